Source: an optimization exercise on an open RTL-to-GDS flow (aim: a short achievable clock period and few clock cycles). Production flows keep margins and buffers that such runs may drop. RTL that was checked went through simulation tests only; none was proved equivalent to the original. Runs are listed by start time; runs that overlapped did not see each other's results, and the first one shown may already differ from the original design. The series may have gaps, and a smaller design here may also do less where the tests do not look. No functional check of the RTL was part of run 2. No activity file was given, so power comes from the tool's default toggle rates.

<file path="flow/run.sh">
#!/bin/bash
# synth_recipe.tcl (not shown) runs the flow's synth.tcl, then flattens the netlist and writes it again
# the make line also repeats each setting of config.mk as NAME=value (left out here)
make -C /OpenROAD-flow-scripts/flow DESIGN_CONFIG=/design/flow/config.mk WORK_HOME=/design/flow/orfs CLKGATE_MAP_FILE= SYNTH_SCRIPT=/design/flow/synth_recipe.tcl finish
</file>
<file path="flow/config.mk">
export PLATFORM = sky130hd
export DESIGN_NAME = PipelineCPU
export DESIGN_NICKNAME = PipelineCPU
export VERILOG_FILES = /design/flow/design.v
export SDC_FILE = /design/flow/constraint.sdc
export NUM_CORES = 4
export LEC_CHECK = 0
export CAP_MARGIN = 20
export CORE_MARGIN = 2
export CORE_UTILIZATION = 45
export SLEW_MARGIN = 20
</file>
<file path="flow/constraint.sdc">
create_clock -name core_clock -period 6.5 [get_ports {clk}]
set_input_delay 1.3000 -clock core_clock [delete_from_list [all_inputs] [get_ports {clk}]]
set_output_delay 1.3000 -clock core_clock [all_outputs]
set_load 0.01 [all_outputs]
</file>
<file path="flow/design.v">
module Adder(
 	input [31:0] data1, 
 	input [31:0] data2, 
 	output [31:0] data_o 
);
assign data_o=data1+data2; 
endmodule
module MUX32b(
 	input [31:0] data1, 
 	input [31:0] data2, 
 	input select, 
 	output [31:0] data_o 
 );
assign	data_o=(select)? data1:data2; 
endmodule
module MUX5b(
 	input [4:0] data1, 
 	input [4:0] data2, 
 	input select, 
 	output [4:0] data_o 
);
assign data_o=(select)?data1:data2; 
endmodule
module MUX9b(
 	input [8:0] data1, 
 	input [8:0] data2, 
 	input select, 
 	output [8:0] data_o 
);
assign data_o=(select)?data1:data2; 
endmodule
module MUX32b_3to1(
 	input [31:0] data1, 
 	input [31:0] data2, 
	input [31:0] data3, 
 	input [1:0]select, 
 	output [31:0] data_o 
 );
assign	data_o=(select==2'd0)? data1:(select==2'd1)? data2:data3; 
endmodule
module SE(
 	input [15:0] data_i, 
 	output [31:0] data_o 
);
assign	data_o={16'd0,data_i};
endmodule
module PC(
	input [31:0] Next_Instruction, 
	input PCWrite, 
	input rst, 
 	input clk, 
 	output reg [31:0] Instruction_Address 
);
always@(posedge clk)begin
	if(rst) Instruction_Address<=32'd0;
	else if(PCWrite) Instruction_Address<=Next_Instruction; 
end
endmodule
module IF_ID(
 	input [31:0] Instruction_in, 
 	input clk, 
	input rst, 
	input IF_ID_Write, 
 	output reg [31:0] Instruction_out 
);
always@(posedge clk)begin 
	if(rst) Instruction_out<=32'd0;
	else if(IF_ID_Write) Instruction_out<=Instruction_in;
end
endmodule
module Hazard_detection(
	input [4:0]IF_ID_RSAddress, 
	input [4:0]IF_ID_RTAddress, 
	input [4:0]ID_EX_RTAddress, 
	input ID_EX_MemRead, 
	input ID_EX_MemWrite, 
	output reg Flashctrl, 
	output reg PCWrite, 
	output reg IF_ID_Write 
);
always@(IF_ID_RSAddress or IF_ID_RTAddress or ID_EX_RTAddress or ID_EX_MemRead or ID_EX_MemWrite)begin
	Flashctrl=0;
	PCWrite=1;
	IF_ID_Write=1;
	if(ID_EX_MemRead && ((ID_EX_RTAddress == IF_ID_RSAddress)|(ID_EX_RTAddress==IF_ID_RTAddress)))begin 
		Flashctrl=1;
		PCWrite=0;
		IF_ID_Write=0;
	end
end
endmodule
module Control(
 	input [5:0] Op, 
 	output reg [2:0] ALUOp, 
 	output reg RegDst, 
 	output reg MemRead, 
 	output reg MemtoReg, 
 	output reg MemWrite, 
 	output reg ALUSrc, 
 	output reg RegWrite 
);
always@(Op)begin
	ALUOp=3'd0;
	RegDst=0;
	MemRead=0;
	MemWrite=0;
 	ALUSrc=0;
 	RegWrite=0;
	MemtoReg=0;
	case(Op)
		6'd8:{ALUOp,RegDst,MemRead,MemtoReg,MemWrite,ALUSrc,RegWrite}=9'b000_0_0_0_0_1_1; 
		6'd9:{ALUOp,RegDst,MemRead,MemtoReg,MemWrite,ALUSrc,RegWrite}=9'b001_0_0_0_0_1_1; 
		6'd20:{ALUOp,RegDst,MemRead,MemtoReg,MemWrite,ALUSrc,RegWrite}=9'b010_1_0_0_0_0_1; 
		6'd35:{ALUOp,RegDst,MemRead,MemtoReg,MemWrite,ALUSrc,RegWrite}=9'b000_0_1_1_0_1_1; 
		6'd43:{ALUOp,RegDst,MemRead,MemtoReg,MemWrite,ALUSrc,RegWrite}=9'b000_0_0_0_1_1_0; 
	endcase
end	
endmodule
module RF(
 	input clk, 
	input RegWrite, 
 	input [4:0] RS_Address, 
 	input [4:0] RT_Address, 
 	input [4:0] RD_Address, 
 	output [31:0] RSdata, 
 	output [31:0] RTdata, 
	input [31:0] RDdata 
);
reg [31:0] register[31:1]; 
always@(posedge clk)begin
	if(RegWrite && (RD_Address!=5'd0)) register[RD_Address]<=RDdata; 
end
assign RSdata=(RS_Address==5'd0)?32'd0:(RegWrite && (RD_Address==RS_Address))?RDdata:register[RS_Address];
assign RTdata=(RT_Address==5'd0)?32'd0:(RegWrite && (RD_Address==RT_Address))?RDdata:register[RT_Address];
endmodule
module ID_EX(
 	input [31:0] RS_data_in, 
	input [31:0] RT_data_in, 
	input [31:0] immediate_in, 
	input [4:0] shamt_in, 
	input [5:0] funct_in, 
	input [4:0] RS_Address_in, 
	input [4:0] RT_Address_in, 
	input [4:0] RD_Address_in, 
	input [8:0]Ctrl, 
 	input clk, 
	input rst, 
 	output reg  [31:0] RS_data_out, 
	output reg  [31:0] RT_data_out, 
	output reg  [31:0] immediate_out, 
	output reg  [4:0] shamt_out, 
	output reg  [5:0] funct_out, 
	output reg  [4:0] RS_Address_out, 
	output reg  [4:0] RT_Address_out, 
	output reg  [4:0] RD_Address_out, 
	output reg RegWrite_out, 
	output reg MemtoReg_out, 
	output reg MemRead_out, 
 	output reg MemWrite_out, 
	(* fsm_encoding = "none" *) output reg [2:0] ALUOp_out, 
 	output reg RegDst_out, 
 	output reg ALUSrc_out 
);
always@(posedge clk)begin 
	RS_data_out<=RS_data_in;
	RT_data_out<=RT_data_in;
	immediate_out<=immediate_in;
	shamt_out<=shamt_in;
	funct_out<=funct_in;
	RS_Address_out<=RS_Address_in;
	RT_Address_out<=RT_Address_in;
	RD_Address_out<=RD_Address_in;
	MemtoReg_out<=Ctrl[7];
	ALUOp_out<=Ctrl[4:2];
 	RegDst_out<=Ctrl[1];
 	ALUSrc_out<=Ctrl[0];
	if(rst)begin
		RegWrite_out<=1'b0;
		MemRead_out<=1'b0;
 		MemWrite_out<=1'b0;
	end
	else begin
		RegWrite_out<=Ctrl[8];
		MemRead_out<=Ctrl[6];
 		MemWrite_out<=Ctrl[5];
	end
end
endmodule
module ALUctrl(
 	input [5:0] funct, 
 	input [2:0] ALUOp, 
 	output reg [5:0] operation 
);
always@(funct or ALUOp)begin
	operation=6'd0; 
	case(ALUOp) 
		3'b010:begin 
			case(funct)
				6'd21:operation=6'd27; 
				6'd22:operation=6'd28; 
				6'd23:operation=6'd29; 
				6'd24:operation=6'd30; 
				6'd25:operation=6'd31; 
				6'd26:operation=6'd32; 
				6'd27:operation=6'd33; 
				default:operation=6'd0;
		      	endcase
		end
		3'b000:operation=6'd27; 
		3'b001:operation=6'd28; 
		3'b101:operation=6'd28; 
		default:operation=6'd0;
	endcase
end
endmodule
module ALU(
	input [31:0] Source1,  
	input [31:0] Source2,  
	input [5:0] operation,  
	input [4:0] shamt,  
	output reg [31:0] result,  
	output zero 
);
assign zero=(result==0)?1:0; 
always@(Source1 or Source2 or operation or shamt)begin
	case(operation[5:0]) 
		6'd27: result=Source1+Source2; 
		6'd28: result=Source1-Source2; 
		6'd29: result=Source1>>shamt; 
		6'd30: result=Source1<<shamt; 
		6'd31: result=Source1^Source2; 
		6'd32: result=Source1&Source2; 
		6'd33: result=(Source1<Source2)?32'd1:32'd0; 
		default: result=32'd0; 
	endcase
end
endmodule
module Forwarding(
	input [4:0]ID_EX_RSAddress, 
	input [4:0]ID_EX_RTAddress, 
 	input [4:0]EX_MEM_WriteAddress, 
 	input [4:0]MEM_WB_WriteAddress, 
	input EX_MEM_RegWrite, 
 	input MEM_WB_RegWrite, 
 	output reg [1:0] ForwardA, 
	output reg [1:0] ForwardB 
);
always@(ID_EX_RSAddress or ID_EX_RTAddress or EX_MEM_WriteAddress or MEM_WB_WriteAddress  or EX_MEM_RegWrite or MEM_WB_RegWrite)begin
	ForwardA=2'b00;
	ForwardB=2'b00;
	if(EX_MEM_RegWrite&&(EX_MEM_WriteAddress!= 5'd0)&&(EX_MEM_WriteAddress==ID_EX_RSAddress)) ForwardA=2'b10; 
	else if(MEM_WB_RegWrite&&(MEM_WB_WriteAddress!= 5'd0)&&(MEM_WB_WriteAddress==ID_EX_RSAddress)) ForwardA=2'b01; 
	if(EX_MEM_RegWrite&&(EX_MEM_WriteAddress!= 5'd0)&&(EX_MEM_WriteAddress==ID_EX_RTAddress)) ForwardB=2'b10; 
	else if(MEM_WB_RegWrite&&(MEM_WB_WriteAddress!= 5'd0)&&(MEM_WB_WriteAddress==ID_EX_RTAddress)) ForwardB=2'b01; 
end
endmodule
module EX_MEM(
 	input [31:0] ALU_result_in, 
	input [31:0] RT_data_in, 
	input [4:0] Write_Address_in, 
	input RegWrite_in, 
	input MemtoReg_in, 
	input MemRead_in, 
 	input MemWrite_in, 
 	input clk, 
	input rst, 
 	output reg  [31:0] ALU_result_out, 
	output reg  [31:0] RT_data_out, 
	output reg  [4:0] Write_Address_out, 
	output reg RegWrite_out, 
	output reg MemtoReg_out, 
	output reg MemRead_out, 
 	output reg MemWrite_out 
);
always@(posedge clk)begin 
	ALU_result_out<=ALU_result_in;
	RT_data_out<=RT_data_in;
	Write_Address_out<=Write_Address_in;
	MemtoReg_out<=MemtoReg_in;
	if(rst)begin
		RegWrite_out<=1'b0;
		MemRead_out<=1'b0;
 		MemWrite_out<=1'b0;
	end
	else begin
		RegWrite_out<=RegWrite_in;
		MemRead_out<=MemRead_in;
 		MemWrite_out<=MemWrite_in;
	end
end
endmodule
module MEM_WB(
 	input [31:0] DM_data_in, 
	input [31:0] ALU_result_in, 
	input [4:0] Write_Address_in, 
 	input MemtoReg_in, 
 	input RegWrite_in, 
 	input clk, 
	input rst, 
 	output reg [31:0] DM_data_out, 
	output reg [31:0] ALU_result_out, 
	output reg [4:0] Write_Address_out, 
 	output reg MemtoReg_out, 
 	output reg RegWrite_out 
);
always@(posedge clk)begin 
	DM_data_out<=DM_data_in;
	ALU_result_out<=ALU_result_in;
	Write_Address_out<=Write_Address_in;
 	MemtoReg_out<=MemtoReg_in;
	if(rst) RegWrite_out<=1'b0;
 	else RegWrite_out<=RegWrite_in;
end
endmodule
module PipelineCPU(
 	input clk, 
 	input rst, 
 	output [31:0] imem_addr, 
 	input [31:0] imem_data, 
 	output [31:0] dmem_addr, 
 	output [31:0] dmem_wdata, 
 	output dmem_we, 
 	output dmem_re, 
 	input [31:0] dmem_rdata, 
 	output wb_en, 
 	output [4:0] wb_rd, 
 	output [31:0] wb_data 
);
wire [31:0]Instruction_Address; 
wire [31:0]Next_Address; 
wire [31:0]RSdata; 
wire [31:0]RTdata; 
wire [31:0]RDdata; 
wire [31:0]Instruction; 
wire [31:0]ALUSrc1; 
wire [31:0]ALUSrc2; 
wire [31:0]IF_ID_Instruction; 
wire IF_ID_Write; 
wire PCWrite; 
wire Flashctrl; 
wire [8:0]Ctrl; 
wire [31:0]ID_EX_RS_data; 
wire [31:0]ID_EX_RT_data; 
wire [31:0]ID_EX_immediate; 
wire [4:0]ID_EX_shamt; 
wire [5:0]ID_EX_funct; 
wire [4:0]ID_EX_RS_Address; 
wire [4:0]ID_EX_RT_Address; 
wire [4:0]ID_EX_RD_Address; 
wire [2:0]ID_EX_ALUOp; 
wire ID_EX_RegDst; 
wire ID_EX_MemRead; 
wire ID_EX_MemtoReg; 
wire ID_EX_MemWrite; 
wire ID_EX_ALUSrc; 
wire ID_EX_RegWrite; 
wire [31:0]immediate; 
wire [5:0]operation; 
wire [2:0]ALUOp; 
wire RegDst; 
wire MemRead; 
wire MemtoReg; 
wire MemWrite; 
wire ALUSrc; 
wire RegWrite; 
wire [4:0]Write_Address; 
wire [31:0]ALUResult; 
wire [31:0]EX_MEM_ALUResult; 
wire zero; 
wire [1:0]ForwardA; 
wire [1:0]ForwardB; 
wire [31:0]ForwardB_data; 
wire [31:0]EX_MEM_RT_data; 
wire [4:0]EX_MEM_Write_Address; 
wire EX_MEM_RegWrite; 
wire EX_MEM_MemtoReg; 
wire EX_MEM_MemRead; 
wire EX_MEM_MemWrite; 
wire [31:0]DM_data; 
wire [4:0]MEM_WB_Write_Address; 
wire [31:0]MEM_WB_DM_data; 
wire [31:0]MEM_WB_ALUResult; 
wire MEM_WB_RegWrite; 
wire MEM_WB_MemtoReg; 
PC PC(Next_Address,PCWrite,rst,clk,Instruction_Address);
Adder Adder(32'd4,Instruction_Address,Next_Address);
assign imem_addr=Instruction_Address;
assign Instruction=imem_data;
IF_ID IF_ID(Instruction,clk,rst,IF_ID_Write,IF_ID_Instruction);
Hazard_detection Hazard_detection(IF_ID_Instruction[25:21],IF_ID_Instruction[20:16],ID_EX_RT_Address,
	                          ID_EX_MemRead,ID_EX_MemWrite,
	                          Flashctrl,PCWrite,IF_ID_Write);
Control ctrl(IF_ID_Instruction[31:26],ALUOp,RegDst,MemRead,MemtoReg,MemWrite,ALUSrc,RegWrite);
MUX9b MUX_ID(9'd0,{RegWrite,MemtoReg,MemRead,MemWrite,ALUOp,RegDst,ALUSrc},Flashctrl,Ctrl);
RF RF(clk,MEM_WB_RegWrite,IF_ID_Instruction[25:21],IF_ID_Instruction[20:16],MEM_WB_Write_Address,RSdata,RTdata,RDdata);
SE SE(IF_ID_Instruction[15:0],immediate);
ID_EX ID_EX(RSdata,RTdata,immediate,IF_ID_Instruction[10:6],IF_ID_Instruction[5:0],IF_ID_Instruction[25:21],IF_ID_Instruction[20:16],IF_ID_Instruction[15:11],
	    Ctrl,clk,rst,
	    ID_EX_RS_data,ID_EX_RT_data,ID_EX_immediate,ID_EX_shamt,ID_EX_funct,ID_EX_RS_Address,ID_EX_RT_Address,ID_EX_RD_Address,
	    ID_EX_RegWrite,ID_EX_MemtoReg,ID_EX_MemRead,ID_EX_MemWrite,ID_EX_ALUOp,ID_EX_RegDst,ID_EX_ALUSrc);
MUX32b_3to1 MUX_EX1(ID_EX_RS_data,RDdata,EX_MEM_ALUResult,ForwardA,ALUSrc1);
MUX32b_3to1 MUX_EX2(ID_EX_RT_data,RDdata,EX_MEM_ALUResult,ForwardB,ForwardB_data);
MUX32b MUX_EX3(ID_EX_immediate,ForwardB_data,ID_EX_ALUSrc,ALUSrc2);
ALUctrl ALUctrl(ID_EX_funct,ID_EX_ALUOp,operation);
ALU ALU(ALUSrc1,ALUSrc2,operation,ID_EX_shamt,ALUResult,zero);
MUX5b MUX_EX4(ID_EX_RD_Address,ID_EX_RT_Address,ID_EX_RegDst,Write_Address);
Forwarding Forwarding(ID_EX_RS_Address,ID_EX_RT_Address,EX_MEM_Write_Address,MEM_WB_Write_Address,
                      EX_MEM_RegWrite,MEM_WB_RegWrite,
                      ForwardA,ForwardB);
EX_MEM EX_MEM(ALUResult,ForwardB_data,Write_Address,ID_EX_RegWrite,ID_EX_MemtoReg,ID_EX_MemRead,ID_EX_MemWrite,clk,rst,
 	      EX_MEM_ALUResult,EX_MEM_RT_data,EX_MEM_Write_Address,
              EX_MEM_RegWrite,EX_MEM_MemtoReg,EX_MEM_MemRead,EX_MEM_MemWrite);
assign dmem_addr=EX_MEM_ALUResult;
assign dmem_wdata=EX_MEM_RT_data;
assign dmem_we=EX_MEM_MemWrite;
assign dmem_re=EX_MEM_MemRead;
assign DM_data=dmem_rdata;
MEM_WB MEM_WB(DM_data,EX_MEM_ALUResult,EX_MEM_Write_Address,EX_MEM_MemtoReg,EX_MEM_RegWrite,clk,rst,
              MEM_WB_DM_data,MEM_WB_ALUResult,MEM_WB_Write_Address,
              MEM_WB_MemtoReg,MEM_WB_RegWrite);
MUX32b MUX_WB(MEM_WB_DM_data,MEM_WB_ALUResult,MEM_WB_MemtoReg,RDdata);
assign wb_en=MEM_WB_RegWrite;
assign wb_rd=MEM_WB_Write_Address;
assign wb_data=RDdata;
endmodule
</file>
==> flow_summary.ini, run 1 <==
[timing]
max_slew_margin_pct = 23.32
fin_hold_ws_ns = 0.3396
setup_viol = 0
timing.fmax_mhz = 165.1
fin_ws_ns = 0.4437
clock_skew_ns = 0.02641
worst_pin_slew_ns = 1.148
rsz0062_at_grt = no
period_needed_ns = 6.056
timing.setup.tns_ns = 0
period_share_pct = 93.17
hold_viol = 0
maxSlewViolCount = 0

[drt]
drt-wirelength-per-cell_um = 34.13
remaining_drc_errors = 0
firstDrtPassIters = 6
vias_per_cell = 6.599
postRouteAntennaNets = 0
routed_wl_mm = 226.9
vias = 43870
drtIter0Drc = 5527

[cts]
clkTransAtPathRegs_ns = 0.06
cts_made_buffers = 145
cts_sinks = 1296
clockBufferDepth = 3
cts-htree-levels = 4
tritoncts = built
clockRootBuffer = clkbuf_16
cts_setup_buffers = 0
clk_latency_ns = 0.78

[yosys]
yosys_warnings = 11
yosysSeqAreaShare_pct = 56.03
synth_flop_cell = edfxtp_1
synth_cell_types = 86
synth_seq_cells = 1296
syn_inst = 4495
syn_avg_cell_area_sq_um = 14.25
synth_edf_count = 992
syn_area_sq_um = 64030
async_flop_share_pct = 0

[global_route]
first_global_vias = 43490
antenna_found_initial = 6
grt_pass1_wl_mm = 322.8
gr-usage-all-layers_pct = 30.95
grt_start_max_net_pins = 119
grt_overflow_total = 0

[power_and_ir_drop]
peakVddDrop_v = 0.0004324
cellPowerDensity_nw_per_um2 = 314.3
power.static_leakage_nw = 24.15
power_mw = 23.02

[run_status]
status = no timing/DRC/antenna violations

[setup_path]
crit_arrival_ns = 6.70
crit_path_cell_trace = or3_1 -> o31ai_1 -> nor4_4 -> o21ai_0 -> o21ai_0 -> mux2_2 -> ha_1 -> inv_1 -> fa_1 -> nor2b_1 -> o31a_1 -> o41ai_1 -> a21oi_1 -> o41a_1 -> a211oi_1 -> nor2_1 -> a221o_1 -> o21ai_0 -> nand3_1
worst-path-buf-inv = 1
crit_fanout = 6
end_kind = flop
cp.required_ns = 7.15
regToRegSetupSlack_ns = 0.44
crit_path_start_kind = flop
crit_top_cell = o21ai_0
crit_family = compound AO/OA/AOI/OAI gates
crit_type = flop to flop
critPathSlowestCell = o31ai_1
slowest_delay_ns = 0.65

[layout]
layout.nets = 4779
fin_util_pct = 51.79
drive_gt1_share_pct = 23.58
antenna_cells = 0
area_growth_syn_to_layout_pct = 14.38
final_cell_area_sq_um = 73240
layout.cells.non_filler = 6648

[floorplan]
start_util_pct = 45.28
die-width_um = 381.2
ioPinCount = 202
die_area_sq_um = 145300
die_h_um = 381.2
coreArea_sq_um = 141400
placementRows = 138

[placed_design]
post-place-ws_ns = 0.4215
place_area_sq_um = 68720
port_buffers = 199
placed_cells = 6388
routabilityCongestion = 0.9850
dp_hpwl_mm = 145.7

[job]
cap_violations = 0

[worst_hold_path]
hp-class = flop to flop
[cells by family (layout without fill, tap and decap cells)]
kind of cell	after synthesis	in the layout	synth area share (%)
DFF	1296	1296	56.03
muxes	905	905	23.87
AOI/OAI and AO/OA	882	882	9.037
and+or+nand+nor	799	799	5.833
buffers and inverters	469	731	2.849
xor gates and xnor gates	75	75	1.026
adders and majority gates	68	68	1.352
other	1	2	0.005856
[power breakdown]
| group | internal [mW] | switching [mW] | total [mW] |
|---|---|---|---|
| registers | 9.99 | 0.459 | 10.4 |
| logic | 1.58 | 3.03 | 4.61 |
| clock network | 4.53 | 3.43 | 7.96 |
[state kept, by name (all words and copies together), names as in the netlist, 2 cells and up]
name                      cells
RF.register                 992
EX_MEM.ALU_result_out        32
EX_MEM.RT_data_out           32
ID_EX.RS_data_out            32
ID_EX.RT_data_out            32
IF_ID.Instruction_out        32
MEM_WB.ALU_result_out        32
MEM_WB.DM_data_out           32
PC.Instruction_Address       30
EX_MEM.Write_Address_out      5
ID_EX.RD_Address_out          5
ID_EX.RS_Address_out          5
ID_EX.RT_Address_out          5
ID_EX.funct_out               5
MEM_WB.Write_Address_out      5
ID_EX.shamt_out               4
ID_EX.ALUOp_out               2
ID_EX.immediate_out           2
[timing repair]
| item | CTS | global route |
|---|---|---|
| endpoints found under the setup margin | 0 | 6 |
| hold buffers | 0 | 0 |
| gates resized for setup | 0 | 1 |
[metal layers]
metal | wire length (um) | track usage (%) | part of all wire, %
met3 | 21960 | 6.458 | 9.7
met4 | 10740 | 13.53 | 4.7
met5 | 12 | 0 | 0.0053
met2 | 103800 | 47.73 | 46
met1 | 90370 | 42.45 | 40
[cell type report]
type | instances | area, sq um
Clock buffer | 197 | 3925
Clock inverter | 63 | 586.8
Fill cell | 11770 | 68170
Inverter | 116 | 435.4
Multi-Input combinational cell | 2731 | 26700
Sequential cell | 1296 | 35920
Tap cell | 1890 | 2365
Timing Repair Buffer | 355 | 3308
[placed cells by master (no fill, tap or decap), types with 171 or more instances in the layout]
cell             count
mux4_2             479
o21ai_0            174
nor2_1             234
edfxtp_1           992
clkdlybuf4s50_1    198
a21oi_1            310
nand2_1            178
dfxtp_1            290
mux2_2             171
mux2i_1            253
[worst paths after layout]
kind / from / end / depth (start not counted)
worst max-delay path: MEM_WB.Write_Address_out[4]$_DFF_P_ / EX_MEM.ALU_result_out[28]$_DFF_P_ / 19
worst min-delay path: ID_EX.MemtoReg_out$_SDFF_PP0_ / EX_MEM.MemtoReg_out$_DFF_P_ / 0
worst max register to register: MEM_WB.Write_Address_out[4]$_DFF_P_ / EX_MEM.ALU_result_out[28]$_DFF_P_ / 19
worst min register to register: ID_EX.MemtoReg_out$_SDFF_PP0_ / EX_MEM.MemtoReg_out$_DFF_P_ / 0
[cells in the mapped netlist, drive strengths merged, types with 37 or more instances]
cell	n	area [sq um]
edfxtp	992	29790
dfxtp	304	6086
nor3	118	595.6
clkbuf	258	968.4
mux2i	254	2546
a21oi	310	1551
xor2	37	324.1
xnor2	38	332.8
nand3	45	225.2
a221oi	103	908.4
nand4	49	306.5
buf	95	420.4
mux2	171	1926
o21ai	189	945.9
ha	66	825.8
nand2	180	675.7
nor2	267	1005
mux4	480	10810
inv	115	431.7
nand2b	37	239.0
Testbench counts, summed over its fixed seeds: cycles 6,158.
==> run 2: changes to the inputs <==
--- a/flow/design.v
+++ b/flow/design.v
@@ -326,100 +326,122 @@
  	output [4:0] wb_rd, 
  	output [31:0] wb_data 
 );
-wire [31:0]Instruction_Address; 
-wire [31:0]Next_Address; 
-wire [31:0]RSdata; 
-wire [31:0]RTdata; 
-wire [31:0]RDdata; 
-wire [31:0]Instruction; 
-wire [31:0]ALUSrc1; 
-wire [31:0]ALUSrc2; 
-wire [31:0]IF_ID_Instruction; 
-wire IF_ID_Write; 
-wire PCWrite; 
-wire Flashctrl; 
-wire [8:0]Ctrl; 
-wire [31:0]ID_EX_RS_data; 
-wire [31:0]ID_EX_RT_data; 
-wire [31:0]ID_EX_immediate; 
-wire [4:0]ID_EX_shamt; 
-wire [5:0]ID_EX_funct; 
-wire [4:0]ID_EX_RS_Address; 
-wire [4:0]ID_EX_RT_Address; 
-wire [4:0]ID_EX_RD_Address; 
-wire [2:0]ID_EX_ALUOp; 
-wire ID_EX_RegDst; 
-wire ID_EX_MemRead; 
-wire ID_EX_MemtoReg; 
-wire ID_EX_MemWrite; 
-wire ID_EX_ALUSrc; 
-wire ID_EX_RegWrite; 
-wire [31:0]immediate; 
-wire [5:0]operation; 
-wire [2:0]ALUOp; 
-wire RegDst; 
-wire MemRead; 
-wire MemtoReg; 
-wire MemWrite; 
-wire ALUSrc; 
-wire RegWrite; 
-wire [4:0]Write_Address; 
-wire [31:0]ALUResult; 
-wire [31:0]EX_MEM_ALUResult; 
-wire zero; 
-wire [1:0]ForwardA; 
-wire [1:0]ForwardB; 
-wire [31:0]ForwardB_data; 
-wire [31:0]EX_MEM_RT_data; 
-wire [4:0]EX_MEM_Write_Address; 
-wire EX_MEM_RegWrite; 
-wire EX_MEM_MemtoReg; 
-wire EX_MEM_MemRead; 
-wire EX_MEM_MemWrite; 
-wire [31:0]DM_data; 
-wire [4:0]MEM_WB_Write_Address; 
-wire [31:0]MEM_WB_DM_data; 
-wire [31:0]MEM_WB_ALUResult; 
-wire MEM_WB_RegWrite; 
-wire MEM_WB_MemtoReg; 
-PC PC(Next_Address,PCWrite,rst,clk,Instruction_Address);
-Adder Adder(32'd4,Instruction_Address,Next_Address);
-assign imem_addr=Instruction_Address;
-assign Instruction=imem_data;
-IF_ID IF_ID(Instruction,clk,rst,IF_ID_Write,IF_ID_Instruction);
-Hazard_detection Hazard_detection(IF_ID_Instruction[25:21],IF_ID_Instruction[20:16],ID_EX_RT_Address,
-	                          ID_EX_MemRead,ID_EX_MemWrite,
-	                          Flashctrl,PCWrite,IF_ID_Write);
-Control ctrl(IF_ID_Instruction[31:26],ALUOp,RegDst,MemRead,MemtoReg,MemWrite,ALUSrc,RegWrite);
-MUX9b MUX_ID(9'd0,{RegWrite,MemtoReg,MemRead,MemWrite,ALUOp,RegDst,ALUSrc},Flashctrl,Ctrl);
-RF RF(clk,MEM_WB_RegWrite,IF_ID_Instruction[25:21],IF_ID_Instruction[20:16],MEM_WB_Write_Address,RSdata,RTdata,RDdata);
-SE SE(IF_ID_Instruction[15:0],immediate);
-ID_EX ID_EX(RSdata,RTdata,immediate,IF_ID_Instruction[10:6],IF_ID_Instruction[5:0],IF_ID_Instruction[25:21],IF_ID_Instruction[20:16],IF_ID_Instruction[15:11],
-	    Ctrl,clk,rst,
-	    ID_EX_RS_data,ID_EX_RT_data,ID_EX_immediate,ID_EX_shamt,ID_EX_funct,ID_EX_RS_Address,ID_EX_RT_Address,ID_EX_RD_Address,
-	    ID_EX_RegWrite,ID_EX_MemtoReg,ID_EX_MemRead,ID_EX_MemWrite,ID_EX_ALUOp,ID_EX_RegDst,ID_EX_ALUSrc);
-MUX32b_3to1 MUX_EX1(ID_EX_RS_data,RDdata,EX_MEM_ALUResult,ForwardA,ALUSrc1);
-MUX32b_3to1 MUX_EX2(ID_EX_RT_data,RDdata,EX_MEM_ALUResult,ForwardB,ForwardB_data);
-MUX32b MUX_EX3(ID_EX_immediate,ForwardB_data,ID_EX_ALUSrc,ALUSrc2);
-ALUctrl ALUctrl(ID_EX_funct,ID_EX_ALUOp,operation);
-ALU ALU(ALUSrc1,ALUSrc2,operation,ID_EX_shamt,ALUResult,zero);
-MUX5b MUX_EX4(ID_EX_RD_Address,ID_EX_RT_Address,ID_EX_RegDst,Write_Address);
-Forwarding Forwarding(ID_EX_RS_Address,ID_EX_RT_Address,EX_MEM_Write_Address,MEM_WB_Write_Address,
-                      EX_MEM_RegWrite,MEM_WB_RegWrite,
-                      ForwardA,ForwardB);
-EX_MEM EX_MEM(ALUResult,ForwardB_data,Write_Address,ID_EX_RegWrite,ID_EX_MemtoReg,ID_EX_MemRead,ID_EX_MemWrite,clk,rst,
- 	      EX_MEM_ALUResult,EX_MEM_RT_data,EX_MEM_Write_Address,
-              EX_MEM_RegWrite,EX_MEM_MemtoReg,EX_MEM_MemRead,EX_MEM_MemWrite);
-assign dmem_addr=EX_MEM_ALUResult;
-assign dmem_wdata=EX_MEM_RT_data;
-assign dmem_we=EX_MEM_MemWrite;
-assign dmem_re=EX_MEM_MemRead;
-assign DM_data=dmem_rdata;
-MEM_WB MEM_WB(DM_data,EX_MEM_ALUResult,EX_MEM_Write_Address,EX_MEM_MemtoReg,EX_MEM_RegWrite,clk,rst,
-              MEM_WB_DM_data,MEM_WB_ALUResult,MEM_WB_Write_Address,
-              MEM_WB_MemtoReg,MEM_WB_RegWrite);
-MUX32b MUX_WB(MEM_WB_DM_data,MEM_WB_ALUResult,MEM_WB_MemtoReg,RDdata);
-assign wb_en=MEM_WB_RegWrite;
-assign wb_rd=MEM_WB_Write_Address;
-assign wb_data=RDdata;
+reg [31:0] pc;
+reg [31:0] d_ins;              
+reg [31:0] e_a, e_b, e_sd;     
+reg [4:0]  e_sh;
+reg [4:0]  e_dest;
+reg        e_wr, e_rd, e_st;   
+reg        e_fa, e_fb, e_fsd;  
+reg        e_add, e_sub, e_srl, e_sll, e_xor, e_and, e_slt;
+reg [31:0] m_res, m_sd;        
+reg [4:0]  m_dest;
+reg        m_wr, m_rd, m_st;
+reg [31:0] w_data;             
+reg [4:0]  w_dest;
+reg        w_wr;
+reg [31:0] rf [1:31];
+wire [31:0] mem_val = m_rd ? dmem_rdata : m_res;
+wire [5:0] op = d_ins[31:26];
+wire [4:0] rs = d_ins[25:21];
+wire [4:0] rt = d_ins[20:16];
+wire [4:0] rd = d_ins[15:11];
+wire [5:0] fn = d_ins[5:0];
+wire is_r   = (op == 6'd20);
+wire is_ai  = (op == 6'd8);
+wire is_si  = (op == 6'd9);
+wire is_lw  = (op == 6'd35);
+wire is_sw  = (op == 6'd43);
+wire f_add = is_r & (fn == 6'd21);
+wire f_sub = is_r & (fn == 6'd22);
+wire f_srl = is_r & (fn == 6'd23);
+wire f_sll = is_r & (fn == 6'd24);
+wire f_xor = is_r & (fn == 6'd25);
+wire f_and = is_r & (fn == 6'd26);
+wire f_slt = is_r & (fn == 6'd27);
+wire [4:0] dest = is_r ? rd : rt;
+wire wr = (is_r | is_ai | is_si | is_lw) & (dest != 5'd0);
+wire use_rs = f_add | f_sub | f_srl | f_sll | f_xor | f_and | f_slt | is_ai | is_si | is_lw | is_sw;
+wire use_rt = f_add | f_sub | f_xor | f_and | f_slt;
+wire stall = e_rd & e_wr & ((use_rs & (e_dest == rs)) | (use_rt & (e_dest == rt)));
+wire m_fs = m_wr & (m_dest == rs);
+wire m_ft = m_wr & (m_dest == rt);
+wire [31:0] rs_val = (rs == 5'd0) ? 32'd0 : m_fs ? mem_val : rf[rs];
+wire [31:0] rt_val = (rt == 5'd0) ? 32'd0 : m_ft ? mem_val : rf[rt];
+wire [31:0] a = e_fa ? m_res : e_a;
+wire [31:0] b = e_fb ? m_res : e_b;
+wire [32:0] sum = {1'b0, a} + {1'b0, b ^ {32{e_sub}}} + {32'd0, e_sub};
+wire [31:0] res = ({32{e_add}} & sum[31:0])
+                | ({32{e_srl}} & (a >> e_sh))
+                | ({32{e_sll}} & (a << e_sh))
+                | ({32{e_xor}} & (a ^ b))
+                | ({32{e_and}} & (a & b))
+                | {31'd0, e_slt & ~sum[32]};
+wire [31:0] sd = e_fsd ? mem_val : e_sd;
+always @(posedge clk) begin
+	if (rst) begin
+		pc <= 32'd0;
+		d_ins <= 32'd0;
+	end else if (!stall) begin
+		pc <= pc + 32'd4;
+		d_ins <= imem_data;
+	end
+end
+always @(posedge clk) begin
+	e_a <= rs_val;
+	e_b <= is_r ? rt_val : {16'd0, d_ins[15:0]};
+	e_sd <= rt_val;
+	e_sh <= d_ins[10:6];
+	e_dest <= dest;
+	e_fa <= e_wr & (e_dest == rs);
+	e_fb <= e_wr & (e_dest == rt) & is_r;
+	e_fsd <= e_wr & (e_dest == rt);
+	e_add <= f_add | f_sub | is_ai | is_si | is_lw | is_sw;
+	e_sub <= f_sub | f_slt | is_si;
+	e_srl <= f_srl;
+	e_sll <= f_sll;
+	e_xor <= f_xor;
+	e_and <= f_and;
+	e_slt <= f_slt;
+	if (rst | stall) begin
+		e_wr <= 1'b0;
+		e_rd <= 1'b0;
+		e_st <= 1'b0;
+	end else begin
+		e_wr <= wr;
+		e_rd <= is_lw;
+		e_st <= is_sw;
+	end
+end
+always @(posedge clk) begin
+	m_res <= res;
+	m_sd <= sd;
+	m_dest <= e_dest;
+	if (rst) begin
+		m_wr <= 1'b0;
+		m_rd <= 1'b0;
+		m_st <= 1'b0;
+	end else begin
+		m_wr <= e_wr;
+		m_rd <= e_rd;
+		m_st <= e_st;
+	end
+end
+always @(posedge clk) begin
+	w_data <= mem_val;
+	w_dest <= m_dest;
+	if (rst) w_wr <= 1'b0;
+	else w_wr <= m_wr;
+end
+always @(posedge clk) begin
+	if (m_wr) rf[m_dest] <= mem_val;
+end
+assign imem_addr = pc;
+assign dmem_addr = m_res;
+assign dmem_wdata = m_sd;
+assign dmem_we = m_st;
+assign dmem_re = m_rd;
+assign wb_en = w_wr;
+assign wb_rd = w_dest;
+assign wb_data = w_data;
 endmodule
--- a/flow/config.mk
+++ b/flow/config.mk
@@ -5,7 +5,10 @@
 export SDC_FILE = /design/flow/constraint.sdc
 export NUM_CORES = 4
 export LEC_CHECK = 0
+export ABC_CLOCK_PERIOD_IN_PS = 2500
 export CAP_MARGIN = 20
 export CORE_MARGIN = 2
 export CORE_UTILIZATION = 45
+export SETUP_SLACK_MARGIN = 3.5
 export SLEW_MARGIN = 20
+export TNS_END_PERCENT = 100
==> run 2 against run 1 <==
Via count decreased by 2.4%. Hold slack improved by 0.044 ns. Area after synthesis decreased by 0.75%. Critical path type unchanged. Clock skew increased by 0.0085 ns. Critical endpoint is now m_res[24]$_DFF_P_. Highest routed layer unchanged. Flip-flop and latch count decreased by 8. Die area decreased by 0.74%. Setup slack improved by 2.4 ns. Clock power increased by 6.0%. Combinational power decreased by 44%. Register-to-register slack improved by 2.4 ns.
==> flow_summary.ini, run 2 <==
[run_status]
status = no timing/DRC/antenna violations

[power_and_ir_drop]
peakVddDrop_v = 0.0002853
power.static_leakage_nw = 25.57
cellPowerDensity_nw_per_um2 = 265.9

[placed_design]
port_buffers = 199
dp_hpwl_mm = 137.1
routabilityCongestion = 0.9669

[drt]
remaining_drc_errors = 0
drt-wirelength-per-cell_um = 35.35
routed_wl_mm = 227.2
drtIter0Drc = 5889
vias = 42820
firstDrtPassIters = 7
vias_per_cell = 6.660
postRouteAntennaNets = 0

[layout]
mostFrequentLayoutCells = 992 x edfxtp_1, 542 x mux4_2, 260 x nor2_1
multiInputGateArea_sq_um = 27720
area_growth_syn_to_layout_pct = 19.60
drive_gt1_share_pct = 32.88
largest_reg_flops = 992
layout.nets = 4558
seq_area_sq_um = 35910
fillers = 11250
largest_register = rf
final_common_cell = edfxtp_1

[cts]
cts-htree-levels = 4
tritoncts = built
clockBufferDepth = 3
cts_sinks = 1288
clk_latency_ns = 0.81
clkTransAtPathRegs_ns = 0.06
cts_made_buffers = 144
clockRootBuffer = clkbuf_16
ctsHoldBuffers = 0

[setup_path]
crit_type = flop to flop
worstReg2RegStart = e_fb$_DFF_P_
crit_top_cell = nor2b_4
crit_path_cell_trace = buf_12 -> mux2i_4 -> a32oi_2 -> nor2b_4 -> fa_2 -> nor2b_4 -> o31ai_4 -> a21oi_2 -> or4b_4 -> nand4_1 -> buf_6 -> a311oi_4 -> o211a_1 -> a31o_1 -> a221o_1
critPathSlowestCell = or4b_4
end_kind = flop
slowest_delay_ns = 0.48
crit_path_start_kind = flop
cp.required_ns = 7.18
crit_start = e_fb$_DFF_P_
crit_fanout = 6
crit_arrival_ns = 4.30

[global_route]
grt_pass1_wl_mm = 317.1
busiest_layer = met2
grt_util_met3_pct = 6.878
grtUsageMet1_pct = 43.43
grt_overflow_total = 0
gr-usage-all-layers_pct = 30.86
grt_start_max_net_pins = 81
antenna_found_initial = 5
use_met2_pct = 47.31
first_global_vias = 41220

[yosys]
synthMostInstantiatedCell = edfxtp_1
synth_flop_cell = edfxtp_1
syn_inst = 4146
synth_seq_cells = 1288
synth_cell_types = 83
yosysTopAreaCell = edfxtp_1
yosysSeqAreaShare_pct = 56.20
synth_top_cell_area_share_pct = 46.87
synth_edf_count = 992
yosys_warnings = 1
syn_area_sq_um = 63550
synth_top_cells_by_count = 992 x edfxtp_1, 542 x mux4_2, 296 x dfxtp_1, 295 x nor2_1, 256 x mux2i_1
async_flop_share_pct = 0
syn_avg_cell_area_sq_um = 15.33
synth_area_leaders = edfxtp_1 47%, mux4_2 19%, dfxtp_1 9.3%

[floorplan]
start_util_pct = 45.44
die_h_um = 379.8
placementRows = 137
ioPinCount = 202
die-width_um = 379.8
coreArea_sq_um = 139900
die_area_sq_um = 144200

[timing]
timing.fmax_mhz = 276.2
rsz0062_at_grt = yes
hold_viol = 0
max_slew_margin_pct = 13.56
setup_viol = 0
timing.setup.tns_ns = 0
worst_pin_slew_ns = 1.283
period_share_pct = 55.70
clock_skew_ns = 0.03494
period_needed_ns = 3.621
fin_hold_ws_ns = 0.3837
maxSlewViolCount = 0

[job]
cap_violations = 0

[worst_hold_path]
hp-class = flop to flop
hp-start = d_ins[9]$_SDFFE_PP0N_
-- run 2: changes by cell type after synthesis, moves of 53 or more --
cell      previous run  this run
a211oi_1            22       106
a21oi_1            310       169
buf_2               21        74
clkbuf_1           258       203
o21ai_0            174       105
mux4_2             479       542
inv_1              103        43
nand2_1            180       122
nor3_1             117        57
-- run 2: final timing paths --
check                      end  slack (ns)  depth (start not counted)
max          m_res[24]$_DFF_P_        2.88                         15
min            e_sh[3]$_DFF_P_        0.38                          0
max reg2reg  m_res[24]$_DFF_P_        2.88                         15
min reg2reg    e_sh[3]$_DFF_P_        0.38                          0
-- run 2: repair_timing --
| action | CTS | global route |
|---|---|---|
| endpoints found under the setup margin | 474 | 367 |
| buffers inserted | 90 | 39 |
| resized for setup | 344 | 116 |
| cloned | 10 | 8 |
| pin swaps | 41 | 30 |
-- run 2: per-layer routing --
| layer | part of all wire [%] | vias to the layer above |
|---|---|---|
| li1 | - | 17350 |
| met1 | 40 | 22380 |
| met2 | 45 | 2653 |
| met3 | 11 | 429 |
| met4 | 3.9 | 2 |
| met5 | 0.0057 | - |
-- run 2: where the power goes --
group | switching [mW] | leakage, nW | internal [mW]
clock network | 3.46 | 2.39 | 4.98
logic | 1.47 | 11.5 | 1.11
registers | 0.212 | 11.6 | 8.98
total | 5.14 | 25.6 | 15.1
-- run 2: logic make-up after synthesis --
| kind of cell | Yosys count | synth area share [%] |
|---|---|---|
| AO/OA/AOI/OAI | 624 | 6.641 |
| XOR/XNOR | 113 | 1.569 |
| adder cells (fa/ha/maj) | 65 | 1.292 |
| buffers and inverters | 374 | 2.479 |
| flip-flops | 1288 | 56.20 |
| multiplexers | 991 | 26.66 |
| other | 1 | 0.005901 |
| AND/OR/NAND/NOR | 690 | 5.158 |
-- run 2: critical path, delay by kind of cell (launching register included) --
| kind | cells | cell delay, ns |
|---|---|---|
| AND/OR/NAND/NOR | 4 | 1.00 |
| adder cells (fa/ha/maj) | 1 | 0.42 |
| buffers and inverters | 2 | 0.30 |
| multiplexers | 1 | 0.25 |
| flip-flops | 1 | 0.37 |
| AO/OA/AOI/OAI | 7 | 1.16 |
-- run 2: metrics by stage --
| step | utilization (%) | setup slack, ns | power (mW) | cells | cell area (sq um) |
|---|---|---|---|---|---|
| finish | 54.34 | 2.879 | 20.21 | 6429 | 76010 |
| global route | 54.34 | 2.783 | 20.75 | 6426 | 76000 |
| CTS | 53.56 | 2.912 | 20.16 | 6378 | 74920 |
| detailed placement | 48.64 | 2.080 | 11.64 | 6009 | 68040 |
| global placement | 48.63 | 2.107 | 11.64 | 6008 | 68020 |
| floorplan | - | 2.783 | 10.72 | 4147 | 63870 |
-- run 2: layout make-up --
type | count | area share [%]
multi-input cells | 2487 | 36.47
clock buffers | 208 | 5.506
repair buffers | 462 | 6.530
well taps | 1876 | 3.088
diodes | 3 | 0.009877
inverters | 43 | 0.2222
clock inverters | 61 | 0.9251
flip-flops and latches | 1288 | 47.24
repair inverters | 1 | 0.006584
==> run 3: changes to the inputs <==
--- a/flow/design.v
+++ b/flow/design.v
@@ -328,14 +328,18 @@
 );
 reg [31:0] pc;
 reg [31:0] d_ins;              
+reg        d_stall;            
+reg        d_fs, d_ft;         
 reg [31:0] e_a, e_b, e_sd;     
 reg [4:0]  e_sh;
 reg [4:0]  e_dest;
+reg [31:1] e_we;               
 reg        e_wr, e_rd, e_st;   
-reg        e_fa, e_fb, e_fsd;  
+reg        e_fsd;              
 reg        e_add, e_sub, e_srl, e_sll, e_xor, e_and, e_slt;
 reg [31:0] m_res, m_sd;        
 reg [4:0]  m_dest;
+reg [31:1] m_we;
 reg        m_wr, m_rd, m_st;
 reg [31:0] w_data;             
 reg [4:0]  w_dest;
@@ -361,56 +365,104 @@
 wire f_slt = is_r & (fn == 6'd27);
 wire [4:0] dest = is_r ? rd : rt;
 wire wr = (is_r | is_ai | is_si | is_lw) & (dest != 5'd0);
-wire use_rs = f_add | f_sub | f_srl | f_sll | f_xor | f_and | f_slt | is_ai | is_si | is_lw | is_sw;
-wire use_rt = f_add | f_sub | f_xor | f_and | f_slt;
-wire stall = e_rd & e_wr & ((use_rs & (e_dest == rs)) | (use_rt & (e_dest == rt)));
-wire m_fs = m_wr & (m_dest == rs);
-wire m_ft = m_wr & (m_dest == rt);
-wire [31:0] rs_val = (rs == 5'd0) ? 32'd0 : m_fs ? mem_val : rf[rs];
-wire [31:0] rt_val = (rt == 5'd0) ? 32'd0 : m_ft ? mem_val : rf[rt];
-wire [31:0] a = e_fa ? m_res : e_a;
-wire [31:0] b = e_fb ? m_res : e_b;
-wire [32:0] sum = {1'b0, a} + {1'b0, b ^ {32{e_sub}}} + {32'd0, e_sub};
-wire [31:0] res = ({32{e_add}} & sum[31:0])
-                | ({32{e_srl}} & (a >> e_sh))
-                | ({32{e_sll}} & (a << e_sh))
-                | ({32{e_xor}} & (a ^ b))
-                | ({32{e_and}} & (a & b))
-                | {31'd0, e_slt & ~sum[32]};
-wire [31:0] sd = e_fsd ? mem_val : e_sd;
+reg [31:0] rf_s, rf_t;
+always @(*) begin
+	rf_s = (rs == 5'd0) ? 32'd0 : rf[rs];
+	rf_t = (rt == 5'd0) ? 32'd0 : rf[rt];
+end
+wire [31:0] rs_val = d_fs ? mem_val : rf_s;
+wire [31:0] rt_val = d_ft ? mem_val : rf_t;
+wire [5:0] i_op = imem_data[31:26];
+wire [4:0] i_rs = imem_data[25:21];
+wire [4:0] i_rt = imem_data[20:16];
+wire [5:0] i_fn = imem_data[5:0];
+wire i_r = (i_op == 6'd20);
+wire i_use_rt = i_r & ((i_fn == 6'd21) | (i_fn == 6'd22) | (i_fn == 6'd25) | (i_fn == 6'd26) | (i_fn == 6'd27));
+wire i_use_rs = (i_r & (i_fn >= 6'd21) & (i_fn <= 6'd27)) | (i_op == 6'd8) | (i_op == 6'd9) | (i_op == 6'd35) | (i_op == 6'd43);
+wire stall_next = !d_stall & is_lw & wr & ((i_use_rs & (i_rs == rt)) | (i_use_rt & (i_rt == rt)));
+wire [4:0] n_rs = d_stall ? rs : i_rs;
+wire [4:0] n_rt = d_stall ? rt : i_rt;
+wire fs_next = e_wr & (e_dest == n_rs);
+wire ft_next = e_wr & (e_dest == n_rt);
+wire [31:0] a = e_a;
+wire [31:0] b = e_b;
+wire [31:0] s_add = a + b;
+wire [32:0] s_sub = {1'b0, a} - {1'b0, b};
+wire [31:0] s_srl = a >> e_sh;
+wire [31:0] s_sll = a << e_sh;
+wire [31:0] s_xor = a ^ b;
+wire [31:0] s_and = a & b;
+wire [31:0] res = ({32{e_add}} & s_add)
+                | ({32{e_sub}} & s_sub[31:0])
+                | ({32{e_srl}} & s_srl)
+                | ({32{e_sll}} & s_sll)
+                | ({32{e_xor}} & s_xor)
+                | ({32{e_and}} & s_and)
+                | {31'd0, e_slt & s_sub[32]};
+wire [31:0] sd = e_fsd ? dmem_rdata : e_sd;
+wire fa = e_wr & (e_dest == rs);
+wire fb = e_wr & (e_dest == rt) & is_r;
+wire fd = e_wr & (e_dest == rt);
+wire [31:0] b_id = is_r ? rt_val : {16'd0, d_ins[15:0]};
+wire [31:0] a_next = ({32{fa & e_add}} & s_add)
+                   | ({32{fa & e_sub}} & s_sub[31:0])
+                   | ({32{fa & e_srl}} & s_srl)
+                   | ({32{fa & e_sll}} & s_sll)
+                   | ({32{fa & e_xor}} & s_xor)
+                   | ({32{fa & e_and}} & s_and)
+                   | {31'd0, fa & e_slt & s_sub[32]}
+                   | ({32{~fa}} & rs_val);
+wire [31:0] b_next = ({32{fb & e_add}} & s_add)
+                   | ({32{fb & e_sub}} & s_sub[31:0])
+                   | ({32{fb & e_srl}} & s_srl)
+                   | ({32{fb & e_sll}} & s_sll)
+                   | ({32{fb & e_xor}} & s_xor)
+                   | ({32{fb & e_and}} & s_and)
+                   | {31'd0, fb & e_slt & s_sub[32]}
+                   | ({32{~fb}} & b_id);
+wire [31:0] sd_next = (fd & !e_rd) ? res : rt_val;
 always @(posedge clk) begin
 	if (rst) begin
 		pc <= 32'd0;
 		d_ins <= 32'd0;
-	end else if (!stall) begin
-		pc <= pc + 32'd4;
-		d_ins <= imem_data;
+		d_stall <= 1'b0;
+		d_fs <= 1'b0;
+		d_ft <= 1'b0;
+	end else begin
+		if (!d_stall) begin
+			pc <= pc + 32'd4;
+			d_ins <= imem_data;
+		end
+		d_stall <= stall_next;
+		d_fs <= fs_next;
+		d_ft <= ft_next;
 	end
 end
+integer k;
 always @(posedge clk) begin
-	e_a <= rs_val;
-	e_b <= is_r ? rt_val : {16'd0, d_ins[15:0]};
-	e_sd <= rt_val;
+	e_a <= a_next;
+	e_b <= b_next;
+	e_sd <= sd_next;
 	e_sh <= d_ins[10:6];
 	e_dest <= dest;
-	e_fa <= e_wr & (e_dest == rs);
-	e_fb <= e_wr & (e_dest == rt) & is_r;
-	e_fsd <= e_wr & (e_dest == rt);
-	e_add <= f_add | f_sub | is_ai | is_si | is_lw | is_sw;
-	e_sub <= f_sub | f_slt | is_si;
+	e_fsd <= fd & e_rd;
+	e_add <= f_add | is_ai | is_lw | is_sw;
+	e_sub <= f_sub | is_si;
 	e_srl <= f_srl;
 	e_sll <= f_sll;
 	e_xor <= f_xor;
 	e_and <= f_and;
 	e_slt <= f_slt;
-	if (rst | stall) begin
+	if (rst | d_stall) begin
 		e_wr <= 1'b0;
 		e_rd <= 1'b0;
 		e_st <= 1'b0;
+		e_we <= 31'd0;
 	end else begin
 		e_wr <= wr;
 		e_rd <= is_lw;
 		e_st <= is_sw;
+		for (k = 1; k < 32; k = k + 1) e_we[k] <= wr & (dest == k);
 	end
 end
 always @(posedge clk) begin
@@ -421,10 +473,12 @@
 		m_wr <= 1'b0;
 		m_rd <= 1'b0;
 		m_st <= 1'b0;
+		m_we <= 31'd0;
 	end else begin
 		m_wr <= e_wr;
 		m_rd <= e_rd;
 		m_st <= e_st;
+		m_we <= e_we;
 	end
 end
 always @(posedge clk) begin
@@ -434,7 +488,8 @@
 	else w_wr <= m_wr;
 end
 always @(posedge clk) begin
-	if (m_wr) rf[m_dest] <= mem_val;
+	for (k = 1; k < 32; k = k + 1)
+		if (m_we[k]) rf[k] <= mem_val;
 end
 assign imem_addr = pc;
 assign dmem_addr = m_res;
==> flow/config.mk (replaced) <==
export PLATFORM = sky130hd
export DESIGN_NAME = PipelineCPU
export DESIGN_NICKNAME = PipelineCPU
export VERILOG_FILES = /design/flow/design.v
export SDC_FILE = /design/flow/constraint.sdc
export NUM_CORES = 4
export LEC_CHECK = 0
export CAP_MARGIN = 20
export CORE_MARGIN = 2
export CORE_UTILIZATION = 35
export SETUP_SLACK_MARGIN = 4.0
export SLEW_MARGIN = 20
export TNS_END_PERCENT = 100
==> run 3 against run 2 <==
Still clean. Power increased by 11%. Cell count grew 32%. Core utilization down 6.6 points.
==> flow_summary.ini, run 3 <==
[timing]
period_share_pct = 50.31
fin_ws_ns = 3.230
setup_viol = 0
rsz0062_at_grt = yes
timing.fmax_mhz = 305.8
hold_viol = 0
timing.setup.tns_ns = 0
fin_hold_ws_ns = 0.3236
max_slew_margin_pct = 16.77
maxSlewViolCount = 0
clock_skew_ns = 0.04143
worst_pin_slew_ns = 1.248
period_needed_ns = 3.270

[global_route]
gr-usage-all-layers_pct = 38.76
first_global_vias = 56950
antenna_found_initial = 27
grt_pass1_wl_mm = 483.1
grt_start_max_net_pins = 79
grt_overflow_total = 0

[worst_hold_path]
hp-class = flop to flop
hp-start = m_dest[1]$_DFF_P_

[cts]
clockRootBuffer = clkbuf_16
cts_sinks = 1346
clockBufferDepth = 3
cts_made_buffers = 146
tritoncts = built
clk_latency_ns = 0.86
clkTransAtPathRegs_ns = 0.07
ctsHoldBuffers = 0
cts-htree-levels = 4

[yosys]
syn_area_sq_um = 62470
async_flop_share_pct = 0
synth_seq_cells = 1346
synth_area_leaders = edfxtp_1 48%, dfxtp_1 11%, a22oi_1 9.0%
synth_cell_types = 98
syn_avg_cell_area_sq_um = 12.01
syn_inst = 5202
synth_top_cells_by_count = 992 x edfxtp_1, 752 x a22oi_1, 354 x dfxtp_1, 327 x clkbuf_1, 305 x nor2_1
synth_top_cell_area_share_pct = 47.68
synth_flop_cell = edfxtp_1
yosysSeqAreaShare_pct = 59.03
synth_edf_count = 992
synthMostInstantiatedCell = edfxtp_1
yosys_warnings = 34
yosysTopAreaCell = edfxtp_1

[layout]
largest_reg_flops = 992
multiInputGateArea_sq_um = 28420
drive_gt1_share_pct = 36.53
mostFrequentLayoutCells = 992 x edfxtp_1, 714 x a22oi_1, 507 x buf_4
fillers = 15360
final_common_cell = edfxtp_1
layout.nets = 6105
final_cell_area_sq_um = 84930
seq_area_sq_um = 37300
largest_register = rf
area_growth_syn_to_layout_pct = 35.94

[power_and_ir_drop]
seq_power_share_pct = 43.1
power_mw = 22.39
combPwrFrac_pct = 17.8
power.static_leakage_nw = 30.11
cellPowerDensity_nw_per_um2 = 263.6
power.internal_mw = 16.03
p_sw_share_pct = 28.38
peakVddDrop_v = 0.0003174
power.net_switching_mw = 6.355
p_clk_share_pct = 39.1

[floorplan]
start_util_pct = 35.13
coreArea_sq_um = 177800
placementRows = 155
die-width_um = 426.5
die_h_um = 426.5
die_area_sq_um = 181900
ioPinCount = 202

[setup_path]
cp.required_ns = 7.23
crit_type = flop to flop
crit_path_start_kind = flop
worstReg2RegStart = d_ins[20]$_SDFFE_PP0N_
crit_start = d_ins[20]$_SDFFE_PP0N_
end_kind = flop
crit_arrival_ns = 4.00
crit_fanout = 7

[placed_design]
routabilityCongestion = 1.044
place_area_sq_um = 68170
post-place-ws_ns = 1.703
dp_hpwl_mm = 207.5
port_buffers = 199

[drt]
drtIter0Drc = 14260
vias = 62030
drt-wirelength-per-cell_um = 43.44
vias_per_cell = 7.322
remaining_drc_errors = 0
routed_wl_mm = 368.0
postRouteAntennaNets = 0
firstDrtPassIters = 14

[run_status]
status = no timing/DRC/antenna violations

[job]
cap_violations = 0
==> run 3: cell types whose count changed in the layout (fill, tap and decap cells not counted), moves of 77 or more <==
| cell | previous run | this run |
|---|---|---|
| buf_6 | 22 | 264 |
| buf_4 | 176 | 507 |
| mux4_2 | 542 | 77 |
| dfxtp_2 | 29 | 137 |
| nand4_1 | 8 | 153 |
| mux2i_1 | 238 | 64 |
| buf_12 | 27 | 104 |
| and3_1 | 9 | 148 |
| nand2_1 | 120 | 215 |
| nand3_1 | 25 | 126 |
| mux2_2 | 178 | 70 |
| a22oi_1 | 12 | 714 |
| dlygate4sd2_1 | 96 | 0 |
==> run 3: power by group through the flow <==
stage | Clock, mW | Combinational [mW] | Sequential, mW
after global placement | 0 | 2.56 | 9.85
after CTS | 8.74 | 3.45 | 9.64
after global routing | 9.08 | 4.03 | 9.65
final | 8.75 | 3.99 | 9.65
after detailed placement | 0 | 2.56 | 9.85
after floorplan | 0 | 1.50 | 9.69
==> run 3: path summary, 6_finish.rpt <==
check / end / slack [ns] / depth (start not counted)
worst min-delay path: w_dest[1]$_DFF_P_ / 0.32 / 0
worst max-delay path: e_b[16]$_DFF_P_ / 3.23 / 13
worst min register to register: w_dest[1]$_DFF_P_ / 0.32 / 0
worst max register to register: e_b[16]$_DFF_P_ / 3.23 / 13
==> run 3: layout make-up <==
class                   count  share of cell area, %
flip-flops and latches   1346                  43.92
multi-input cells        3353                  33.47
repair buffers           1019                  12.67
clock buffers             200                  4.882
well taps                2355                  3.470
clock inverters            70                  1.005
inverters                 104                 0.5083
diodes                     23                0.06777
repair inverters            1               0.008840
==> run 3: layer usage <==
metal	routed length [um]	GRT usage (%)	vias to the layer above
li1	-	-	22330
met1	116000	43.29	29780
met2	149000	55.35	7201
met3	60490	19.28	2689
met4	42090	31.84	26
met5	394	0.3175	-
==> run 3: logic make-up after synthesis <==
logic type | synth area share [%]
buf+inv | 3.242
flops | 59.03
mux | 5.696
fa+ha+maj | 1.386
other cells | 0.006003
simple gates | 11.25
compound gates | 18.31
xor+xnor | 1.079
==> run 3: critical path: stages, from the launching register on <==
cell	delay, ns
dfxtp_4	0.36
buf_8	0.14
buf_4	0.13
nor3b_4	0.04
buf_12	0.17
buf_6	0.19
buf_4	0.17
and3_1	0.19
a2111oi_0	0.52
nand3_1	0.21
nor4_2	0.33
a2bb2oi_2	0.37
a21oi_1	0.13
a21boi_2	0.20
==> run 3: repair_timing <==
| item | CTS | global route |
|---|---|---|
| gates resized for setup | 1759 | 324 |
| endpoints found under the setup margin | 328 | 287 |
| gates cloned | 22 | 6 |
| buffers inserted | 453 | 152 |
| pin swaps | 276 | 181 |
==> run 3: per-stage QoR <==
step                instances  utilization, %
floorplan                5203               -
global placement         7543           38.32
detailed placement       7545           38.33
CTS                      8290           46.10
global route             8450           47.73
finish                   8471           47.76
Testbench counts for the RTL of run 3, summed over its fixed seeds: cycles 6,046.
==> run 4: changes to the inputs <==
--- a/flow/design.v
+++ b/flow/design.v
@@ -331,12 +331,13 @@
 reg        d_stall;            
 reg        d_fs, d_ft;         
 reg [31:0] e_a, e_b, e_sd;     
-reg [4:0]  e_sh;
+reg [3:0]  e_l1, e_l2, e_r1, e_r2;  
+reg [1:0]  e_l3, e_r3;              
 reg [4:0]  e_dest;
 reg [31:1] e_we;               
 reg        e_wr, e_rd, e_st;   
-reg        e_fsd;              
-reg        e_add, e_sub, e_srl, e_sll, e_xor, e_and, e_slt;
+reg        e_fsd, e_fsm;       
+reg        e_add, e_sub, e_xor, e_and, e_slt;
 reg [31:0] m_res, m_sd;        
 reg [4:0]  m_dest;
 reg [31:1] m_we;
@@ -388,39 +389,46 @@
 wire [31:0] b = e_b;
 wire [31:0] s_add = a + b;
 wire [32:0] s_sub = {1'b0, a} - {1'b0, b};
-wire [31:0] s_srl = a >> e_sh;
-wire [31:0] s_sll = a << e_sh;
+wire [31:0] l1 = ({32{e_l1[0]}} & a) | ({32{e_l1[1]}} & (a << 1))
+               | ({32{e_l1[2]}} & (a << 2)) | ({32{e_l1[3]}} & (a << 3));
+wire [31:0] l2 = ({32{e_l2[0]}} & l1) | ({32{e_l2[1]}} & (l1 << 4))
+               | ({32{e_l2[2]}} & (l1 << 8)) | ({32{e_l2[3]}} & (l1 << 12));
+wire [31:0] s_sll = ({32{e_l3[0]}} & l2) | ({32{e_l3[1]}} & (l2 << 16));
+wire [31:0] r1 = ({32{e_r1[0]}} & a) | ({32{e_r1[1]}} & (a >> 1))
+               | ({32{e_r1[2]}} & (a >> 2)) | ({32{e_r1[3]}} & (a >> 3));
+wire [31:0] r2 = ({32{e_r2[0]}} & r1) | ({32{e_r2[1]}} & (r1 >> 4))
+               | ({32{e_r2[2]}} & (r1 >> 8)) | ({32{e_r2[3]}} & (r1 >> 12));
+wire [31:0] s_srl = ({32{e_r3[0]}} & r2) | ({32{e_r3[1]}} & (r2 >> 16));
 wire [31:0] s_xor = a ^ b;
 wire [31:0] s_and = a & b;
 wire [31:0] res = ({32{e_add}} & s_add)
                 | ({32{e_sub}} & s_sub[31:0])
-                | ({32{e_srl}} & s_srl)
-                | ({32{e_sll}} & s_sll)
+                | s_srl
+                | s_sll
                 | ({32{e_xor}} & s_xor)
                 | ({32{e_and}} & s_and)
                 | {31'd0, e_slt & s_sub[32]};
-wire [31:0] sd = e_fsd ? dmem_rdata : e_sd;
+wire [31:0] sd = e_fsd ? dmem_rdata : e_fsm ? m_res : e_sd;
 wire fa = e_wr & (e_dest == rs);
 wire fb = e_wr & (e_dest == rt) & is_r;
 wire fd = e_wr & (e_dest == rt);
 wire [31:0] b_id = is_r ? rt_val : {16'd0, d_ins[15:0]};
 wire [31:0] a_next = ({32{fa & e_add}} & s_add)
                    | ({32{fa & e_sub}} & s_sub[31:0])
-                   | ({32{fa & e_srl}} & s_srl)
-                   | ({32{fa & e_sll}} & s_sll)
+                   | ({32{fa}} & s_srl)
+                   | ({32{fa}} & s_sll)
                    | ({32{fa & e_xor}} & s_xor)
                    | ({32{fa & e_and}} & s_and)
                    | {31'd0, fa & e_slt & s_sub[32]}
                    | ({32{~fa}} & rs_val);
 wire [31:0] b_next = ({32{fb & e_add}} & s_add)
                    | ({32{fb & e_sub}} & s_sub[31:0])
-                   | ({32{fb & e_srl}} & s_srl)
-                   | ({32{fb & e_sll}} & s_sll)
+                   | ({32{fb}} & s_srl)
+                   | ({32{fb}} & s_sll)
                    | ({32{fb & e_xor}} & s_xor)
                    | ({32{fb & e_and}} & s_and)
                    | {31'd0, fb & e_slt & s_sub[32]}
                    | ({32{~fb}} & b_id);
-wire [31:0] sd_next = (fd & !e_rd) ? res : rt_val;
 always @(posedge clk) begin
 	if (rst) begin
 		pc <= 32'd0;
@@ -442,14 +450,20 @@
 always @(posedge clk) begin
 	e_a <= a_next;
 	e_b <= b_next;
-	e_sd <= sd_next;
-	e_sh <= d_ins[10:6];
+	e_sd <= rt_val;
+	for (k = 0; k < 4; k = k + 1) begin
+		e_l1[k] <= f_sll & (d_ins[7:6] == k);
+		e_l2[k] <= f_sll & (d_ins[9:8] == k);
+		e_r1[k] <= f_srl & (d_ins[7:6] == k);
+		e_r2[k] <= f_srl & (d_ins[9:8] == k);
+	end
+	e_l3 <= {f_sll & d_ins[10], f_sll & ~d_ins[10]};
+	e_r3 <= {f_srl & d_ins[10], f_srl & ~d_ins[10]};
 	e_dest <= dest;
 	e_fsd <= fd & e_rd;
+	e_fsm <= fd & ~e_rd;
 	e_add <= f_add | is_ai | is_lw | is_sw;
 	e_sub <= f_sub | is_si;
-	e_srl <= f_srl;
-	e_sll <= f_sll;
 	e_xor <= f_xor;
 	e_and <= f_and;
 	e_slt <= f_slt;
--- a/flow/config.mk
+++ b/flow/config.mk
@@ -7,7 +7,7 @@
 export LEC_CHECK = 0
 export CAP_MARGIN = 20
 export CORE_MARGIN = 2
-export CORE_UTILIZATION = 35
-export SETUP_SLACK_MARGIN = 4.0
+export CORE_UTILIZATION = 40
+export SETUP_SLACK_MARGIN = 3.8
 export SLEW_MARGIN = 20
 export TNS_END_PERCENT = 100
==> run 4 against run 3 <==
Global-route usage grew 0.086 points. Critical path depth fell by 1. Clock skew shrank 0.013 ns. Clock power decreased by 2%. Via count decreased by 7.4%. Design area down 7.5%. Combinational power down 25%. Area after synthesis is 2.1% lower. Core utilization is 3.9 points higher. Sequential power up 0.8%. Largest cell class unchanged.
==> flow_summary.ini, run 4 <==
[yosys]
syn_avg_cell_area_sq_um = 11.79
synth_top_cell_area_share_pct = 48.69
yosysSeqAreaShare_pct = 60.73
syn_area_sq_um = 61180
synth_edf_count = 992
async_flop_share_pct = 0
synth_cell_types = 102
yosysTopAreaCell = edfxtp_1
synth_top_cells_by_count = 992 x edfxtp_1, 984 x a22oi_1, 431 x nand2_1, 368 x dfxtp_1, 304 x nor2_1
synth_seq_cells = 1360
synth_flop_cell = edfxtp_1
synth_area_leaders = edfxtp_1 49%, a22oi_1 12%, dfxtp_1 12%
yosys_warnings = 34
syn_inst = 5191
synthMostInstantiatedCell = edfxtp_1

[drt]
routed_wl_mm = 321.1
vias_per_cell = 7.257
drtIter0Drc = 13610
drt-wirelength-per-cell_um = 40.57
postRouteAntennaNets = 0
remaining_drc_errors = 0
vias = 57440
firstDrtPassIters = 12

[placed_design]
post-place-ws_ns = 1.774
routabilityCongestion = 1.011
port_buffers = 199
place_area_sq_um = 65860
dp_hpwl_mm = 179.2

[setup_path]
crit_path_start_kind = flop
rr_worst_depth = 12
crit_path_cell_trace = buf_8 -> buf_4 -> or3b_4 -> buf_4 -> nor2_4 -> buf_8 -> a22oi_1 -> nand4_1 -> nor2_1 -> a21oi_1 -> a211oi_1 -> a21oi_2
crit_fanout = 21
crit_arrival_ns = 3.86
crit_family = compound AO/OA/AOI/OAI gates
critPathSlowestCell = a21oi_1
worst-path-buf-inv = 4
cp.required_ns = 7.24
slowest_delay_ns = 0.63
crit_type = flop to flop
end_kind = flop
cp_num_cells = 12

[power_and_ir_drop]
peakVddDrop_v = 0.0003194
power_mw = 21.32
cellPowerDensity_nw_per_um2 = 271.6
power.static_leakage_nw = 27.41

[layout]
fillers = 12850
drive_gt1_share_pct = 28.44
mostFrequentLayoutCells = 992 x edfxtp_1, 949 x a22oi_1, 428 x buf_4
multiInputGateArea_sq_um = 25310
seq_area_sq_um = 37480
area_growth_syn_to_layout_pct = 28.33
largest_reg_flops = 992
final_cell_area_sq_um = 78520
layout.nets = 5888
final_common_cell = edfxtp_1
largest_register = rf

[timing]
rsz0062_at_grt = yes
setup_viol = 0
timing.fmax_mhz = 321.3
period_needed_ns = 3.112
clock_skew_ns = 0.02810
max_slew_margin_pct = 18.36
fin_hold_ws_ns = 0.3263
hold_viol = 0
worst_pin_slew_ns = 1.225
maxSlewViolCount = 0
fin_ws_ns = 3.388
timing.setup.tns_ns = 0
period_share_pct = 47.88

[global_route]
grt_pass1_wl_mm = 424.7
antenna_found_initial = 14
first_global_vias = 53330
gr-usage-all-layers_pct = 38.85
grt_overflow_total = 0
grt_start_max_net_pins = 65

[worst_hold_path]
hold_depth = 0
hp-class = flop to flop

[floorplan]
placementRows = 143
die_h_um = 395.1
die_area_sq_um = 156100
ioPinCount = 202
start_util_pct = 40.28
coreArea_sq_um = 151900
die-width_um = 395.1

[cts]
clk_latency_ns = 0.83
clkTransAtPathRegs_ns = 0.06
cts-htree-levels = 4
cts_made_buffers = 147
clockBufferDepth = 3
cts_sinks = 1360
tritoncts = built
ctsHoldBuffers = 0
clockRootBuffer = clkbuf_16

[run_status]
status = no timing/DRC/antenna violations

[job]
cap_violations = 0
## run 4: cell count changes after synthesis, moves of 46 or more
cell	previous run	this run
buf_2	43	121
a22oi_1	752	984
and3_1	155	21
nand2_1	240	431
mux4_2	77	0
clkbuf_1	327	211
mux2_2	81	35
## run 4: stage by stage
| step | std cells | utilization (%) |
|---|---|---|
| final | 7915 | 51.69 |
| after global routing | 7905 | 51.67 |
| after CTS | 7778 | 50.22 |
| after detailed placement | 7187 | 43.36 |
| after global placement | 7187 | 43.35 |
| after floorplan | 5192 | - |
## run 4: final timing paths
path,slack (ns),from,to
setup reg to reg,3.39,d_ins[25]$_SDFFE_PP0N_,e_a[16]$_DFF_P_
setup / recovery,3.39,d_ins[25]$_SDFFE_PP0N_,e_a[16]$_DFF_P_
hold / removal,0.33,m_dest[0]$_DFF_P_,w_dest[0]$_DFF_P_
hold reg to reg,0.33,m_dest[0]$_DFF_P_,w_dest[0]$_DFF_P_
## run 4: routing by layer
| metal | up-vias | GRT usage, % | share of wire [%] |
|---|---|---|---|
| met5 | - | 1.262 | 0.29 |
| met3 | 2009 | 16.60 | 17 |
| met1 | 27570 | 46.02 | 32 |
| met4 | 28 | 28.56 | 10 |
| li1 | 21640 | - | - |
| met2 | 6192 | 55.96 | 40 |
## run 4: cells by family (layout without fill, tap and decap cells)
family | Yosys count | count (layout) | synth area share (%)
adder cells (fa/ha/maj) | 69 | 69 | 1.436
flip-flops | 1360 | 1360 | 60.73
AO/OA/AOI/OAI | 1758 | 1758 | 21.06
AND/OR/NAND/NOR | 1290 | 1291 | 10.00
buffers and inverters | 514 | 1193 | 3.613
XOR/XNOR | 83 | 83 | 1.188
multiplexers | 116 | 116 | 1.969
other | 1 | 15 | 0.006129
## run 4: final cells by class
| class | instances | area share, % |
|---|---|---|
| inverters | 107 | 0.5466 |
| diodes | 13 | 0.04143 |
| repair buffers | 818 | 10.03 |
| well taps | 2030 | 3.235 |
| flip-flops and latches | 1360 | 47.74 |
| multi-input cells | 3319 | 32.24 |
| clock inverters | 77 | 1.042 |
| clock buffers | 191 | 5.130 |
## run 4: where the power goes
| group | switching (mW) | internal (mW) |
|---|---|---|
| registers | 0.214 | 9.52 |
| logic | 1.84 | 1.15 |
| clock network | 3.69 | 4.91 |
| total | 5.74 | 15.6 |
## run 4: timing repair
action | CTS | global route
pin swaps | 210 | 173
setup buffers | 319 | 115
gates cloned | 4 | 9
gates resized for setup | 1181 | 255
endpoints found under the setup margin | 295 | 144
Testbench counts for the RTL of run 4, summed over its fixed seeds: cycles 6,046.
==> run 5: changes to the inputs <==
--- a/flow/design.v
+++ b/flow/design.v
@@ -328,6 +328,7 @@
 );
 reg [31:0] pc;
 reg [31:0] d_ins;              
+reg [31:1] d_rs_oh, d_rt_oh;   
 reg        d_stall;            
 reg        d_fs, d_ft;         
 reg [31:0] e_a, e_b, e_sd;     
@@ -346,6 +347,7 @@
 reg [4:0]  w_dest;
 reg        w_wr;
 reg [31:0] rf [1:31];
+integer k;
 wire [31:0] mem_val = m_rd ? dmem_rdata : m_res;
 wire [5:0] op = d_ins[31:26];
 wire [4:0] rs = d_ins[25:21];
@@ -367,9 +369,14 @@
 wire [4:0] dest = is_r ? rd : rt;
 wire wr = (is_r | is_ai | is_si | is_lw) & (dest != 5'd0);
 reg [31:0] rf_s, rf_t;
+integer j;
 always @(*) begin
-	rf_s = (rs == 5'd0) ? 32'd0 : rf[rs];
-	rf_t = (rt == 5'd0) ? 32'd0 : rf[rt];
+	rf_s = 32'd0;
+	rf_t = 32'd0;
+	for (j = 1; j < 32; j = j + 1) begin
+		rf_s = rf_s | ({32{d_rs_oh[j]}} & rf[j]);
+		rf_t = rf_t | ({32{d_rt_oh[j]}} & rf[j]);
+	end
 end
 wire [31:0] rs_val = d_fs ? mem_val : rf_s;
 wire [31:0] rt_val = d_ft ? mem_val : rf_t;
@@ -433,6 +440,8 @@
 	if (rst) begin
 		pc <= 32'd0;
 		d_ins <= 32'd0;
+		d_rs_oh <= 31'd0;
+		d_rt_oh <= 31'd0;
 		d_stall <= 1'b0;
 		d_fs <= 1'b0;
 		d_ft <= 1'b0;
@@ -440,13 +449,16 @@
 		if (!d_stall) begin
 			pc <= pc + 32'd4;
 			d_ins <= imem_data;
+			for (k = 1; k < 32; k = k + 1) begin
+				d_rs_oh[k] <= (imem_data[25:21] == k);
+				d_rt_oh[k] <= (imem_data[20:16] == k);
+			end
 		end
 		d_stall <= stall_next;
 		d_fs <= fs_next;
 		d_ft <= ft_next;
 	end
 end
-integer k;
 always @(posedge clk) begin
 	e_a <= a_next;
 	e_b <= b_next;
--- a/flow/config.mk
+++ b/flow/config.mk
@@ -7,7 +7,7 @@
 export LEC_CHECK = 0
 export CAP_MARGIN = 20
 export CORE_MARGIN = 2
-export CORE_UTILIZATION = 40
-export SETUP_SLACK_MARGIN = 3.8
+export CORE_UTILIZATION = 45
+export SETUP_SLACK_MARGIN = 3.6
 export SLEW_MARGIN = 20
 export TNS_END_PERCENT = 100
==> run 5 against run 4 <==
Wire length down 3.1%. Hold slack better by 0.0032 ns. Sequential power about the same. Still clean on timing, DRC and antenna. Critical path depth down 3. Global-route usage up 4.0 points. Fmax down 3.9%. Design area down 6.7%. Combinational power down 39%. Critical endpoint is now e_b[0]$_DFF_P_. Die area down 9.8%. Clock skew up 0.0074 ns.
==> flow_summary.ini, run 5 <==
[drt]
routed_wl_mm = 311.0
vias_per_cell = 7.628
firstDrtPassIters = 11
drt-wirelength-per-cell_um = 43.06
postRouteAntennaNets = 0
vias = 55110
remaining_drc_errors = 0
drtIter0Drc = 12470

[setup_path]
cp.required_ns = 7.20
end_kind = flop
crit_path_start_kind = flop
worstReg2RegStart = d_rt_oh[22]$_SDFFE_PP0N_
crit_arrival_ns = 3.94
crit_type = flop to flop
crit_start = d_rt_oh[22]$_SDFFE_PP0N_
crit_fanout = 13

[yosys]
yosys_warnings = 2
yosysTopAreaCell = edfxtp_1
syn_area_sq_um = 61990
synthMuxAreaShare_pct = 2.049
synth_edf_count = 992
synth_top_cell_area_share_pct = 48.05
async_flop_share_pct = 0
synth_top_cells_by_count = 992 x edfxtp_1, 774 x a22oi_1, 430 x dfxtp_1, 347 x clkbuf_1, 269 x nand2_1
synth_top_family_by_area = compound AO/OA/AOI/OAI gates
synthMostInstantiatedCell = edfxtp_1
yosysSeqAreaShare_pct = 61.94
synth_area_leaders = edfxtp_1 48%, dfxtp_1 14%, a22oi_1 9.4%
synth_cell_types = 84
synthAdderAreaFrac_pct = 1.377
syn_avg_cell_area_sq_um = 12.11
synthSimpleGateAreaFrac_pct = 8.298
synth_compound_area_share_pct = 21.62
synth_seq_cells = 1422
synth_flop_cell = edfxtp_1
synth_xor_area_share_pct = 1.229
syn_inst = 5118

[layout]
largest_register = rf
fillers = 11640
area_growth_syn_to_layout_pct = 18.12
largest_reg_flops = 992
layout.cells.non_filler = 7224
final_common_cell = edfxtp_1
drive_gt1_share_pct = 16.19
mostFrequentLayoutCells = 992 x edfxtp_1, 774 x a22oi_1, 270 x dfxtp_1
layout.nets = 5430
final_cell_area_sq_um = 73220

[floorplan]
ioPinCount = 202
coreArea_sq_um = 137200
placementRows = 136
die-width_um = 375.2
die_area_sq_um = 140700
die_h_um = 375.2
start_util_pct = 45.20

[cts]
cts_sinks = 1422
cts_made_buffers = 150
clockBufferDepth = 3
clkTransAtPathRegs_ns = 0.06
clk_latency_ns = 0.82
clockRootBuffer = clkbuf_16
ctsHoldBuffers = 0
cts-htree-levels = 4
tritoncts = built

[timing]
rsz0062_at_grt = yes
period_share_pct = 49.82
fin_hold_ws_ns = 0.3295
hold_viol = 0
max_slew_margin_pct = 13.26
setup_viol = 0
maxSlewViolCount = 0
timing.setup.tns_ns = 0
worst_pin_slew_ns = 1.301
clock_skew_ns = 0.03547
period_needed_ns = 3.238
timing.fmax_mhz = 308.8

[global_route]
gr-usage-all-layers_pct = 42.83
first_global_vias = 50900
antenna_found_initial = 18
grt_overflow_total = 0
grt_start_max_net_pins = 103
grt_pass1_wl_mm = 416.7

[run_status]
status = no timing/DRC/antenna violations

[placed_design]
routabilityCongestion = 1.002
port_buffers = 199
place_area_sq_um = 66260
placed_cells = 6864
dp_hpwl_mm = 177.2

[worst_hold_path]
hp-class = flop to flop
hp-start = m_dest[1]$_DFF_P_

[power_and_ir_drop]
peakVddDrop_v = 0.0002408
cellPowerDensity_nw_per_um2 = 283.4
power.static_leakage_nw = 25.80

[job]
cap_violations = 0
-- run 5: cell types whose count changed after synthesis, moves of 62 or more --
cell      previous run  this run
a221oi_1            47       247
a22o_1              62       253
a22oi_1            984       774
buf_2              121         9
clkbuf_1           211       347
dfxtp_1            368       430
nand2_1            431       269
-- run 5: kinds of logic after synthesis --
kind of cell | after synthesis
multiplexers | 125
buffers and inverters | 561
AO/OA/AOI/OAI | 1791
XOR/XNOR | 87
other | 1
flip-flops | 1422
AND/OR/NAND/NOR | 1064
adder cells (fa/ha/maj) | 67
-- run 5: stage by stage --
stage,power (mW),setup WS [ns],util (%)
final,20.75,3.262,53.39
after global routing,21.15,3.292,53.37
after CTS,20.51,3.341,52.78
after detailed placement,11.64,2.460,48.31
after global placement,11.64,2.495,48.29
after floorplan,10.93,3.600,-
-- run 5: final timing paths --
kind / to / slack (ns) / depth (start not counted)
max: e_b[0]$_DFF_P_ / 3.26 / 9
min: w_dest[1]$_DFF_P_ / 0.33 / 0
max reg2reg: e_b[0]$_DFF_P_ / 3.26 / 9
min reg2reg: w_dest[1]$_DFF_P_ / 0.33 / 0
-- run 5: metal layers --
metal	wire length [um]	global-route usage, %
met4	27910	29.09
met2	120000	57.20
met1	109600	55.02
met3	53430	19.50
met5	88	0.2058
-- run 5: area by class of cell --
| cell class | count | area [sq um] | area share, % |
|---|---|---|---|
| Inverter | 134 | 515.5 | 0.7040 |
| Sequential cell | 1422 | 38660 | 52.80 |
| Antenna cell | 12 | 30.03 | 0.04101 |
| Multi-Input combinational cell | 3136 | 22770 | 31.09 |
| Timing Repair Buffer | 453 | 3944 | 5.386 |
| Clock buffer | 202 | 4270 | 5.832 |
| Clock inverter | 71 | 788.3 | 1.077 |
| Tap cell | 1794 | 2245 | 3.066 |
-- run 5: where the power goes --
part / internal (mW) / switching, mW / total (mW)
Clock: 5.17 / 3.75 / 8.92
Combinational: 0.656 / 1.15 / 1.81
Sequential: 9.82 / 0.202 / 10.0
Total: 15.7 / 5.10 / 20.8
-- run 5: worst max-delay path: stages, from the launching register on --
cell and delay (ns):
dfxtp_2 0.56, buf_4 0.39, a22o_1 0.26, a221oi_1 0.20, nand3_1 0.13, nor3_2 0.73
a21oi_1 0.31, o21ai_0 0.29, a21oi_2 0.06, a21o_1 0.17
-- run 5: timing repair --
action,in CTS,in global routing
gates resized for setup,372,115
cloned,0,0
setup buffers,38,37
pin swaps,44,46
setup endpoints to repair,656,124
Testbench counts for the RTL of run 5, summed over its fixed seeds: cycles 6,046.
==> run 6: changes to the inputs <==
--- a/flow/design.v
+++ b/flow/design.v
@@ -328,9 +328,10 @@
 );
 reg [31:0] pc;
 reg [31:0] d_ins;              
-reg [31:1] d_rs_oh, d_rt_oh;   
 reg        d_stall;            
 reg        d_fs, d_ft;         
+reg        d_fws, d_fwt;       
+reg [31:0] d_rsv, d_rtv;       
 reg [31:0] e_a, e_b, e_sd;     
 reg [3:0]  e_l1, e_l2, e_r1, e_r2;  
 reg [1:0]  e_l3, e_r3;              
@@ -347,7 +348,6 @@
 reg [4:0]  w_dest;
 reg        w_wr;
 reg [31:0] rf [1:31];
-integer k;
 wire [31:0] mem_val = m_rd ? dmem_rdata : m_res;
 wire [5:0] op = d_ins[31:26];
 wire [4:0] rs = d_ins[25:21];
@@ -368,18 +368,8 @@
 wire f_slt = is_r & (fn == 6'd27);
 wire [4:0] dest = is_r ? rd : rt;
 wire wr = (is_r | is_ai | is_si | is_lw) & (dest != 5'd0);
-reg [31:0] rf_s, rf_t;
-integer j;
-always @(*) begin
-	rf_s = 32'd0;
-	rf_t = 32'd0;
-	for (j = 1; j < 32; j = j + 1) begin
-		rf_s = rf_s | ({32{d_rs_oh[j]}} & rf[j]);
-		rf_t = rf_t | ({32{d_rt_oh[j]}} & rf[j]);
-	end
-end
-wire [31:0] rs_val = d_fs ? mem_val : rf_s;
-wire [31:0] rt_val = d_ft ? mem_val : rf_t;
+wire [31:0] rs_val = d_fs ? mem_val : d_fws ? w_data : d_rsv;
+wire [31:0] rt_val = d_ft ? mem_val : d_fwt ? w_data : d_rtv;
 wire [5:0] i_op = imem_data[31:26];
 wire [4:0] i_rs = imem_data[25:21];
 wire [4:0] i_rt = imem_data[20:16];
@@ -392,6 +382,13 @@
 wire [4:0] n_rt = d_stall ? rt : i_rt;
 wire fs_next = e_wr & (e_dest == n_rs);
 wire ft_next = e_wr & (e_dest == n_rt);
+wire fws_next = m_wr & (m_dest == n_rs);
+wire fwt_next = m_wr & (m_dest == n_rt);
+reg [31:0] rf_s, rf_t;
+always @(*) begin
+	rf_s = (n_rs == 5'd0) ? 32'd0 : rf[n_rs];
+	rf_t = (n_rt == 5'd0) ? 32'd0 : rf[n_rt];
+end
 wire [31:0] a = e_a;
 wire [31:0] b = e_b;
 wire [31:0] s_add = a + b;
@@ -440,25 +437,28 @@
 	if (rst) begin
 		pc <= 32'd0;
 		d_ins <= 32'd0;
-		d_rs_oh <= 31'd0;
-		d_rt_oh <= 31'd0;
 		d_stall <= 1'b0;
 		d_fs <= 1'b0;
 		d_ft <= 1'b0;
+		d_fws <= 1'b0;
+		d_fwt <= 1'b0;
+		d_rsv <= 32'd0;
+		d_rtv <= 32'd0;
 	end else begin
 		if (!d_stall) begin
 			pc <= pc + 32'd4;
 			d_ins <= imem_data;
-			for (k = 1; k < 32; k = k + 1) begin
-				d_rs_oh[k] <= (imem_data[25:21] == k);
-				d_rt_oh[k] <= (imem_data[20:16] == k);
-			end
 		end
 		d_stall <= stall_next;
 		d_fs <= fs_next;
 		d_ft <= ft_next;
+		d_fws <= fws_next;
+		d_fwt <= fwt_next;
+		d_rsv <= rf_s;
+		d_rtv <= rf_t;
 	end
 end
+integer k;
 always @(posedge clk) begin
 	e_a <= a_next;
 	e_b <= b_next;
--- a/flow/config.mk
+++ b/flow/config.mk
@@ -7,7 +7,7 @@
 export LEC_CHECK = 0
 export CAP_MARGIN = 20
 export CORE_MARGIN = 2
-export CORE_UTILIZATION = 45
-export SETUP_SLACK_MARGIN = 3.6
+export CORE_UTILIZATION = 40
+export SETUP_SLACK_MARGIN = 3.8
 export SLEW_MARGIN = 20
 export TNS_END_PERCENT = 100
==> run 6 against run 5 <==
Synthesized cell count increased by 5.5%. Register-to-register slack improved by 0.09 ns. Highest routed layer unchanged. Clock-buffer cell count decreased by 12.
==> flow_summary.ini, run 6 <==
[run_status]
status = no timing/DRC/antenna violations

[layout]
layout.nets = 6207
area_growth_syn_to_layout_pct = 31.57
fillers = 13270
largest_register = rf
largest_reg_flops = 992
final_common_cell = edfxtp_1
mostFrequentLayoutCells = 992 x edfxtp_1, 662 x a22oi_1, 470 x buf_4
drive_gt1_share_pct = 31.07

[cts]
clkTransAtPathRegs_ns = 0.06
tritoncts = built
clockRootBuffer = clkbuf_16
cts-htree-levels = 4
ctsHoldBuffers = 0
clk_latency_ns = 0.86
clockBufferDepth = 3
cts_made_buffers = 152
cts_sinks = 1426

[floorplan]
die_h_um = 403.9
die_area_sq_um = 163100
placementRows = 146
coreArea_sq_um = 158600
die-width_um = 403.9
start_util_pct = 40.33
ioPinCount = 202

[setup_path]
crit_arrival_ns = 3.84
crit_type = flop to flop
crit_top_cell = a211oi_4
cp.required_ns = 7.19
slowest_delay_ns = 0.40
critPathSlowestCell = nor4_4
end_kind = flop
crit_path_cell_trace = inv_4 -> ha_4 -> inv_2 -> fa_2 -> a211oi_4 -> nor4_4 -> o211ai_2 -> a211oi_4 -> buf_6 -> nand2b_4 -> buf_4 -> and4_4 -> mux2i_4 -> and2_4 -> a21oi_1
crit_path_start_kind = flop
crit_fanout = 3

[timing]
worst_pin_slew_ns = 1.241
fin_ws_ns = 3.350
timing.setup.tns_ns = 0
timing.fmax_mhz = 317.4
period_share_pct = 48.47
max_slew_margin_pct = 17.29
rsz0062_at_grt = yes
clock_skew_ns = 0.04461
setup_viol = 0
maxSlewViolCount = 0
hold_viol = 0
period_needed_ns = 3.150
fin_hold_ws_ns = 0.4060

[yosys]
syn_area_sq_um = 63950
yosys_warnings = 34
synth_flop_cell = edfxtp_1
synth_cell_types = 97
syn_avg_cell_area_sq_um = 11.85
synth_seq_cells = 1426
synth_edf_count = 992
async_flop_share_pct = 0
synth_top_cell_area_share_pct = 46.58
synth_top_cells_by_count = 992 x edfxtp_1, 705 x a22oi_1, 434 x dfxtp_1, 356 x nand2_1, 331 x nor2_1
yosysSeqAreaShare_pct = 60.16
yosysTopAreaCell = edfxtp_1
syn_inst = 5398
synthMostInstantiatedCell = edfxtp_1
synth_area_leaders = edfxtp_1 47%, dfxtp_1 14%, a22oi_1 8.3%

[worst_hold_path]
hp-class = flop to flop

[placed_design]
port_buffers = 199
post-place-ws_ns = 1.444
routabilityCongestion = 1.030
dp_hpwl_mm = 206.5

[drt]
firstDrtPassIters = 17
vias = 61810
remaining_drc_errors = 0
vias_per_cell = 7.455
postRouteAntennaNets = 0
drtIter0Drc = 14220
routed_wl_mm = 359.0
drt-wirelength-per-cell_um = 43.30

[global_route]
first_global_vias = 56040
grt_start_max_net_pins = 82
gr-usage-all-layers_pct = 41.74
antenna_found_initial = 25
grt_pass1_wl_mm = 468.3
grt_overflow_total = 0

[power_and_ir_drop]
power.net_switching_mw = 5.738
power.internal_mw = 16.31
power.static_leakage_nw = 29.57
seq_power_share_pct = 45.8
p_sw_share_pct = 26.03
combPwrFrac_pct = 11.2
peakVddDrop_v = 0.0003348
p_clk_share_pct = 43.1
cellPowerDensity_nw_per_um2 = 262.0

[job]
cap_violations = 0
## run 6: cell types whose count changed in the layout (fill, tap and decap cells not counted), moves of 106 or more
cell and delta:
a221oi_1 -171, a221oi_2 +106, a22oi_1 -112, buf_12 +106, buf_4 +242, dlygate4sd2_1 -131
o21ai_0 +107
## run 6: critical path, delay by kind of cell, from the launching register on
family	cells	cell delay, ns
flops	1	0.37
simple gates	4	0.99
mux	1	0.33
fa+ha+maj	2	0.37
compound gates	4	0.57
buf+inv	4	0.36
## run 6: cell families (layout without fill, tap and decap cells)
kind of cell / Yosys count / after routing / share of synthesized area, %
AO/OA/AOI/OAI: 1809 / 1809 / 21.09
adder cells (fa/ha/maj): 69 / 69 / 1.373
AND/OR/NAND/NOR: 1268 / 1274 / 9.414
multiplexers: 193 / 197 / 3.111
flip-flops: 1426 / 1426 / 60.16
other: 1 / 23 / 0.005864
XOR/XNOR: 100 / 100 / 1.370
buffers and inverters: 532 / 1321 / 3.469
## run 6: path summary, 6_finish.rpt
check | startpoint | endpoint | slack, ns | depth (start not counted)
max | e_a[0]$_DFF_P_ | e_b[24]$_DFF_P_ | 3.35 | 15
min | m_dest[3]$_DFF_P_ | w_dest[3]$_DFF_P_ | 0.41 | 0
max reg2reg | e_a[0]$_DFF_P_ | e_b[24]$_DFF_P_ | 3.35 | 15
min reg2reg | m_dest[3]$_DFF_P_ | w_dest[3]$_DFF_P_ | 0.41 | 0
## run 6: power groups by stage
stage	Sequential (mW)	Combinational, mW	Clock [mW]
after floorplan	10.1	1.02	0
after global placement	10.3	1.68	0
after detailed placement	10.3	1.68	0
after CTS	10.1	2.11	9.46
after global routing	10.1	2.51	9.84
final	10.1	2.46	9.49
## run 6: area by class of cell
cell class,count,area (sq um),area share [%]
multi-input combinational,3451,27250,32.39
tap,2072,2592,3.081
sequential,1426,38870,46.20
antenna,21,52.55,0.06245
timing repair buffer,936,9544,11.34
clock inverter,90,1309,1.555
clock buffer,190,4108,4.882
inverter,105,415.4,0.4937
## run 6: routing by layer
metal	GRT usage, %	up-vias	wire [um]
met4	30.75	54	37230
met1	49.32	29480	117800
met3	19.94	2504	61070
met2	58.52	6970	141600
met5	2.825	-	1239
li1	-	22800	-
## run 6: per-stage QoR
step	instances	instance area [sq um]	util [%]	total power, mW
floorplan	5399	65020	-	11.13
global placement	7438	69350	43.74	11.96
detailed placement	7439	69360	43.74	11.96
CTS	8061	79830	50.34	21.63
global route	8278	84110	53.05	22.43
finish	8291	84140	53.07	22.04
## run 6: timing repair
action,CTS,global route
cloned,10,14
endpoints found under the hold margin,0,0
setup buffers,332,195
pin swaps,175,273
gates resized for setup,1135,526
endpoints found under the setup margin,284,188
Testbench counts for the RTL of run 6, summed over its fixed seeds: cycles 6,046.
==> run 7: changes to the inputs <==
--- a/flow/design.v
+++ b/flow/design.v
@@ -332,6 +332,7 @@
 reg        d_fs, d_ft;         
 reg        d_fws, d_fwt;       
 reg [31:0] d_rsv, d_rtv;       
+reg [31:0] e_as;               
 reg [31:0] e_a, e_b, e_sd;     
 reg [3:0]  e_l1, e_l2, e_r1, e_r2;  
 reg [1:0]  e_l3, e_r3;              
@@ -339,7 +340,7 @@
 reg [31:1] e_we;               
 reg        e_wr, e_rd, e_st;   
 reg        e_fsd, e_fsm;       
-reg        e_add, e_sub, e_xor, e_and, e_slt;
+reg        e_add, e_inv, e_xor, e_and, e_slt;
 reg [31:0] m_res, m_sd;        
 reg [4:0]  m_dest;
 reg [31:1] m_we;
@@ -390,49 +391,47 @@
 	rf_t = (n_rt == 5'd0) ? 32'd0 : rf[n_rt];
 end
 wire [31:0] a = e_a;
-wire [31:0] b = e_b;
-wire [31:0] s_add = a + b;
-wire [32:0] s_sub = {1'b0, a} - {1'b0, b};
-wire [31:0] l1 = ({32{e_l1[0]}} & a) | ({32{e_l1[1]}} & (a << 1))
-               | ({32{e_l1[2]}} & (a << 2)) | ({32{e_l1[3]}} & (a << 3));
+wire [31:0] bx = e_b;           
+wire [31:0] b = bx;              
+wire [33:0] t_sum = {1'b0, a, 1'b1} + {1'b0, bx, e_inv};
+wire [31:0] s_sum = t_sum[32:1];
+wire lt = ~t_sum[33];
+wire [31:0] p = a ^ bx;
+wire [31:0] cin = s_sum ^ p;    
+wire [31:0] l1 = ({32{e_l1[0]}} & e_as) | ({32{e_l1[1]}} & (e_as << 1))
+               | ({32{e_l1[2]}} & (e_as << 2)) | ({32{e_l1[3]}} & (e_as << 3));
 wire [31:0] l2 = ({32{e_l2[0]}} & l1) | ({32{e_l2[1]}} & (l1 << 4))
                | ({32{e_l2[2]}} & (l1 << 8)) | ({32{e_l2[3]}} & (l1 << 12));
 wire [31:0] s_sll = ({32{e_l3[0]}} & l2) | ({32{e_l3[1]}} & (l2 << 16));
-wire [31:0] r1 = ({32{e_r1[0]}} & a) | ({32{e_r1[1]}} & (a >> 1))
-               | ({32{e_r1[2]}} & (a >> 2)) | ({32{e_r1[3]}} & (a >> 3));
+wire [31:0] r1 = ({32{e_r1[0]}} & e_as) | ({32{e_r1[1]}} & (e_as >> 1))
+               | ({32{e_r1[2]}} & (e_as >> 2)) | ({32{e_r1[3]}} & (e_as >> 3));
 wire [31:0] r2 = ({32{e_r2[0]}} & r1) | ({32{e_r2[1]}} & (r1 >> 4))
                | ({32{e_r2[2]}} & (r1 >> 8)) | ({32{e_r2[3]}} & (r1 >> 12));
 wire [31:0] s_srl = ({32{e_r3[0]}} & r2) | ({32{e_r3[1]}} & (r2 >> 16));
 wire [31:0] s_xor = a ^ b;
 wire [31:0] s_and = a & b;
-wire [31:0] res = ({32{e_add}} & s_add)
-                | ({32{e_sub}} & s_sub[31:0])
-                | s_srl
-                | s_sll
-                | ({32{e_xor}} & s_xor)
-                | ({32{e_and}} & s_and)
-                | {31'd0, e_slt & s_sub[32]};
+wire [31:0] e_res = s_srl | s_sll | ({32{e_xor}} & s_xor) | ({32{e_and}} & s_and);
+wire [31:0] res0 = e_res | ({32{e_add}} & p);
+wire [31:0] res1 = e_res | ({32{e_add}} & ~p);
+wire [31:0] res = ((~cin & res0) | (cin & res1)) | {31'd0, e_slt & lt};
 wire [31:0] sd = e_fsd ? dmem_rdata : e_fsm ? m_res : e_sd;
 wire fa = e_wr & (e_dest == rs);
 wire fb = e_wr & (e_dest == rt) & is_r;
 wire fd = e_wr & (e_dest == rt);
 wire [31:0] b_id = is_r ? rt_val : {16'd0, d_ins[15:0]};
-wire [31:0] a_next = ({32{fa & e_add}} & s_add)
-                   | ({32{fa & e_sub}} & s_sub[31:0])
-                   | ({32{fa}} & s_srl)
-                   | ({32{fa}} & s_sll)
-                   | ({32{fa & e_xor}} & s_xor)
-                   | ({32{fa & e_and}} & s_and)
-                   | {31'd0, fa & e_slt & s_sub[32]}
-                   | ({32{~fa}} & rs_val);
-wire [31:0] b_next = ({32{fb & e_add}} & s_add)
-                   | ({32{fb & e_sub}} & s_sub[31:0])
-                   | ({32{fb}} & s_srl)
-                   | ({32{fb}} & s_sll)
-                   | ({32{fb & e_xor}} & s_xor)
-                   | ({32{fb & e_and}} & s_and)
-                   | {31'd0, fb & e_slt & s_sub[32]}
-                   | ({32{~fb}} & b_id);
+wire [31:0] ea = ({32{fa}} & e_res) | ({32{~fa}} & rs_val);
+wire [31:0] a0 = ea | ({32{fa & e_add}} & p);
+wire [31:0] a1 = ea | ({32{fa & e_add}} & ~p);
+wire [31:0] a_next = ((~cin & a0) | (cin & a1)) | {31'd0, fa & e_slt & lt};
+wire [31:0] eb = ({32{fb}} & e_res) | ({32{~fb}} & b_id);
+wire inv_id = f_sub | f_slt | is_si;
+wire [31:0] b0 = eb | ({32{fb & e_add}} & p);
+wire [31:0] b1 = eb | ({32{fb & e_add}} & ~p);
+wire [31:0] bx0 = b0 ^ {32{inv_id}};
+wire [31:0] bx1 = b1 ^ {32{inv_id}};
+wire [31:0] bxm = (~cin & bx0) | (cin & bx1);
+wire b_bit0 = ((~cin[0] & b0[0]) | (cin[0] & b1[0]) | (fb & e_slt & lt)) ^ inv_id;
+wire [31:0] b_next = {bxm[31:1], b_bit0};
 always @(posedge clk) begin
 	if (rst) begin
 		pc <= 32'd0;
@@ -461,6 +460,7 @@
 integer k;
 always @(posedge clk) begin
 	e_a <= a_next;
+	e_as <= {32{f_srl | f_sll}} & a_next;
 	e_b <= b_next;
 	e_sd <= rt_val;
 	for (k = 0; k < 4; k = k + 1) begin
@@ -474,8 +474,8 @@
 	e_dest <= dest;
 	e_fsd <= fd & e_rd;
 	e_fsm <= fd & ~e_rd;
-	e_add <= f_add | is_ai | is_lw | is_sw;
-	e_sub <= f_sub | is_si;
+	e_add <= f_add | f_sub | is_ai | is_si | is_lw | is_sw;
+	e_inv <= f_sub | f_slt | is_si;
 	e_xor <= f_xor;
 	e_and <= f_and;
 	e_slt <= f_slt;
==> run 7 against run 6 <==
Design area shrank 2.0%. Global-route usage shrank 0.97 points. Combinational power shrank 28%. Critical path depth shrank 7. Clock-buffer cell count grew 31. Core utilization shrank 1.2 points. Area after synthesis grew 0.34%. Critical path type unchanged. Setup slack gained 0.21 ns. Still clean on timing, DRC and antenna. Sequential power is essentially flat. Die area grew 0.34%.
==> flow_summary.ini, run 7 <==
[power_and_ir_drop]
power_mw = 21.03
power.static_leakage_nw = 28.78
peakVddDrop_v = 0.0001930
cellPowerDensity_nw_per_um2 = 254.9

[drt]
firstDrtPassIters = 20
remaining_drc_errors = 0
postRouteAntennaNets = 0
drtIter0Drc = 15220
vias_per_cell = 7.600
drt-wirelength-per-cell_um = 43.69
vias = 61960
routed_wl_mm = 356.2

[timing]
setup_viol = 0
clock_skew_ns = 0.04589
worst_pin_slew_ns = 1.259
period_share_pct = 45.23
rsz0062_at_grt = yes
hold_viol = 0
period_needed_ns = 2.940
timing.fmax_mhz = 340.2
max_slew_margin_pct = 16.06
fin_ws_ns = 3.560
maxSlewViolCount = 0
timing.setup.tns_ns = 0

[yosys]
synth_edf_count = 992
yosysTopAreaCell = edfxtp_1
async_flop_share_pct = 0
syn_inst = 5316
synth_cell_types = 111
syn_area_sq_um = 64170
synth_top_cell_area_share_pct = 46.42
synth_top_cells_by_count = 992 x edfxtp_1, 652 x a22oi_1, 466 x dfxtp_1, 346 x nand2_1, 255 x o21ai_0
synth_seq_cells = 1458
syn_avg_cell_area_sq_um = 12.07
yosysSeqAreaShare_pct = 60.96
synthMostInstantiatedCell = edfxtp_1
synth_area_leaders = edfxtp_1 46%, dfxtp_1 15%, a22oi_1 7.6%
yosys_warnings = 34
synth_flop_cell = edfxtp_1

[global_route]
antenna_found_initial = 39
first_global_vias = 54910
gr-usage-all-layers_pct = 40.77
grt_start_max_net_pins = 65
grt_pass1_wl_mm = 458.8
grt_overflow_total = 0

[placed_design]
placed_cells = 7354
dp_hpwl_mm = 193.7
port_buffers = 199
routabilityCongestion = 1.023
post-place-ws_ns = 1.576

[layout]
drive_gt1_share_pct = 28.63
area_growth_syn_to_layout_pct = 28.55
layout.nets = 6017
largest_register = rf
largest_reg_flops = 992
layout.cells.non_filler = 8152
mostFrequentLayoutCells = 992 x edfxtp_1, 606 x a22oi_1, 431 x buf_4
final_common_cell = edfxtp_1

[job]
cap_violations = 0

[run_status]
status = no timing/DRC/antenna violations

[floorplan]
coreArea_sq_um = 158900
placementRows = 146
ioPinCount = 202
die_h_um = 404.5
die-width_um = 404.5
start_util_pct = 40.38
die_area_sq_um = 163600

[cts]
clockBufferDepth = 3
cts_sinks = 1458
clkTransAtPathRegs_ns = 0.06
clockRootBuffer = clkbuf_16
clk_latency_ns = 0.85
tritoncts = built
cts-htree-levels = 4
ctsHoldBuffers = 0
cts_made_buffers = 153

[setup_path]
end_kind = flop
crit_fanout = 3
crit_type = flop to flop
crit_arrival_ns = 3.64
cp.required_ns = 7.20
crit_path_start_kind = flop

[worst_hold_path]
hp-class = flop to flop
run 7: final cells by class:
type | instances | area, sq um
diodes | 34 | 85.08
clock buffers | 221 | 4397
clock inverters | 63 | 693.2
fillers | 13300 | 76440
inverters | 52 | 201.4
multi-input cells | 3373 | 25880
flip-flops and latches | 1458 | 39400
well taps | 2072 | 2592
repair buffers | 879 | 9250
run 7: layer usage:
metal  share of wire, %  wire, um  up-vias  track usage, %
li1                   -         -    22470               -
met1                 32    115400    29520           48.00
met2                 38    136800     7371           56.11
met3                 18     63270     2554           20.68
met4                 11     39420       39           30.91
met5               0.35      1244        -           1.933
run 7: logic make-up after synthesis:
family	share of synthesized area, %
other	0.005844
XOR/XNOR	1.201
flip-flops	60.96
AND/OR/NAND/NOR	9.837
multiplexers	3.061
buffers and inverters	3.338
adder cells (fa/ha/maj)	0.6746
AO/OA/AOI/OAI	20.92
run 7: stage by stage:
stage | util [%] | area, sq um | hold slack, ns
2_1_floorplan | - | 65270 | 0.3734
3_3_place_gp | 43.71 | 69470 | 0.3927
3_5_place_dp | 43.73 | 69500 | 0.3913
4_1_cts | 49.75 | 79070 | 0.3985
5_1_grt | 51.87 | 82440 | 0.4059
6_report | 51.91 | 82490 | 0.3972
run 7: worst max-delay path: stages, from the launching register on:
cell      delay, ns
dfxtp_4        0.36
fa_2           0.45
a222oi_1       0.74
o21ai_1        0.19
a211oi_2       0.41
o21ai_1        0.17
buf_6          0.20
a21o_1         0.17
nor2b_1        0.12
run 7: where the power goes:
group          switching [mW]  internal, mW
sequential              0.190          10.0
combinational            1.11         0.653
clock                    3.98          5.11
run 7: final timing paths:
path | startpoint | to | slack (ns) | depth (start not counted)
hold / removal | m_dest[1]$_DFF_P_ | w_dest[1]$_DFF_P_ | 0.40 | 0
hold reg to reg | m_dest[1]$_DFF_P_ | w_dest[1]$_DFF_P_ | 0.40 | 0
setup reg to reg | e_b[0]$_DFF_P_ | e_as[0]$_DFF_P_ | 3.56 | 8
setup / recovery | e_b[0]$_DFF_P_ | e_as[0]$_DFF_P_ | 3.56 | 8
run 7: repair_timing:
action	in CTS	in global routing
gates resized for setup	1078	384
endpoints found under the setup margin	312	210
cloned	16	23
buffers inserted	269	172
pin swaps	138	199
Testbench counts for the RTL of run 7, summed over its fixed seeds: cycles 6,046.
==> run 8: changes to the inputs <==
--- a/flow/config.mk
+++ b/flow/config.mk
@@ -7,7 +7,7 @@
 export LEC_CHECK = 0
 export CAP_MARGIN = 20
 export CORE_MARGIN = 2
-export CORE_UTILIZATION = 40
-export SETUP_SLACK_MARGIN = 3.8
+export CORE_UTILIZATION = 36
+export SETUP_SLACK_MARGIN = 3.7
 export SLEW_MARGIN = 20
 export TNS_END_PERCENT = 100
==> run 8 against run 7 <==
Critical path depth increased by 1. Fmax down 0.51%. Clock skew shrank 0.0078 ns. Critical path type is now input pin to flop. Clock power up 2.2%. Synthesized cell count stayed put. Via count shrank 2.8%. Design area fell by 2.6%.
==> flow_summary.ini, run 8 <==
[run_status]
status = no timing/DRC/antenna violations

[setup_path]
worstReg2RegStart = d_stall$_SDFF_PP0_
crit_start = imem_data[20]
crit_type = input pin to flop
crit_path_start_kind = input pin
crit_fanout = 32
cp.required_ns = 7.24
slowest_delay_ns = 0.54
end_kind = flop
critPathSlowestCell = buf_6
rr_worst_depth = 9
regToRegSetupSlack_ns = 3.58
crit_arrival_ns = 3.70
r2r-end = d_rtv[3]$_SDFF_PP0_
crit_path_cell_trace = clkbuf_4 -> mux2i_4 -> buf_12 -> bufbuf_16 -> and3_4 -> a21oi_4 -> buf_6 -> o21ai_0 -> nor2_1

[power_and_ir_drop]
cellPowerDensity_nw_per_um2 = 263.2
power.static_leakage_nw = 27.58
peakVddDrop_v = 0.0002087

[layout]
area_growth_syn_to_layout_pct = 25.21
drive_gt1_share_pct = 22.86
mostFrequentLayoutCells = 992 x edfxtp_1, 626 x a22oi_1, 340 x dfxtp_1
multiInputGateArea_sq_um = 25250
largest_reg_flops = 992
layout.nets = 5836
final_common_cell = edfxtp_1
largest_register = rf
fillers = 15760
seq_area_sq_um = 39360

[drt]
vias = 60250
drtIter0Drc = 15220
routed_wl_mm = 353.2
remaining_drc_errors = 0
firstDrtPassIters = 14
postRouteAntennaNets = 0
drt-wirelength-per-cell_um = 42.88
vias_per_cell = 7.314

[global_route]
grt_overflow_total = 0
gr-usage-all-layers_pct = 36.52
grt_start_max_net_pins = 65
grt_pass1_wl_mm = 457.2
antenna_found_initial = 22
first_global_vias = 54330

[yosys]
yosys_warnings = 34
synth_area_leaders = edfxtp_1 46%, dfxtp_1 15%, a22oi_1 7.6%
async_flop_share_pct = 0
yosysTopAreaCell = edfxtp_1
synth_seq_cells = 1458
synth_flop_cell = edfxtp_1
syn_area_sq_um = 64170
synth_top_cells_by_count = 992 x edfxtp_1, 652 x a22oi_1, 466 x dfxtp_1, 346 x nand2_1, 255 x o21ai_0
synth_top_cell_area_share_pct = 46.42
synthMostInstantiatedCell = edfxtp_1
synth_edf_count = 992
yosysSeqAreaShare_pct = 60.96
syn_inst = 5316
synth_cell_types = 111
syn_avg_cell_area_sq_um = 12.07

[timing]
hold_viol = 0
fin_hold_ws_ns = 0.3993
maxSlewViolCount = 0
timing.setup.tns_ns = 0
setup_viol = 0
max_slew_margin_pct = 16.45
period_needed_ns = 2.955
worst_pin_slew_ns = 1.253
timing.fmax_mhz = 338.4
rsz0062_at_grt = yes
clock_skew_ns = 0.03810
period_share_pct = 45.46

[cts]
tritoncts = built
clk_latency_ns = 0.82
cts-htree-levels = 4
clkTransAtPathRegs_ns = 0.06
ctsHoldBuffers = 0
clockBufferDepth = 3
cts_sinks = 1458
cts_made_buffers = 157
clockRootBuffer = clkbuf_16

[worst_hold_path]
hp-start = m_dest[1]$_DFF_P_
min_to = w_dest[1]$_DFF_P_
hp-class = flop to flop
hold_depth = 0

[placed_design]
dp_hpwl_mm = 203.1
routabilityCongestion = 1.029
port_buffers = 199

[floorplan]
coreArea_sq_um = 176700
ioPinCount = 202
placementRows = 154
start_util_pct = 36.32
die_h_um = 426.2
die-width_um = 426.2
die_area_sq_um = 181600

[job]
cap_violations = 0
[run 8: final cells by class]
class	instances	share of cell area, %
multi-input cells	3376	31.42
repair buffers	691	9.058
well taps	2340	3.644
clock buffers	211	5.436
clock inverters	79	1.120
diodes	30	0.09343
inverters	52	0.2429
flip-flops and latches	1458	48.98
[run 8: worst max path at each step]
stage | endpoint | slack [ns]
detailed placement | d_rtv[25]$_SDFF_PP0_ | 1.49
CTS | e_as[15]$_DFF_P_ | 3.62
finish | d_rtv[3]$_SDFF_PP0_ | 3.55
global route | d_rsv[20]$_SDFF_PP0_ | 3.62
floorplan | d_rsv[28]$_SDFF_PP0_ | 3.53
global placement | d_rsv[29]$_SDFF_PP0_ | 1.59
[run 8: per-stage QoR]
stage	utilization (%)	area (sq um)	instances	setup slack (ns)	power, mW
2_1_floorplan	-	65270	5317	3.526	10.99
3_3_place_gp	39.59	69940	7631	1.595	11.70
3_5_place_dp	39.60	69960	7632	1.486	11.71
4_1_cts	44.28	78250	8105	3.622	20.90
5_1_grt	45.44	80290	8212	3.616	21.47
6_report	45.48	80350	8237	3.545	21.15
[run 8: power by group]
group | internal, mW | leakage, nW | switching, mW | total [mW]
Combinational | 0.587 | 11.9 | 1.11 | 1.69
Clock | 5.32 | 2.57 | 3.96 | 9.28
Sequential | 10.0 | 13.2 | 0.184 | 10.2
[run 8: cell families (layout without fill, tap and decap cells)]
group           after synthesis  after routing  share of synthesized area, %
flops                      1458           1458                         60.96
buf+inv                     487           1033                         3.338
xor+xnor                     88             88                         1.201
compound gates             1809           1809                         20.92
simple gates               1249           1251                         9.837
mux                         190            192                         3.061
fa+ha+maj                    34             34                        0.6746
other cells                   1             32                      0.005844
[run 8: metal layers]
layer  up-vias  part of all wire [%]  track usage [%]
li1      22080                     -                -
met1     28830                    32            42.60
met2      6932                    40            52.15
met3      2386                    17            17.12
met4        21                    11            27.11
met5         -                  0.16           0.4233
[run 8: worst max-delay path, delay by kind of cell]
kind	cells	cell delay (ns)
buffers and inverters	4	1.19
muxes	1	0.14
AOI/OAI and AO/OA	2	0.45
and+or+nand+nor	2	0.43
[run 8: repair_timing]
item	CTS	global route
pin swaps	88	90
buffers inserted	174	87
setup endpoints to repair	291	147
cloned	9	15
hold endpoints to repair	0	0
gates resized for setup	650	230

-- what the ideal ports hide --
In the flow no input, the clock included, has a driving cell. The finished layouts below were timed again as built, in two steps.
Step 1: set_driving_cell puts a clkbuf_16 on clk and a buf_2 on each other input, an assumption about the parent block.
Step 2, shift: input delay + t, output delay - t, t = (earliest + latest rising clock arrival at the registers) / 2. This alone moves slack from input paths to output paths.
Slacks: no drivers / after step 1 / after step 2; pairs: no drivers / after step 1.
run | shift t [ns] | slack for setup (ns) | latest minus earliest clock arrival (ns)
run 1 | 0.847 | 0.444 / 0.444 / 0.444 | 0.036 / 0.036
run 2 | 0.870 | 2.879 / 2.879 / 2.763 | 0.036 / 0.036
run 3 | 0.910 | 3.230 / 3.230 / 2.502 | 0.066 / 0.066
run 4 | 0.892 | 3.388 / 3.388 / 3.019 | 0.034 / 0.034
run 5 | 0.880 | 3.262 / 3.262 / 2.667 | 0.036 / 0.036
run 6 | 0.920 | 3.350 / 3.350 / 2.691 | 0.052 / 0.051
run 7 | 0.920 | 3.560 / 3.560 / 2.708 | 0.053 / 0.053
run 8 | 0.889 | 3.545 / 3.585 / 2.719 | 0.050 / 0.050
After both steps setup and hold are still met in every run listed. For run 7, which loses most, drivers alone change the setup slack by 0.000 ns; drivers and shift together by -0.852 ns.
